From an optimization exercise on the open Yosys and OpenROAD flow, aimed at small area; shortcuts taken in it are not production practice. Only simulation tests tie the RTL to the original design; equivalence was not proved. The runs stand in the order in which they began. Some may have run side by side, so a run need not build on the results above it, and the first need not be the original design. The series may have gaps, and a smaller design here may also do less where the tests do not look. The flow treats the clock pin as an ideal source, which a real chip does not have. Power is estimated from default activity; no workload was simulated.

$ cat design/flow/run.sh
#!/bin/bash
# synth_recipe.tcl (not shown) runs the flow's synth.tcl, then flattens the netlist and writes it again
# the make line also repeats each setting of config.mk as NAME=value (left out here)
make -C /OpenROAD-flow-scripts/flow DESIGN_CONFIG=/design/flow/config.mk WORK_HOME=/design/flow/orfs CLKGATE_MAP_FILE= SYNTH_SCRIPT=/design/flow/synth_recipe.tcl finish
$ cat design/flow/config.mk
export PLATFORM = sky130hd
export DESIGN_NAME = exp7_test5
export DESIGN_NICKNAME = exp7_test5
export VERILOG_FILES = /design/flow/design.v
export SDC_FILE = /design/flow/constraint.sdc
export NUM_CORES = 4
export LEC_CHECK = 0
export CAP_MARGIN = 20
export CORE_MARGIN = 2
export CORE_UTILIZATION = 40
export SLEW_MARGIN = 20
$ cat design/flow/constraint.sdc
create_clock -name core_clock -period 20.0 [get_ports {clk}]
set_input_delay 4.0000 -clock core_clock [delete_from_list [all_inputs] [get_ports {clk}]]
set_output_delay 4.0000 -clock core_clock [all_outputs]
set_load 0.01 [all_outputs]
$ cat design/flow/design.v
module exp7_test5(clk,rst_div,rst,p_1,p_2,p_3,p_4,host,jt,jf,en1,en2,en3,P_LED,ds,a,b,c,d,e,f,g,h,sound,row,col,out_1hz,out_10hz,out_100hz,out_1khz);
input clk,rst_div;
input rst,p_1,p_2,p_3,p_4,host,jt,jf;
output en1,en2,en3;
output [3:0]P_LED;
output [7:0]ds;
output a,b,c,d,e,f,g;
output h;
output sound;
output [15:0] row;
output [3:0] col;
output out_1hz,out_10hz,out_100hz,out_1khz;
localparam [14:0] TERM = 15'h77b9;
reg [14:0] lf;
wire term = (lf == TERM);
always @(posedge clk)
	if (!rst_div || term) lf <= 15'd0;
	else lf <= {lf[13:0], ~(lf[14] ^ lf[13])};
reg khz, h100, h10, h1;
reg [2:0] ca, cb, cc;
function [2:0] inc5;
	input [2:0] x;
	inc5 = {x[1] & x[0], x[1] ^ x[0], ~(x[0] | x[2])};
endfunction
wire ea = term & khz;
wire eh100 = ea & ca[2];
wire eb = eh100 & h100;
wire eh10 = eb & cb[2];
wire ec = eh10 & h10;
wire eh1 = ec & cc[2];
always @(posedge clk)
	if (!rst_div) begin
		khz <= 1'b0; h100 <= 1'b0; h10 <= 1'b0; h1 <= 1'b0;
		ca <= 3'd0; cb <= 3'd0; cc <= 3'd0;
	end else begin
		khz <= khz ^ term;
		if (ea) ca <= inc5(ca);
		h100 <= h100 ^ eh100;
		if (eb) cb <= inc5(cb);
		h10 <= h10 ^ eh10;
		if (ec) cc <= inc5(cc);
		h1 <= h1 ^ eh1;
	end
wire tick = rst_div & term & ~khz;
assign out_1khz = khz;
assign out_100hz = h100;
assign out_10hz = h10;
assign out_1hz = h1;
reg [1:0] st;
reg [2:0] P;
reg [3:0] s1, s2, s3, s4;
assign en1 = st[0];
assign en2 = st[1];
assign en3 = ~(st[0] | st[1]);
wire anyp = ~(p_1 & p_2 & p_3 & p_4);
wire t1 = P[0] & ~P[1];
wire t2 = P[1] & ~P[0];
wire t3 = P[1] & P[0];
wire t4 = P[2];
assign P_LED = {~t1, ~t2, ~t3, ~t4};
assign sound = anyp & khz;
function [3:0] upd;
	input [3:0] s;
	input up;
	reg [3:0] t;
	begin
		t[0] = up | (|s);
		t[1] = up ? s[0] : (~s[0] & (|s[3:1]));
		t[2] = up ? (&s[1:0]) : (~|s[1:0] & (|s[3:2]));
		t[3] = up ? (&s[2:0]) : (~|s[2:0] & s[3]);
		upd = s ^ t;
	end
endfunction
always @(posedge clk or negedge rst)
	if (!rst) begin
		st <= 2'b00; P <= 3'd0;
		s1 <= 4'd0; s2 <= 4'd0; s3 <= 4'd0; s4 <= 4'd0;
	end else if (tick) begin
		if (st[0] & anyp) begin
			case ({p_1,p_2,p_3,p_4})
				4'b0111: P <= 3'd1;
				4'b1011: P <= 3'd2;
				4'b1101: P <= 3'd3;
				4'b1110: P <= 3'd4;
				default: ;
			endcase
			st <= 2'b10;
		end else if (st[1] & ~(jt & jf)) begin
			if (t1) s1 <= upd(s1, ~jt);
			if (t2) s2 <= upd(s2, ~jt);
			if (t3) s3 <= upd(s3, ~jt);
			if (t4) s4 <= upd(s4, ~jt);
			st <= 2'b00;
		end else if (en3 & ~host) begin
			P <= 3'd0;
			st <= 2'b01;
		end
	end
reg [2:0] w, wp;
reg [3:0] colr;
assign col = colr;
always @(posedge clk)
	if (!rst_div) begin
		w <= 3'd0; wp <= 3'd0; colr <= 4'd0;
	end else if (tick) begin
		wp <= w;
		w <= (&s1) ? 3'd1 : (&s2) ? 3'd2 : (&s3) ? 3'd3 : (&s4) ? 3'd4 : 3'd0;
		colr <= {colr[3] ^ (&colr[2:0]), colr[2] ^ (&colr[1:0]), colr[1] ^ colr[0], ~colr[0]};
	end
wire W1 = wp[0] & ~wp[1];
wire W2 = wp[1] & ~wp[0];
wire W3 = wp[1] & wp[0];
wire W4 = wp[2];
wire [15:0] cpd = 16'd1 << (colr - 4'd1);
wire pF  = (W1 & cpd[7]) | ((W2 | W3) & cpd[10]) | (W4 & (cpd[3] | cpd[11]));
wire pP2 = (W2 & cpd[4]) | (W3 & cpd[3]);
wire pP3 = W3 & cpd[6];
wire pP4a = W4 & (cpd[4] | cpd[5] | cpd[6]);
wire pP4b = W4 & cpd[7];
wire pP4c = W4 & (cpd[8] | cpd[9] | cpd[10]);
wire [5:0] rc;  
assign rc[5] = pF | pP4a | pP4b | pP4c;
assign rc[4] = pF | pP4b;
assign rc[3] = pF | pP2 | pP4b;
assign rc[2] = pF | pP2 | pP3 | pP4b;
assign rc[1] = pF | pP2 | pP3 | pP4a | pP4b;
assign rc[0] = pF | pP2 | pP3;
assign row = {rc[5], rc[4], rc[3], rc[3], rc[2], rc[1], rc[0], rc[0],
              rc[0], rc[0], rc[1], rc[2], rc[3], rc[3], rc[4], rc[5]};
assign ds = ~(8'b1000_0000 >> colr[2:0]);
reg [3:0] sc;
always @(*)
	case (colr[2:1])
		2'd0: sc = s4;
		2'd1: sc = s3;
		2'd2: sc = s2;
		default: sc = s1;
	endcase
reg [6:0] seg;
always @(*)
	case ({colr[0], sc})
		5'd0: seg = 7'b1111110;
		5'd1: seg = 7'b0110000;
		5'd2: seg = 7'b1101101;
		5'd3: seg = 7'b1111001;
		5'd4: seg = 7'b0110011;
		5'd5: seg = 7'b1011011;
		5'd6: seg = 7'b1011111;
		5'd7: seg = 7'b1110000;
		5'd8: seg = 7'b1111111;
		5'd9: seg = 7'b1111011;
		5'd10: seg = 7'b1111110;
		5'd11: seg = 7'b0110000;
		5'd12: seg = 7'b1101101;
		5'd13: seg = 7'b1111001;
		5'd14: seg = 7'b0110011;
		5'd15: seg = 7'b1011011;
		5'd16: seg = 7'b1111110;
		5'd17: seg = 7'b1111110;
		5'd18: seg = 7'b1111110;
		5'd19: seg = 7'b1111110;
		5'd20: seg = 7'b1111110;
		5'd21: seg = 7'b1111110;
		5'd22: seg = 7'b1111110;
		5'd23: seg = 7'b1111110;
		5'd24: seg = 7'b1111110;
		5'd25: seg = 7'b1111110;
		5'd26: seg = 7'b0110000;
		5'd27: seg = 7'b0110000;
		5'd28: seg = 7'b0110000;
		5'd29: seg = 7'b0110000;
		5'd30: seg = 7'b0110000;
		5'd31: seg = 7'b0110000;
		default: seg = 7'b0000000;
	endcase
assign {a,b,c,d,e,f,g} = seg;
assign h = 1'b0;
endmodule
==> run_results.csv, run 1 <==
group,metric,value,unit
status,status,"complete, no violations",
synth,syn_area_per_cell,8.87,um2
final_layout,antenna_cells,0,
synth,yosysMostFrequentCell,"nand2_1",
die,rows,34,
setup_path,cp.required,16.00,ns
placed_design,detailed_place_hpwl,5.07,mm
setup_path,crit_path_end_kind,"output port",
sta,hold_viol,0,
setup_path,path_cells,"clkdlybuf4s50_1 > nand4_1 > and2_1 > clkdlybuf4s50_1",
setup_path,cp-start-kind,"input pin",
drt,vias,2879,
setup_path,cp_num_buf_inv,2,
clocking,cts-htree-levels,3,
setup_path,cpMostUsedCell,"clkdlybuf4s50_1",
power_and_ir_drop,power_leakage,0.00176,uW
final_layout,multi_input_area,1990,um2
final_layout,stdcell_count,541,
synth,ys_dominant_reg_cell,"dfxtp_1",
synth,synth_top_area_cell,"dfxtp_1",
synth,synth_cell_types,50,
sta,setup_tns,0,ns
die,dieWidth,97.7,um
drt,antenna_left,0,
synth,async_flop_share,0.356,
global_route,grt_antenna_before_repair,0,
synth,syn_inst,396,
synth,ys_seq_elements,59,
synth,synth_area_leaders,"dfxtp_1, dfrtp_1, ha_1, mux2i_1, nand2_1",
sta,skew,0.00868,ns
sta,fin_crit_sh,0.476,
placed_design,gp_congestion,0.793,
die,start_util,0.407,
clocking,cts_tree,"built",
flow_run,maxCapViolCount,0,
final_layout,area_growth,20.7,%
clocking,cts_buffers,9,
global_route,grt_max_degree,40,
sta,slew_headroom,0.312,
final_layout,ff_latch_area,1290,um2
synth,yosys_warnings,1,
global_route,gr-total-overflow,0,
clocking,postCtsSetupRepairBufs,0,
clocking,clk_pin_slew_worst_paths,0.07,ns
die,die_y,97.7,um
drt,routed_wl,7.09,mm
hold_path,hold_path_class,"flip-flop to flip-flop",
synth,synth_edf_count,0,
setup_path,reg2reg_setup_slack,16.87,ns
drt,dr.pass1.iters,4,
placed_design,place_ws,10.51,ns
clocking,cts_resized,0,
sta,drv_slew,0,
global_route,grt_use_total,0.159,
power_and_ir_drop,irDropWorstVdd,33.4,uV
global_route,grt_pass1_wl,12.5,mm
synth,synth_nets,426,
final_layout,layout.nets,458,
sta,tightestPinTransition,1.02,ns
drt,drt_iter0_drc,114,
clocking,clock_latency,0.35,ns
setup_path,cp_top_family,"buffers and inverters",
synth,synth_area,3510,um2
drt,wl_per_cell,13.1,um
synth,ys_seq_area_frac,0.366,
setup_path,crit_fanout,6,
clocking,cts_buffer_depth,2,
sta,fmax,105,MHz
sta,setup_viol,0,
placed_design,port_buffers,56,
clocking,hold_buffers,0,
die,ios,58,
setup_path,critPathKind,"input pin to output port",
setup_path,critPathMaxStageDelay,0.60,ns
final_layout,fillers,821,
sta,fin_ws,10.48,ns
die,dieArea,9550,um2
synth,synth_top_cell_area_share,0.217,
setup_path,cp_data_arrival_time,5.52,ns
placed_design,dpl.cell_count,525,
drt,via_per_inst,5.32,
clocking,cts.sinks,59,
clocking,cts_root_buffer,"clkbuf_8",
die,coreArea,8640,um2
sta,grt_setup_unrepaired,"false",
sta,fin_crit,9.52,ns
synth,synth_common_cells,"nand2_1, dfxtp_1, clkbuf_1",
drt,drc_errors,0,
final_layout,final_layout_size_suffix_gt1_frac,0.0808,
setup_path,cp_slowest_cell,"clkdlybuf4s50_1",
power_and_ir_drop,p_per_area,56.4,nW/um2
global_route,first_global_vias,2668,
state kept, by name (all words and copies together), names as in the netlist, 2 cells and up:
signal	flops
P	3
ca	3
cb	3
cc	3
colr	4
lf	15
s1	4
s2	4
s3	4
s4	4
st	2
w	3
wp	3
worst reg2reg max path: cells and delay by family (launching register included):
family,cells,cell delay [ns]
simple gates,6,1.74
fa+ha+maj,3,0.73
flops,1,0.32
xor+xnor,1,0.13
buf+inv,1,0.10
per-layer routing:
metal / vias up / share of wire / global-route usage
li1: 1458 / - / -
met1: 1336 / 0.50 / 0.209
met2: 73 / 0.42 / 0.254
met3: 12 / 0.052 / 0.0266
met4: 0 / 0.022 / 0.0769
met5: - / 0 / 0
power by group:
part / internal [uW] / switching (uW) / leakage, uW / total (uW)
combinational: 4.58 / 6.07 / 0.00106 / 10.7
sequential: 119 / 0.643 / 0.000593 / 119
clock: 58.1 / 51.0 / 0.000100 / 109
kinds of logic (layout without fill, tap and decap cells):
| group | Yosys count | count (layout) | share of synthesized area |
|---|---|---|---|
| flip-flops | 59 | 59 | 0.366 |
| other | 1 | 1 | 0.00107 |
| buffers and inverters | 53 | 90 | 0.0684 |
| adder cells (fa/ha/maj) | 21 | 21 | 0.0741 |
| multiplexers | 22 | 22 | 0.0780 |
| AO/OA/AOI/OAI | 71 | 71 | 0.138 |
| AND/OR/NAND/NOR | 150 | 150 | 0.227 |
| XOR/XNOR | 19 | 19 | 0.0474 |
path summary, 6_finish.rpt:
check                      cells past startpoint              start                  to
hold reg to reg                                2  w[2]$_SDFFE_PN0N_  wp[2]$_SDFFE_PN0N_
min in group asynchronous                      1                rst   s1[2]$_DFFE_PN0P_
setup / recovery                               4                p_3               sound
hold / removal                                 2  w[2]$_SDFFE_PN0N_  wp[2]$_SDFFE_PN0N_
max in group asynchronous                      1                rst   s3[3]$_DFFE_PN0P_
setup reg to reg                              11   lf[2]$_SDFF_PP0_       h1$_SDFF_PN0_
stage by stage:
step	total power, uW	instance area (um2)	utilization	hold slack (ns)
final	239	4240	0.491	0.446
after global routing	250	4240	0.491	0.463
after CTS	243	4240	0.491	0.449
after detailed placement	133	4040	0.468	0.440
after global placement	133	4040	0.468	0.433
after floorplan	128	3510	-	0.423
cells in the final DEF (no fill, tap or decap), drive strengths merged, types with 3 or more instances in the layout:
cell           instances
clkdlybuf4s50         55
nand2                 40
dfxtp                 38
dfrtp                 21
ha                    20
inv                   19
nand3                 17
o21ai                 16
nor2                  16
and3                  16
mux2i                 15
nor2b                 12
a21oi                 10
xor2                  10
and2                   9
xnor2                  9
o22ai                  9
clkbuf                 9
nand2b                 7
or3                    7
nand4                  5
o21a                   5
mux4                   4
nor3b                  4
nor3                   4
a31oi                  4
nor4                   4
or4                    4
mux2                   3
o31ai                  3
a21boi                 3
a21bo                  3
o311ai                 3
o41ai                  3
clkinv                 3
area by class of cell:
class / count / area share
tap: 108 / 0.0319
timing repair buffer: 57 / 0.133
multi-input combinational: 284 / 0.470
inverter: 17 / 0.0150
clock inverter: 7 / 0.0177
clock buffer: 9 / 0.0292
sequential: 59 / 0.303
==> inputs of run 2 (changes only) <==
--- a/design/flow/design.v
+++ b/design/flow/design.v
@@ -12,13 +12,15 @@
 output out_1hz,out_10hz,out_100hz,out_1khz;
-localparam [14:0] TERM = 15'h77b9;
+localparam [14:0] LF_START = 15'h537a;
+localparam [14:0] LF_TERM = 15'h7dd5;
+localparam [14:0] LF_MASK = 15'h557f;
 reg [14:0] lf;
-wire term = (lf == TERM);
+wire term = ((lf & LF_MASK) == (LF_TERM & LF_MASK));
 always @(posedge clk)
-	if (!rst_div || term) lf <= 15'd0;
-	else lf <= {lf[13:0], ~(lf[14] ^ lf[13])};
+	if (!rst_div || term) lf <= LF_START;
+	else lf <= {~lf[13:0], lf[14] ^ lf[13]};
 reg khz, h100, h10, h1;
 reg [2:0] ca, cb, cc;
-function [2:0] inc5;
+function [2:0] tg5;
 	input [2:0] x;
-	inc5 = {x[1] & x[0], x[1] ^ x[0], ~(x[0] | x[2])};
+	tg5 = {x[2] | (x[1] & x[0]), x[0], ~x[2]};
 endfunction
@@ -36,7 +38,7 @@
 		khz <= khz ^ term;
-		if (ea) ca <= inc5(ca);
+		ca <= ca ^ (tg5(ca) & {3{ea}});
 		h100 <= h100 ^ eh100;
-		if (eb) cb <= inc5(cb);
+		cb <= cb ^ (tg5(cb) & {3{eb}});
 		h10 <= h10 ^ eh10;
-		if (ec) cc <= inc5(cc);
+		cc <= cc ^ (tg5(cc) & {3{ec}});
 		h1 <= h1 ^ eh1;
@@ -61,14 +63,18 @@
 assign sound = anyp & khz;
-function [3:0] upd;
-	input [3:0] s;
-	input up;
-	reg [3:0] t;
-	begin
-		t[0] = up | (|s);
-		t[1] = up ? s[0] : (~s[0] & (|s[3:1]));
-		t[2] = up ? (&s[1:0]) : (~|s[1:0] & (|s[3:2]));
-		t[3] = up ? (&s[2:0]) : (~|s[2:0] & s[3]);
-		upd = s ^ t;
-	end
-endfunction
+wire up = ~jt;
+wire go1 = tick & st[0] & anyp;
+wire go2 = tick & st[1] & ~(jt & jf);
+wire go3 = tick & en3 & ~host;
+wire [3:0] ss = ({4{t1}} & s1) | ({4{t2}} & s2) | ({4{t3}} & s3) | ({4{t4}} & s4);
+wire [3:0] tg;
+assign tg[0] = up | (|ss);
+assign tg[1] = up ? ss[0] : (~ss[0] & (|ss[3:1]));
+assign tg[2] = up ? (&ss[1:0]) : (~|ss[1:0] & (|ss[3:2]));
+assign tg[3] = up ? (&ss[2:0]) : (~|ss[2:0] & ss[3]);
+wire [3:0] tm = go2 ? tg : 4'd0;
+wire o1 = ~p_1 & p_2 & p_3 & p_4;
+wire o2 = p_1 & ~p_2 & p_3 & p_4;
+wire o3 = p_1 & p_2 & ~p_3 & p_4;
+wire o4 = p_1 & p_2 & p_3 & ~p_4;
+wire [2:0] Pn = {o4, o2 | o3, o1 | o3};
 always @(posedge clk or negedge rst)
@@ -77,22 +83,9 @@
 		s1 <= 4'd0; s2 <= 4'd0; s3 <= 4'd0; s4 <= 4'd0;
-	end else if (tick) begin
-		if (st[0] & anyp) begin
-			case ({p_1,p_2,p_3,p_4})
-				4'b0111: P <= 3'd1;
-				4'b1011: P <= 3'd2;
-				4'b1101: P <= 3'd3;
-				4'b1110: P <= 3'd4;
-				default: ;
-			endcase
-			st <= 2'b10;
-		end else if (st[1] & ~(jt & jf)) begin
-			if (t1) s1 <= upd(s1, ~jt);
-			if (t2) s2 <= upd(s2, ~jt);
-			if (t3) s3 <= upd(s3, ~jt);
-			if (t4) s4 <= upd(s4, ~jt);
-			st <= 2'b00;
-		end else if (en3 & ~host) begin
-			P <= 3'd0;
-			st <= 2'b01;
-		end
+	end else begin
+		st <= {go1 | (st[1] & ~go2), go3 | (st[0] & ~go1)};
+		P <= go1 ? Pn : go3 ? 3'd0 : P;
+		s1 <= s1 ^ (tm & {4{t1}});
+		s2 <= s2 ^ (tm & {4{t2}});
+		s3 <= s3 ^ (tm & {4{t3}});
+		s4 <= s4 ^ (tm & {4{t4}});
 	end
@@ -104,6 +97,8 @@
 		w <= 3'd0; wp <= 3'd0; colr <= 4'd0;
-	end else if (tick) begin
-		wp <= w;
-		w <= (&s1) ? 3'd1 : (&s2) ? 3'd2 : (&s3) ? 3'd3 : (&s4) ? 3'd4 : 3'd0;
-		colr <= {colr[3] ^ (&colr[2:0]), colr[2] ^ (&colr[1:0]), colr[1] ^ colr[0], ~colr[0]};
+	end else begin
+		if (tick) begin
+			wp <= w;
+			w <= (&s1) ? 3'd1 : (&s2) ? 3'd2 : (&s3) ? 3'd3 : (&s4) ? 3'd4 : 3'd0;
+		end
+		colr <= colr ^ ({&colr[2:0], &colr[1:0], colr[0], 1'b1} & {4{tick}});
 	end
@@ -113,3 +108,7 @@
 wire W4 = wp[2];
-wire [15:0] cpd = 16'd1 << (colr - 4'd1);
+wire [15:0] cpd;  
+genvar gk;
+generate for (gk = 0; gk < 16; gk = gk + 1) begin : g_cpd
+	assign cpd[gk] = (colr == ((gk + 1) % 16));
+end endgenerate
 wire pF  = (W1 & cpd[7]) | ((W2 | W3) & cpd[10]) | (W4 & (cpd[3] | cpd[11]));
@@ -129,3 +128,5 @@
               rc[0], rc[0], rc[1], rc[2], rc[3], rc[3], rc[4], rc[5]};
-assign ds = ~(8'b1000_0000 >> colr[2:0]);
+generate for (gk = 0; gk < 8; gk = gk + 1) begin : g_ds
+	assign ds[7 - gk] = (colr[2:0] != gk);
+end endgenerate
 reg [3:0] sc;
==> run 2 against run 1 <==
Net effect:
- critical endpoint unchanged
- register-to-register slack better by 0.46 ns
- via count shrank 12%
- largest cell class unchanged
- still clean on timing, DRC and antenna
- non-clock buffer count unchanged
- highest routed layer unchanged
==> run_results.csv, run 2 <==
group,metric,value,unit
setup_path,cp_data_arrival_time,5.40,ns
die,start_util,0.416,
power_and_ir_drop,power_leakage,0.00157,uW
die,ios,58,
synth,ys_seq_area_frac,0.398,
global_route,grt_antenna_before_repair,0,
die,dieWidth,93.9,um
sta,setup_viol,0,
clocking,postCtsSetupRepairBufs,0,
synth,synth_top_cell_area_share,0.235,
global_route,grt_max_degree,33,
clocking,cts_buffers,9,
clocking,cts_resized,0,
synth,yosys_warnings,1,
final_layout,final_layout_size_suffix_gt1_frac,0.0863,
final_layout,final_cell_mix,"clkdlybuf4s50_1, nand2_1, dfxtp_1",
clocking,cts.sinks,59,
global_route,grt_use_total,0.161,
die,dieArea,8810,um2
die,rows,32,
sta,skew,0.00892,ns
setup_path,reg2reg_setup_slack,17.33,ns
synth,ys_dominant_reg_cell,"dfxtp_1",
global_route,gr-total-overflow,0,
synth,async_flop_share,0.356,
synth,synth_area_leaders,"dfxtp_1, dfrtp_1, xnor2_1, nand2_1, o21ai_0",
final_layout,layout.nets,409,
sta,fin_crit_sh,0.470,
setup_path,cp-start-kind,"input pin",
synth,ys_seq_elements,59,
hold_path,whs_endpoint,"lf[8]$_SDFF_PP1_",
sta,grt_setup_unrepaired,"false",
sta,tightestPinTransition,0.921,ns
drt,via_per_inst,5.13,
final_layout,antenna_cells,0,
drt,antenna_left,0,
clocking,cts_tree,"built",
clocking,cts_buffer_depth,2,
synth,yosysMostFrequentCell,"nand2_1",
setup_path,rr_startpoint,"lf[3]$_SDFF_PP1_",
final_layout,stdcell_count,496,
hold_path,whs_path_depth,1,
sta,slew_headroom,0.384,
setup_path,cp.required,16.00,ns
final_layout,regMostFlops,"lf",
hold_path,min_from,"lf[7]$_SDFF_PP0_",
drt,drt_iter0_drc,111,
power_and_ir_drop,p_per_area,59.3,nW/um2
clocking,hold_buffers,0,
drt,dr.pass1.iters,4,
placed_design,gp_congestion,0.918,
sta,hold_viol,0,
global_route,grt_pass1_wl,11.3,mm
sta,fin_ws,10.60,ns
setup_path,rr_endpoint,"cc[0]$_SDFF_PN0_",
status,status,"complete, no violations",
setup_path,critPathKind,"input pin to output port",
synth,synth_top_area_cell,"dfxtp_1",
drt,wl_per_cell,13.4,um
final_layout,final_core_util,0.513,
placed_design,dpl.cell_count,480,
clocking,clock_latency,0.32,ns
synth,syn_inst,346,
power_and_ir_drop,irDropWorstVdd,41.6,uV
clocking,cts_root_buffer,"clkbuf_8",
setup_path,crit_fanout,4,
flow_run,maxCapViolCount,0,
drt,routed_wl,6.64,mm
synth,syn_area_per_cell,9.34,um2
die,die_y,93.9,um
clocking,clk_pin_slew_worst_paths,0.07,ns
synth,synth_cell_types,55,
synth,synth_common_cells,"nand2_1, dfxtp_1, o21ai_0, xnor2_1, dfrtp_1",
synth,synth_edf_count,0,
synth,synth_nets,366,
setup_path,crit_path_end_kind,"output port",
drt,drc_errors,0,
placed_design,place_ws,10.59,ns
sta,fin_crit,9.40,ns
final_layout,fillers,781,
placed_design,port_buffers,56,
clocking,cts-htree-levels,3,
sta,fmax,106,MHz
final_layout,area_growth,23.3,%
sta,drv_slew,0,
setup_path,reg2reg_depth,10,
final_layout,mostFrequentLayoutCell,"clkdlybuf4s50_1",
sta,setup_tns,0,ns
die,coreArea,7770,um2
final_layout,largest_reg_flops,15,
placed_design,detailed_place_hpwl,4.82,mm
global_route,first_global_vias,2393,
drt,vias,2543,
hold_path,hold_path_class,"flip-flop to flip-flop",
synth,synth_area,3230,um2
## run 2: cell count changes in the layout (fill, tap and decap cells not counted), sizes merged, moves of 7 or more
cell,delta
ha,-10
xnor2,+17
and3,-15
inv,-7
mux2i,-9
nor2,-7
and2,+11
o21ai,+10
o22ai,-9
## run 2: report_power, final
group / total (uW) / switching (uW) / internal [uW]
logic: 7.10 / 3.85 / 3.24
registers: 121 / 0.936 / 120
clock network: 108 / 45.3 / 62.9
total: 236 / 50.1 / 186
## run 2: cells by family after synthesis
kind of cell	Yosys count	synth area share
compound gates	56	0.112
xor+xnor	32	0.0868
fa+ha+maj	10	0.0387
buf+inv	35	0.0577
flops	59	0.398
mux	16	0.0686
other cells	1	0.00116
simple gates	137	0.237
## run 2: how the worst max path moves through the flow
stage,start,endpoint,slack (ns),depth (start not counted)
5_1_grt,p_3,sound,10.51,4
4_1_cts,p_3,sound,10.58,4
2_1_floorplan,p_4,sound,11.66,2
3_3_place_gp,p_3,sound,10.60,4
3_5_place_dp,p_3,sound,10.59,4
6_report,p_3,sound,10.60,4
## run 2: critical path, cell delays in order
cell and delay, ns:
clkdlybuf4s50_1 0.54, nand4_1 0.18, and2_1 0.21, clkdlybuf4s50_1 0.47
## run 2: routing by layer
layer | part of all wire | GRT usage
met1 | 0.49 | 0.220
met2 | 0.44 | 0.250
met3 | 0.058 | 0.0329
met4 | 0.0096 | 0.0616
met5 | 0 | 0
## run 2: cell type report
type                            instances  area, um2  area share
Multi-Input combinational cell        252       1760       0.441
Sequential cell                        59       1290       0.323
Timing Repair Buffer                   57        568       0.143
Clock buffer                           14        194      0.0487
Tap cell                              102        128      0.0320
Inverter                               10       37.5     0.00942
Clock inverter                          2       12.5     0.00314
## run 2: through the flow
stage	hold slack [ns]	total power, uW	instance area, um2
6_report	0.365	236	3980
5_1_grt	0.384	246	3980
4_1_cts	0.368	239	3980
3_5_place_dp	0.354	130	3780
3_3_place_gp	0.347	130	3780
2_1_floorplan	0.343	126	3230
==> inputs of run 3 (changes only) <==
==> design/flow/flow/run.sh (new file) <==
#!/bin/bash
# Standard layout, but the port buffers use the smallest buffer cell.
set -euo pipefail
export BUFFER_PORTS_ARGS="-buffer_cell sky130_fd_sc_hd__buf_1"
bash standard.sh > standard.log 2>&1
==> design/flow/standard.sh (new file) <==
#!/bin/bash
# synth_recipe.tcl (not shown) runs the flow's synth.tcl, then flattens the netlist and writes it again
# the make line also repeats each setting of config.mk as NAME=value (left out here)
make -C /OpenROAD-flow-scripts/flow DESIGN_CONFIG=/design/flow/config.mk WORK_HOME=/design/flow/orfs CLKGATE_MAP_FILE= SYNTH_SCRIPT=/design/flow/synth_recipe.tcl "${@:-finish}"
removed: design/flow/run.sh
==> run 3 against run 2 <==
Net effect:
- largest power group is now the clock network
- sequential power is essentially flat
- area after synthesis is the same
- largest cell class unchanged
- hold slack gained 0.0029 ns
- clock power grew 15%
- clock skew shrank 0.0012 ns
- clock-buffer cell count shrank 2
- die area is the same
- maximum frequency grew 8.1%
- worst setup slack gained 0.70 ns
==> run_results.csv, run 3 <==
group,metric,value,unit
power_and_ir_drop,p_per_area,68.2,nW/um2
clocking,cts_buffer_depth,2,
drt,drt_iter0_drc,118,
setup_path,crit_path_start,"p_3",
power_and_ir_drop,power_leakage,0.00145,uW
clocking,cts_resized,0,
setup_path,critPathMaxStageDelay,0.21,ns
sta,drv_slew,0,
synth,synth_cell_types,55,
power_and_ir_drop,netSwitchingFraction,0.209,
die,ios,58,
final_layout,final_layout_size_suffix_gt1_frac,0.0937,
sta,fin_crit_sh,0.435,
placed_design,detailed_place_hpwl,4.63,mm
clocking,cts_tree,"built",
sta,grt_setup_unrepaired,"false",
sta,fmax,115,MHz
sta,hold_viol,0,
clocking,cts-htree-levels,3,
setup_path,path_cells,"buf_1 > nand4_1 > and2_1 > buf_1",
final_layout,final_cell_mix,"buf_1, nand2_1, dfxtp_1",
power_and_ir_drop,switchingPower,52.5,uW
power_and_ir_drop,power,251,uW
hold_path,whs_endpoint,"lf[8]$_SDFF_PP1_",
drt,antenna_left,0,
synth,synth_top_area_cell,"dfxtp_1",
global_route,gr-total-overflow,0,
sta,skew,0.00773,ns
setup_path,crit_path_end_kind,"output port",
setup_path,crit_fanout,4,
placed_design,port_buffers,56,
clocking,clock_latency,0.33,ns
sta,slew_headroom,0.486,
final_layout,largest_reg_flops,15,
setup_path,cp_data_arrival_time,4.70,ns
setup_path,cp.required,16.00,ns
global_route,met3_usage,0.0401,
drt,routed_wl,6.55,mm
synth,yosysMostFrequentCell,"nand2_1",
sta,setup_viol,0,
global_route,grt_antenna_before_repair,0,
setup_path,cpMostUsedCell,"buf_1",
setup_path,rr_startpoint,"lf[3]$_SDFF_PP1_",
drt,via_per_inst,5.12,
die,rows,32,
power_and_ir_drop,clkPwrFrac,0.494,
final_layout,area_growth,13.8,%
final_layout,regMostFlops,"lf",
power_and_ir_drop,pwr-share-seq,0.481,
power_and_ir_drop,p_comb_frac,0.024,
hold_path,min_from,"lf[7]$_SDFF_PP0_",
global_route,busiest_layer,"met2",
setup_path,reg2reg_setup_slack,17.36,ns
final_layout,mostFrequentLayoutCell,"buf_1",
synth,ys_dominant_reg_cell,"dfxtp_1",
clocking,postCtsSetupRepairBufs,0,
global_route,first_global_vias,2302,
synth,ys_seq_area_frac,0.398,
die,dieArea,8810,um2
setup_path,critPathKind,"input pin to output port",
setup_path,reg2reg_depth,10,
clocking,cts_buffers,9,
die,start_util,0.416,
synth,synth_nets,366,
synth,synth_area_leaders,"dfxtp_1, dfrtp_1, xnor2_1, nand2_1, o21ai_0",
final_layout,antenna_cells,0,
synth,syn_area_per_cell,9.34,um2
global_route,use_met1,0.223,
synth,synth_common_cells,"nand2_1, dfxtp_1, o21ai_0, xnor2_1, dfrtp_1",
global_route,grt_pass1_wl,11.0,mm
power_and_ir_drop,irDropWorstVdd,56.8,uV
global_route,grt_max_degree,32,
synth,synth_area,3230,um2
status,status,"complete, no violations",
synth,ys_seq_elements,59,
hold_path,hold_path_class,"flip-flop to flip-flop",
drt,wl_per_cell,13.2,um
global_route,grt_use_met2,0.235,
synth,async_flop_share,0.356,
synth,syn_inst,346,
drt,dr.pass1.iters,4,
global_route,grt_use_total,0.159,
placed_design,dpl.cell_count,481,
clocking,cts_root_buffer,"clkbuf_8",
synth,yosys_warnings,1,
hold_path,whs_path_depth,1,
die,dieWidth,93.9,um
setup_path,rr_endpoint,"cc[0]$_SDFF_PN0_",
setup_path,cp_slowest_cell,"and2_1",
placed_design,gp_congestion,0.852,
flow_run,maxCapViolCount,0,
clocking,cts.sinks,59,
final_layout,final_core_util,0.473,
die,coreArea,7770,um2
power_and_ir_drop,p_int,198,uW
clocking,hold_buffers,0,
die,die_y,93.9,um
final_layout,stdcell_count,497,
drt,drc_errors,0,
drt,vias,2546,
synth,synth_edf_count,0,
sta,fin_crit,8.70,ns
synth,synth_top_cell_area_share,0.235,
setup_path,cp-start-kind,"input pin",
sta,tightestPinTransition,0.770,ns
clocking,clk_pin_slew_worst_paths,0.06,ns
sta,setup_tns,0,ns
final_layout,layout.nets,410,
[run 3: worst max path at each step]
| stage | cells after the start | endpoint | slack [ns] |
|---|---|---|---|
| after floorplan | 2 | sound | 11.66 |
| after global placement | 4 | sound | 11.34 |
| after detailed placement | 4 | sound | 11.29 |
| after CTS | 4 | sound | 11.29 |
| after global routing | 4 | sound | 11.22 |
| final | 4 | sound | 11.30 |
[run 3: through the flow]
stage          area (um2)  hold slack (ns)  setup slack, ns
5_1_grt              3680            0.375            11.22
6_report             3680            0.368            11.30
4_1_cts              3670            0.369            11.29
2_1_floorplan        3230            0.343            11.66
3_3_place_gp         3430            0.348            11.34
3_5_place_dp         3430            0.356            11.29
[run 3: final cells by class]
type	instances	area (um2)
fillers	772	4090
multi-input cells	252	1760
flip-flops and latches	59	1290
repair buffers	58	226
clock buffers	12	188
well taps	102	128
clock inverters	4	52.6
inverters	10	37.5
[run 3: critical path, delay by kind of cell]
family                 cells  cell delay [ns]
buffers and inverters      2             0.29
and+or+nand+nor            2             0.40
[run 3: logic make-up after synthesis]
family          synth area share
mux                       0.0686
simple gates               0.237
xor+xnor                  0.0868
flops                      0.398
fa+ha+maj                 0.0387
other cells              0.00116
buf+inv                   0.0577
compound gates             0.112
[run 3: power groups by stage]
stage	sequential, uW	clock (uW)	combinational, uW
floorplan	123	0	3.53
global placement	123	0	6.05
detailed placement	123	0	6.26
CTS	121	128	6.22
global route	121	134	7.11
finish	121	124	6.13
[run 3: routing by layer]
metal | vias to the layer above | wire [um]
met3 | 4 | 427
met1 | 1180 | 3280
met5 | - | 0
met2 | 81 | 2800
met4 | 0 | 50
li1 | 1281 | -
==> inputs of run 4 (changes only) <==
==> design/flow/flow/run.sh (replaced) <==
#!/bin/bash
# Standard ORFS layout with three changes:
#  - synthesis: same script, but no half/full-adder extraction and an area-oriented
#    ABC script (flow/abc_area_deep.script); registers are mapped exactly as standard;
#  - port buffers use the smallest buffer, sky130_fd_sc_hd__buf_1;
#  - clock tree built from smaller clock buffers, without dummy loads.
set -euo pipefail
W=$(pwd)
S=$W/scripts_synth
mkdir -p "$S"
for f in "$FLOW_HOME"/scripts/*; do ln -sf "$f" "$S/$(basename "$f")"; done
rm -f "$S/synth.tcl" "$S/abc_speed.script"
sed 's/^  \[env_var_exists_and_non_empty ADDER_MAP_FILE\] &&$/  0 \&\&/' "$FLOW_HOME/scripts/synth.tcl" > "$S/synth.tcl"
grep -q '^  0 &&$' "$S/synth.tcl"
cp "$W/flow/abc_area_deep.script" "$S/abc_speed.script"

SCRIPTS_DIR=$S bash standard.sh synth > synth.log 2>&1

export BUFFER_PORTS_ARGS="-buffer_cell sky130_fd_sc_hd__buf_1"
export CTS_ARGS="-sink_clustering_enable -repair_clock_nets -dont_use_dummy_load -buf_list sky130_fd_sc_hd__clkbuf_4 -root_buf sky130_fd_sc_hd__clkbuf_4 -sink_clustering_size 20 -sink_clustering_max_diameter 60"
bash standard.sh > layout.log 2>&1
==> design/flow/flow/abc_area_deep.script (new file) <==
strash
&get -n
&deepsyn -T 20
&put
dch -f
map -a
strash
dch -f
map -a
topo
==> run 4 against run 3 <==
Net effect:
- still clean on timing, DRC and antenna
- clock skew grew 0.038 ns
- via count shrank 4.8%
- non-clock buffer count shrank 1
- register-to-register slack lost 0.94 ns
- utilization shrank 2.1 points
- sequential power is essentially flat
- first-iteration DRC count shrank 9.3%
- maximum frequency grew 1.0%
- wire length shrank 7.6%
- sequential share of layout area grew 7.3 points
- hold slack lost 0.011 ns
- sequential cell count is the same
- largest cell class is now sequential cells
- largest power group is now registers
- highest routed layer unchanged
==> run_results.csv, run 4 <==
group,metric,value,unit
status,status,"complete, no violations",
setup_path,cp_slowest_cell,"nor2_1",
synth,synth_nets,361,
sta,grt_setup_unrepaired,"false",
hold_path,hold_path_class,"flip-flop to flip-flop",
final_layout,final_area,3040,um2
sta,slew_headroom,0.456,
sta,fin_crit_sh,0.430,
sta,skew,0.0459,ns
drt,drc_errors,0,
drt,routed_wl,6.05,mm
setup_path,crit_path_end_kind,"output port",
placed_design,detailed_place_hpwl,4.65,mm
drt,wl_per_cell,12.5,um
final_layout,regMostFlops,"lf",
synth,yosys_warnings,1,
die,die_y,86.7,um
synth,ys_dominant_reg_cell,"dfxtp_1",
die,dieWidth,86.7,um
die,start_util,0.407,
clocking,cts_tree,"built",
global_route,gr-total-overflow,0,
synth,synth_cell_types,31,
clocking,postCtsSetupRepairBufs,0,
clocking,cts_buffer_depth,2,
sta,hold_viol,0,
synth,synth_top_area_cell,"dfxtp_1",
hold_path,min_from,"lf[5]$_SDFF_PP1_",
drt,via_per_inst,4.99,
clocking,cts_buffers,9,
clocking,cts-htree-levels,3,
synth,synth_common_cells,"clkinv_1, nand2_1, nor2_1",
setup_path,critPathMaxStageDelay,0.17,ns
drt,antenna_left,0,
synth,syn_inst,351,
clocking,cts_root_buffer,"clkbuf_4",
die,ios,58,
die,dieArea,7510,um2
clocking,hold_buffers,0,
clocking,clk_pin_slew_worst_paths,0.12,ns
sta,fin_crit,8.61,ns
clocking,cts_resized,0,
setup_path,critPathKind,"input pin to output port",
flow_run,maxCapViolCount,0,
sta,setup_viol,0,
synth,synth_area,2730,um2
clocking,clock_latency,0.42,ns
final_layout,layout.nets,418,
setup_path,cp.required,16.00,ns
synth,synth_area_leaders,"dfxtp_1, dfrtp_1, clkinv_1, nand2_1, nor2_1",
drt,drt_iter0_drc,107,
drt,dr.pass1.iters,4,
sta,drv_slew,0,
power_and_ir_drop,power_leakage,0.00112,uW
placed_design,dpl_cell_area,2970,um2
die,rows,30,
placed_design,port_buffers,56,
synth,ys_seq_area_frac,0.470,
global_route,grt_antenna_before_repair,0,
setup_path,path_cells,"buf_1 > nand3_1 > nor2_1 > nor2_1 > buf_1",
global_route,grt_pass1_wl,10.2,mm
final_layout,mostFrequentLayoutCell,"clkinv_1",
final_layout,stdcell_count,486,
synth,yosysMostFrequentCell,"clkinv_1",
setup_path,cp_top_family,"simple AND/OR/NAND/NOR gates",
setup_path,crit_fanout,3,
global_route,grt_max_degree,14,
drt,vias,2424,
power_and_ir_drop,p_per_area,61.9,nW/um2
final_layout,final_layout_size_suffix_gt1_frac,0.0320,
synth,synth_top_cell_area_share,0.278,
final_layout,final_core_util,0.453,
global_route,grt_use_total,0.173,
setup_path,rr_startpoint,"lf[8]$_SDFF_PP1_",
setup_path,cp_data_arrival_time,4.61,ns
final_layout,largest_reg_flops,15,
sta,fmax,116,MHz
placed_design,gp_congestion,0.886,
die,coreArea,6720,um2
synth,syn_area_per_cell,7.79,um2
setup_path,cp-start-kind,"input pin",
final_layout,antenna_cells,0,
synth,async_flop_share,0.356,
setup_path,cp_num_buf_inv,2,
synth,ys_seq_elements,59,
clocking,cts.sinks,59,
setup_path,crit_path_start,"p_1",
global_route,first_global_vias,2170,
sta,setup_tns,0,ns
final_layout,final_cell_mix,"clkinv_1, buf_1, nand2_1",
final_layout,area_growth,11.2,%
power_and_ir_drop,irDropWorstVdd,30.4,uV
sta,tightestPinTransition,0.806,ns
placed_design,dpl.cell_count,477,
synth,synth_edf_count,0,
==> run 4: cell type report <==
type                    instances  area, um2
multi-input cells             223       1150
inverters                      58        218
clock buffers                   9       67.6
repair buffers                 57        221
fillers                       725       3680
flip-flops and latches         59       1290
well taps                      80        100
==> run 4: kinds of logic after synthesis <==
logic type	Yosys count	share of synthesized area
AND/OR/NAND/NOR	137	0.209
flip-flops	59	0.470
AO/OA/AOI/OAI	68	0.155
buffers and inverters	69	0.110
other	1	0.00137
XOR/XNOR	17	0.0545
==> run 4: per-layer routing <==
layer	track usage	up-vias	wire length, um
met3	0.0486	12	257
met5	0	-	0
met1	0.237	1083	3080
met2	0.259	63	2600
li1	-	1266	-
met4	0.0639	0	116
==> run 4: final timing paths <==
check	endpoint	cells after the start	slack (ns)
max	sound	5	11.39
min	lf[6]$_SDFF_PP1_	1	0.36
max reg2reg	s2[3]$_DFF_PN0_	11	16.42
min reg2reg	lf[6]$_SDFF_PP1_	1	0.36
max in group asynchronous	s3[0]$_DFF_PN0_	2	15.87
min in group asynchronous	s2[2]$_DFF_PN0_	1	3.60
==> run 4: through the flow <==
stage                     power, uW  worst slack (ns)  hold slack (ns)
after global placement          132             11.42            0.357
final                           188             11.39            0.357
after global routing            197             11.31            0.376
after detailed placement        133             11.39            0.359
after floorplan                 129             11.72            0.352
after CTS                       191             11.39            0.362
==> run 4: power breakdown <==
| part | total (uW) | switching, uW | internal [uW] |
|---|---|---|---|
| Clock | 58.5 | 37.6 | 20.9 |
| Sequential | 121 | 1.29 | 120 |
| Combinational | 8.54 | 5.93 | 2.61 |
==> inputs of run 5 (changes only) <==
--- a/design/flow/flow/run.sh
+++ b/design/flow/flow/run.sh
@@ -19,3 +19,3 @@
 export BUFFER_PORTS_ARGS="-buffer_cell sky130_fd_sc_hd__buf_1"
-export CTS_ARGS="-sink_clustering_enable -repair_clock_nets -dont_use_dummy_load -buf_list sky130_fd_sc_hd__clkbuf_4 -root_buf sky130_fd_sc_hd__clkbuf_4 -sink_clustering_size 20 -sink_clustering_max_diameter 60"
+export CTS_ARGS="-sink_clustering_enable -repair_clock_nets -dont_use_dummy_load -buf_list sky130_fd_sc_hd__clkbuf_4 -root_buf sky130_fd_sc_hd__clkbuf_8 -sink_clustering_size 12 -sink_clustering_max_diameter 50"
 bash standard.sh > layout.log 2>&1
==> run 5 against run 4 <==
Net effect:
- clock-buffer cell count unchanged
- first-iteration DRC count unchanged
- still clean
- critical path type unchanged
- sequential power about the same
- sequential share of layout area down 0.77 points
- area after synthesis unchanged
- via count about the same
- final cell count unchanged
- wire length up 0.79%
- die area unchanged
- worst setup slack worse by 0.010 ns
- utilization up 0.84 points
==> run_results.csv, run 5 <==
group,metric,value,unit
sta,tightestPinTransition,0.806,ns
clocking,cts_tree,"built",
final_layout,final_layout_size_suffix_gt1_frac,0.0320,
setup_path,reg2reg_depth,11,
synth,ys_seq_area_frac,0.470,
synth,syn_area_per_cell,7.79,um2
clocking,cts_buffer_depth,2,
setup_path,rr_endpoint,"s2[3]$_DFF_PN0_",
power_and_ir_drop,p_per_area,68.0,nW/um2
setup_path,crit_fanout,3,
global_route,first_global_vias,2154,
clocking,hold_buffers,0,
setup_path,reg2reg_setup_slack,16.42,ns
hold_path,whs_endpoint,"lf[6]$_SDFF_PP1_",
die,ios,58,
final_layout,largest_reg_flops,15,
hold_path,min_from,"lf[5]$_SDFF_PP1_",
placed_design,gp_congestion,0.886,
sta,skew,0.0292,ns
hold_path,whs_path_depth,1,
global_route,grt_antenna_before_repair,0,
hold_path,hold_path_class,"flip-flop to flip-flop",
final_layout,mostFrequentLayoutCell,"clkinv_1",
sta,hold_viol,0,
final_layout,final_core_util,0.461,
final_layout,final_area,3100,um2
clocking,clock_latency,0.35,ns
synth,synth_edf_count,0,
final_layout,regMostFlops,"lf",
placed_design,dpl_cell_area,2970,um2
synth,yosysMostFrequentCell,"clkinv_1",
synth,synth_top_cell_area_share,0.278,
drt,dr.pass1.iters,4,
synth,synth_common_cells,"clkinv_1, nand2_1, nor2_1",
clocking,cts_root_buffer,"clkbuf_8",
power_and_ir_drop,power_leakage,0.00115,uW
setup_path,cp-start-kind,"input pin",
final_layout,layout.nets,418,
drt,drt_iter0_drc,107,
drt,antenna_left,0,
sta,slew_headroom,0.456,
synth,synth_area_leaders,"dfxtp_1, dfrtp_1, clkinv_1, nand2_1, nor2_1",
setup_path,cp.required,16.00,ns
setup_path,cp_data_arrival_time,4.62,ns
setup_path,critPathMaxStageDelay,0.17,ns
drt,vias,2423,
setup_path,critPathKind,"input pin to output port",
synth,synth_area,2730,um2
synth,synth_top_area_cell,"dfxtp_1",
global_route,grt_max_degree,14,
setup_path,cp_slowest_cell,"nor2_1",
status,status,"complete, no violations",
die,dieArea,7510,um2
synth,ys_seq_elements,59,
placed_design,detailed_place_hpwl,4.65,mm
setup_path,path_cells,"buf_1 > nand3_1 > nor2_1 > nor2_1 > buf_1",
clocking,cts-htree-levels,3,
setup_path,rr_startpoint,"lf[8]$_SDFF_PP1_",
sta,grt_setup_unrepaired,"false",
setup_path,crit_path_end_kind,"output port",
final_layout,final_cell_mix,"clkinv_1, buf_1, nand2_1",
flow_run,maxCapViolCount,0,
synth,synth_nets,361,
global_route,grt_pass1_wl,10.1,mm
power_and_ir_drop,irDropWorstVdd,35.7,uV
die,coreArea,6720,um2
clocking,postCtsSetupRepairBufs,0,
sta,drv_slew,0,
die,rows,30,
sta,setup_tns,0,ns
placed_design,port_buffers,56,
drt,via_per_inst,4.99,
global_route,gr-total-overflow,0,
global_route,grt_use_total,0.170,
sta,fmax,116,MHz
die,start_util,0.407,
die,dieWidth,86.7,um
final_layout,antenna_cells,0,
synth,async_flop_share,0.356,
drt,wl_per_cell,12.6,um
drt,drc_errors,0,
synth,yosys_warnings,1,
clocking,cts_resized,0,
sta,fin_crit_sh,0.431,
clocking,clk_pin_slew_worst_paths,0.08,ns
final_layout,area_growth,13.3,%
die,die_y,86.7,um
sta,fin_crit,8.62,ns
clocking,cts.sinks,59,
synth,synth_cell_types,31,
synth,syn_inst,351,
drt,routed_wl,6.10,mm
sta,setup_viol,0,
clocking,cts_buffers,9,
synth,ys_dominant_reg_cell,"dfxtp_1",
-- run 5: area by class of cell --
cell class / count / area, um2
sequential: 59 / 1290
fill: 712 / 3620
timing repair buffer: 57 / 221
inverter: 58 / 218
clock buffer: 9 / 124
multi-input combinational: 223 / 1150
tap: 80 / 100
-- run 5: through the flow --
stage	std cells	hold WS [ns]	total power [uW]	worst slack, ns
3_3_place_gp	476	0.357	132	11.42
6_report	486	0.368	210	11.38
3_5_place_dp	477	0.359	133	11.39
4_1_cts	486	0.373	213	11.39
5_1_grt	486	0.388	218	11.31
2_1_floorplan	351	0.352	129	11.72
-- run 5: kinds of logic after synthesis --
family,share of synthesized area
buf+inv,0.110
xor+xnor,0.0545
compound gates,0.155
flops,0.470
other cells,0.00137
simple gates,0.209
-- run 5: power breakdown --
| group | leakage [uW] | switching (uW) | internal, uW |
|---|---|---|---|
| clock | 0.0000647 | 40.5 | 39.9 |
| combinational | 0.000547 | 5.94 | 2.61 |
| sequential | 0.000535 | 1.29 | 120 |
| total | 0.00115 | 47.7 | 163 |
-- run 5: worst max-delay path, delay by kind of cell --
kind	cells	cell delay, ns
buffers and inverters	2	0.26
and+or+nand+nor	3	0.36
-- run 5: layer usage --
metal	GRT usage	vias to the layer above	wire (um)
li1	-	1264	-
met1	0.236	1092	3130
met2	0.258	54	2630
met3	0.0400	13	246
met4	0.0639	0	93
met5	0	-	0
-- run 5: worst max path at each step --
stage | start | endpoint | slack, ns
final | p_1 | sound | 11.38
after global routing | p_2 | sound | 11.31
after CTS | p_1 | sound | 11.39
after detailed placement | p_1 | sound | 11.39
after global placement | p_2 | sound | 11.42
after floorplan | p_2 | sound | 11.72
==> inputs of run 6 (changes only) <==
--- a/design/flow/flow/run.sh
+++ b/design/flow/flow/run.sh
@@ -19,3 +19,3 @@
 export BUFFER_PORTS_ARGS="-buffer_cell sky130_fd_sc_hd__buf_1"
-export CTS_ARGS="-sink_clustering_enable -repair_clock_nets -dont_use_dummy_load -buf_list sky130_fd_sc_hd__clkbuf_4 -root_buf sky130_fd_sc_hd__clkbuf_8 -sink_clustering_size 12 -sink_clustering_max_diameter 50"
+export CTS_ARGS="-sink_clustering_enable -repair_clock_nets -dont_use_dummy_load -buf_list sky130_fd_sc_hd__clkbuf_4 -root_buf sky130_fd_sc_hd__clkbuf_4 -sink_clustering_size 10 -sink_clustering_max_diameter 40"
 bash standard.sh > layout.log 2>&1
==> run 6 against run 5 <==
Net effect:
- utilization decreased by 0.84 points
- clock-buffer cell count unchanged
- die area unchanged
- global-route usage increased by 0.24 points
- maximum frequency increased by 0.12%
- cell area decreased by 1.8%
- critical path type unchanged
- largest cell class unchanged
==> run_results.csv, run 6 <==
group,metric,value,unit
global_route,grt_max_degree,14,
sta,setup_tns,0,ns
die,coreArea,6720,um2
synth,synth_top_family_by_area,"simple AND/OR/NAND/NOR gates",
clocking,clock_latency,0.42,ns
final_layout,fillers,725,
clocking,cts_resized,0,
synth,synth_area,2730,um2
sta,slew_headroom,0.456,
synth,syn_area_per_cell,7.79,um2
global_route,grt_pass1_wl,10.2,mm
sta,grt_setup_unrepaired,"false",
sta,drv_slew,0,
sta,skew,0.0459,ns
status,status,"complete, no violations",
synth,synth_simple_gate_area_frac,0.209,
clocking,cts_tree,"built",
final_layout,mostFrequentLayoutCell,"clkinv_1",
power_and_ir_drop,power_leakage,0.00112,uW
die,dieWidth,86.7,um
sta,fin_crit,8.61,ns
clocking,hold_buffers,0,
synth,async_flop_share,0.356,
global_route,grt_use_total,0.173,
drt,antenna_left,0,
placed_design,detailed_place_hpwl,4.65,mm
synth,synth_cell_types,31,
die,rows,30,
final_layout,ff_latch_area,1290,um2
sta,hold_viol,0,
drt,dr.pass1.iters,4,
setup_path,cp-start-kind,"input pin",
synth,synth_common_cells,"clkinv_1, nand2_1, nor2_1",
drt,wl_per_cell,12.5,um
die,die_y,86.7,um
synth,synth_area_leaders,"dfxtp_1, dfrtp_1, clkinv_1, nand2_1, nor2_1",
setup_path,critPathKind,"input pin to output port",
synth,synth_top_area_cell,"dfxtp_1",
synth,yosys_warnings,1,
clocking,cts.sinks,59,
final_layout,final_cell_mix,"clkinv_1, buf_1, nand2_1",
synth,synth_xor_xnor_area_share,0.0545,
setup_path,cp.required,16.00,ns
clocking,clk_pin_slew_worst_paths,0.12,ns
global_route,gr-total-overflow,0,
setup_path,crit_fanout,3,
power_and_ir_drop,p_per_area,61.9,nW/um2
synth,ys_seq_elements,59,
placed_design,port_buffers,56,
sta,fin_crit_sh,0.430,
synth,synth_edf_count,0,
drt,drc_errors,0,
synth,synth_top_cell_area_share,0.278,
die,dieArea,7510,um2
clocking,cts_buffer_depth,2,
sta,setup_viol,0,
synth,synth_mux_area_frac,0,
final_layout,final_layout_size_suffix_gt1_frac,0.0320,
clocking,cts-htree-levels,3,
global_route,grt_antenna_before_repair,0,
final_layout,largest_reg_flops,15,
final_layout,layout.nets,418,
synth,syn_inst,351,
final_layout,regMostFlops,"lf",
placed_design,gp_congestion,0.886,
setup_path,crit_path_end_kind,"output port",
final_layout,antenna_cells,0,
hold_path,hold_path_class,"flip-flop to flip-flop",
clocking,cts_buffers,9,
die,start_util,0.407,
sta,tightestPinTransition,0.806,ns
flow_run,maxCapViolCount,0,
sta,whs,0.357,ns
synth,yosysMostFrequentCell,"clkinv_1",
synth,ys_seq_area_frac,0.470,
drt,vias,2424,
final_layout,area_growth,11.2,%
synth,yosys.area_share.adder,0,
clocking,postCtsSetupRepairBufs,0,
sta,fmax,116,MHz
global_route,first_global_vias,2170,
final_layout,multi_input_area,1150,um2
drt,drt_iter0_drc,107,
synth,synth_compound_area_frac,0.155,
die,ios,58,
drt,via_per_inst,4.99,
clocking,cts_root_buffer,"clkbuf_4",
synth,synth_nets,361,
synth,ys_dominant_reg_cell,"dfxtp_1",
drt,routed_wl,6.05,mm
setup_path,cp_data_arrival_time,4.61,ns
power_and_ir_drop,irDropWorstVdd,30.4,uV
run 6: path summary, 6_finish.rpt:
kind                                  start  cells past startpoint                to  slack, ns
min reg2reg                lf[5]$_SDFF_PP1_                      1  lf[6]$_SDFF_PP1_       0.36
max                                     p_1                      5             sound      11.39
min in group asynchronous               rst                      1   s2[2]$_DFF_PN0_       3.60
min                        lf[5]$_SDFF_PP1_                      1  lf[6]$_SDFF_PP1_       0.36
max reg2reg                lf[8]$_SDFF_PP1_                     11   s2[3]$_DFF_PN0_      16.42
max in group asynchronous               rst                      2   s3[0]$_DFF_PN0_      15.87
run 6: cell families after synthesis:
kind of cell / after synthesis
simple gates: 137
flops: 59
other cells: 1
buf+inv: 69
compound gates: 68
xor+xnor: 17
run 6: per-stage QoR:
stage	util	area [um2]	power, uW	instances	worst slack (ns)
6_report	0.453	3040	188	486	11.39
2_1_floorplan	-	2730	129	351	11.72
3_3_place_gp	0.441	2960	132	476	11.42
4_1_cts	0.453	3040	191	486	11.39
3_5_place_dp	0.442	2970	133	477	11.39
5_1_grt	0.453	3040	197	486	11.31
run 6: worst max-delay path, cell delays in order:
cell	delay, ns
buf_1	0.13
nand3_1	0.10
nor2_1	0.17
nor2_1	0.07
buf_1	0.13
run 6: layout make-up:
class | instances | share of cell area
Tap cell | 80 | 0.0329
Multi-Input combinational cell | 223 | 0.377
Timing Repair Buffer | 57 | 0.0728
Inverter | 58 | 0.0716
Sequential cell | 59 | 0.423
Clock buffer | 9 | 0.0222
run 6: routing by layer:
| layer | up-vias | wire [um] | part of all wire | global-route usage |
|---|---|---|---|---|
| met2 | 63 | 2600 | 0.43 | 0.259 |
| met4 | 0 | 116 | 0.019 | 0.0639 |
| met3 | 12 | 257 | 0.042 | 0.0486 |
| met5 | - | 0 | 0 | 0 |
| li1 | 1266 | - | - | - |
| met1 | 1083 | 3080 | 0.51 | 0.237 |
run 6: where the power goes:
part	internal (uW)	total, uW	switching, uW
Sequential	120	121	1.29
Combinational	2.61	8.54	5.93
Clock	20.9	58.5	37.6
==> inputs of run 7 (changes only) <==
--- a/design/flow/flow/run.sh
+++ b/design/flow/flow/run.sh
@@ -5,3 +5,4 @@
 #  - port buffers use the smallest buffer, sky130_fd_sc_hd__buf_1;
-#  - clock tree built from smaller clock buffers, without dummy loads.
+#  - clock tree built from clkbuf_4 cells without dummy loads; after CTS, a clock buffer
+#    whose sinks see a slow edge is upsized (flow/post_cts.tcl).
 set -euo pipefail
@@ -19,3 +20,4 @@
 export BUFFER_PORTS_ARGS="-buffer_cell sky130_fd_sc_hd__buf_1"
-export CTS_ARGS="-sink_clustering_enable -repair_clock_nets -dont_use_dummy_load -buf_list sky130_fd_sc_hd__clkbuf_4 -root_buf sky130_fd_sc_hd__clkbuf_4 -sink_clustering_size 10 -sink_clustering_max_diameter 40"
+export CTS_ARGS="-sink_clustering_enable -repair_clock_nets -dont_use_dummy_load -buf_list sky130_fd_sc_hd__clkbuf_4 -root_buf sky130_fd_sc_hd__clkbuf_4 -sink_clustering_size 20 -sink_clustering_max_diameter 60"
+export POST_CTS_TCL=$W/flow/post_cts.tcl
 bash standard.sh > layout.log 2>&1
==> design/flow/flow/abc_area_deep.script (replaced) <==
strash
&get -n
&deepsyn -T 20
&put
dch -f
amap -F 5 -A 5
topo
==> design/flow/flow/post_cts.tcl (new file) <==
estimate_parasitics -placement
set swapped 0
foreach inst [get_cells -quiet clkbuf_*] {
  set ref [get_property $inst ref_name]
  set mx 0
  foreach pin [get_pins -quiet -of_objects [get_nets -of_objects [get_pins -of_objects $inst -filter "direction == output"]] -filter "direction == input"] {
    set s [get_property $pin slew_max]
    if {$s > $mx} { set mx $s }
  }
  if {$mx > 0.090} {
    set big ""
    if {$ref == "sky130_fd_sc_hd__clkbuf_4"} { set big sky130_fd_sc_hd__clkbuf_8 }
    if {$ref == "sky130_fd_sc_hd__clkbuf_8"} { set big sky130_fd_sc_hd__clkbuf_16 }
    if {$big != ""} {
      replace_cell $inst $big
      incr swapped
      puts "post_cts: [get_name $inst] $ref -> $big (sink slew [format %.3f $mx] ns)"
    }
  }
}
if {$swapped > 0} {
  detailed_placement
  check_placement -verbose
  estimate_parasitics -placement
}
==> run 7 against run 6 <==
Net effect:
- hold slack better by 0.0078 ns
- die area shrank 1.3%
- via count rose by 2.7%
- final cell count decreased by 3.7%
- synthesized cell count is 4.3% lower
- clock-buffer cell count stayed put
- sequential cell count did not move
- first-iteration DRC count rose by 46%
- clock power is 8.7% higher
- clock skew decreased by 0.027 ns
==> run_results.csv, run 7 <==
group,metric,value,unit
die,die_y,86.1,um
final_layout,ff_latch_area,1290,um2
clocking,cts_tree,"built",
synth,async_flop_share,0.356,
setup_path,cp.required,16.00,ns
sta,hold_viol,0,
final_layout,multi_input_area,1130,um2
global_route,grt_max_degree,22,
setup_path,cp_top_family,"simple AND/OR/NAND/NOR gates",
synth,yosysMostFrequentCell,"nor2_1",
synth,synth_area_leaders,"dfxtp_1, dfrtp_1, nor2_1, clkinv_1, nand2_1",
final_layout,area_growth,11.8,%
sta,grt_setup_unrepaired,"false",
final_layout,largest_reg_flops,15,
drt,drc_errors,0,
placed_design,port_buffers,56,
drt,drt_iter0_drc,156,
final_layout,regMostFlops,"lf",
setup_path,critPathMaxStageDelay,0.18,ns
final_layout,antenna_cells,0,
clocking,clk_pin_slew_worst_paths,0.06,ns
setup_path,cp_data_arrival_time,4.58,ns
hold_path,hold_path_class,"flip-flop to flip-flop",
drt,via_per_inst,5.32,
synth,ys_seq_area_frac,0.477,
final_layout,final_area,3020,um2
synth,synth_simple_gate_area_frac,0.207,
drt,antenna_left,0,
global_route,grt_antenna_before_repair,0,
sta,slew_headroom,0.377,
power_and_ir_drop,irDropWorstVdd,29.3,uV
final_layout,fillers,647,
die,dieArea,7420,um2
die,ios,58,
synth,synth_top_cell_area_share,0.282,
sta,fin_crit,8.58,ns
sta,fin_ws,11.42,ns
die,coreArea,6420,um2
synth,synth_mux_area_frac,0,
synth,syn_area_per_cell,8.03,um2
power_and_ir_drop,power_leakage,0.00104,uW
placed_design,gp_congestion,0.869,
drt,vias,2490,
synth,synth_area,2700,um2
placed_design,dpl.cell_count,459,
global_route,grt_pass1_wl,9.92,mm
final_layout,stdcell_count,468,
sta,drv_slew,0,
die,dieWidth,86.1,um
final_layout,mostFrequentLayoutCell,"buf_1",
global_route,first_global_vias,2160,
setup_path,cp_num_buf_inv,2,
synth,synth_common_cells,"nor2_1, clkinv_1, dfxtp_1",
final_layout,layout.nets,403,
synth,ys_dominant_reg_cell,"dfxtp_1",
global_route,gr-total-overflow,0,
synth,ys_seq_elements,59,
placed_design,detailed_place_hpwl,4.56,mm
clocking,cts.sinks,59,
die,start_util,0.420,
global_route,busiest_layer,"met2",
synth,synth_nets,346,
status,status,"complete, no violations",
sta,fin_crit_sh,0.429,
global_route,grt_use_total,0.173,
synth,synth_top_family_by_area,"compound AO/OA/AOI/OAI gates",
global_route,met3_usage,0.0549,
die,rows,29,
synth,synth_cell_types,40,
synth,synth_edf_count,0,
drt,routed_wl,6.06,mm
final_layout,final_cell_mix,"buf_1, nor2_1, clkinv_1",
drt,wl_per_cell,12.9,um
synth,syn_inst,336,
drt,dr.pass1.iters,4,
setup_path,cp_slowest_cell,"nor2b_1",
global_route,use_met1,0.227,
setup_path,crit_fanout,3,
global_route,grt_use_met2,0.266,
sta,whs,0.365,ns
flow_run,maxCapViolCount,0,
placed_design,dpl_cell_area,2930,um2
sta,skew,0.0193,ns
sta,fmax,117,MHz
setup_path,crit_path_end_kind,"output port",
sta,tightestPinTransition,0.922,ns
sta,setup_tns,0,ns
setup_path,critPathKind,"input pin to output port",
setup_path,path_cells,"buf_1 > nand3_1 > nor2b_1 > nor2_1 > buf_1",
synth,yosys.area_share.adder,0,
synth,synth_compound_area_frac,0.212,
sta,setup_viol,0,
power_and_ir_drop,p_per_area,62.8,nW/um2
synth,synth_top_area_cell,"dfxtp_1",
placed_design,place_ws,11.41,ns
synth,synth_xor_xnor_area_share,0,
final_layout,final_layout_size_suffix_gt1_frac,0.0256,
synth,yosys_warnings,1,
clocking,clock_latency,0.33,ns
setup_path,cp-start-kind,"input pin",
setup_path,cpMostUsedCell,"buf_1",
## run 7: changes by cell type in the layout (fill, tap and decap cells not counted), sizes merged, moves of 3 or more
cell and delta:
xor2 -16, clkinv -6, nand2 -16, nor4 -3
nand3 -4, a21oi -7, o21ai +8, o311a +4
a31oi +3, a222oi +3, or3 +5, o22ai +4
## run 7: final timing paths
path                             startpoint          endpoint  slack, ns  depth (start not counted)
max                                     p_1             sound      11.42                          5
min                        lf[7]$_SDFF_PP0_  lf[8]$_SDFF_PP1_       0.36                          1
max reg2reg                lf[0]$_SDFF_PP0_   s1[3]$_DFF_PN0_      16.84                         11
min reg2reg                lf[7]$_SDFF_PP0_  lf[8]$_SDFF_PP1_       0.36                          1
max in group asynchronous               rst   s4[0]$_DFF_PN0_      16.14                          2
min in group asynchronous               rst   s3[3]$_DFF_PN0_       3.63                          2
## run 7: stage by stage
step	util	power, uW
after floorplan	-	125
after global placement	0.456	128
after detailed placement	0.456	128
after global routing	0.470	199
final	0.470	189
## run 7: power breakdown
part	internal [uW]	switching, uW
clock network	27.4	36.2
logic	1.38	3.84
registers	120	0.733
## run 7: layout make-up
| cell class | instances | share of cell area |
|---|---|---|
| Sequential cell | 59 | 0.427 |
| Multi-Input combinational cell | 214 | 0.376 |
| Tap cell | 77 | 0.0320 |
| Timing Repair Buffer | 57 | 0.0722 |
| Clock buffer | 9 | 0.0286 |
| Inverter | 52 | 0.0647 |
## run 7: per-layer routing
layer	vias to the layer above	wire [um]
met5	-	0
met4	0	114
met3	12	435
met2	87	2730
met1	1114	2780
li1	1277	-
## run 7: cells by family after synthesis
kind of cell / count (synthesis)
AO/OA/AOI/OAI: 86
buffers and inverters: 63
flip-flops: 59
other: 1
AND/OR/NAND/NOR: 127
==> inputs of run 8 (changes only) <==
--- a/design/flow/flow/run.sh
+++ b/design/flow/flow/run.sh
@@ -5,4 +5,3 @@
 #  - port buffers use the smallest buffer, sky130_fd_sc_hd__buf_1;
-#  - clock tree built from clkbuf_4 cells without dummy loads; after CTS, a clock buffer
-#    whose sinks see a slow edge is upsized (flow/post_cts.tcl).
+#  - a small two-level clock tree built by flow/clock_tree.tcl in place of TritonCTS's.
 set -euo pipefail
@@ -20,4 +19,9 @@
 export BUFFER_PORTS_ARGS="-buffer_cell sky130_fd_sc_hd__buf_1"
-export CTS_ARGS="-sink_clustering_enable -repair_clock_nets -dont_use_dummy_load -buf_list sky130_fd_sc_hd__clkbuf_4 -root_buf sky130_fd_sc_hd__clkbuf_4 -sink_clustering_size 20 -sink_clustering_max_diameter 60"
-export POST_CTS_TCL=$W/flow/post_cts.tcl
+# clock tree: flow/clock_tree.tcl builds it before CTS (root clkbuf_2, 4 clkbuf_8 leaves),
+# so TritonCTS finds the clock port driving a single buffer and leaves it alone
+export PRE_CTS_TCL=$W/flow/clock_tree.tcl
+export CLK_LEAVES=4
+export CLK_LEAF_CELL=sky130_fd_sc_hd__clkbuf_8
+export CLK_ROOT_CELL=sky130_fd_sc_hd__clkbuf_2
+export CTS_ARGS="-clk_nets clk -dont_use_dummy_load"
 bash standard.sh > layout.log 2>&1
==> design/flow/flow/abc_area_deep.script (replaced) <==
strash
&get -n
&deepsyn -T 20
&put
dch -f
map -a
strash
dch -f
amap -F 5 -A 5
strash
dch -f
amap -F 5 -A 5
topo
==> design/flow/flow/clock_tree.tcl (new file) <==
# Hand-built two-level clock tree, run before CTS: clk -> one root buffer -> CLK_LEAVES
# leaf buffers, each driving one cluster of flip-flops (k-means on their placed locations).
set block [ord::get_db_block]
set db [ord::get_db]
set clknet [$block findNet clk]
set nleaf $::env(CLK_LEAVES)
set leafm [$db findMaster $::env(CLK_LEAF_CELL)]
set rootm [$db findMaster $::env(CLK_ROOT_CELL)]
set sinks {}
foreach it [$clknet getITerms] {
  set bb [[$it getInst] getBBox]
  lappend sinks [list $it [expr {([$bb xMin] + [$bb xMax]) / 2.0}] [expr {([$bb yMin] + [$bb yMax]) / 2.0}]]
}
set n [llength $sinks]
# k-means, seeded with sinks spread along the sorted x order
set sorted [lsort -real -index 1 $sinks]
set cx {}; set cy {}
for {set k 0} {$k < $nleaf} {incr k} {
  set s [lindex $sorted [expr {int(($k + 0.5) * $n / $nleaf)}]]
  lappend cx [lindex $s 1]; lappend cy [lindex $s 2]
}
for {set iter 0} {$iter < 50} {incr iter} {
  set asg {}
  foreach s $sinks {
    set best 0; set bd 1e30
    for {set k 0} {$k < $nleaf} {incr k} {
      set d [expr {abs([lindex $s 1] - [lindex $cx $k]) + abs([lindex $s 2] - [lindex $cy $k])}]
      if {$d < $bd} { set bd $d; set best $k }
    }
    lappend asg $best
  }
  set nx {}; set ny {}
  for {set k 0} {$k < $nleaf} {incr k} {
    set sx 0; set sy 0; set c 0
    foreach s $sinks a $asg { if {$a == $k} { set sx [expr {$sx + [lindex $s 1]}]; set sy [expr {$sy + [lindex $s 2]}]; incr c } }
    if {$c > 0} { lappend nx [expr {$sx / $c}]; lappend ny [expr {$sy / $c}] } else { lappend nx [lindex $cx $k]; lappend ny [lindex $cy $k] }
  }
  set cx $nx; set cy $ny
}
set root [odb::dbInst_create $block $rootm clkroot]
set rootnet [odb::dbNet_create $block clknet_root]
$rootnet setSigType CLOCK
set rx 0; set ry 0
for {set k 0} {$k < $nleaf} {incr k} { set rx [expr {$rx + [lindex $cx $k]}]; set ry [expr {$ry + [lindex $cy $k]}] }
$root setLocation [expr {int($rx / $nleaf)}] [expr {int($ry / $nleaf)}]
$root setPlacementStatus PLACED
foreach s $sinks { [lindex $s 0] disconnect }
[$root findITerm A] connect $clknet
[$root findITerm X] connect $rootnet
for {set k 0} {$k < $nleaf} {incr k} {
  set leaf [odb::dbInst_create $block $leafm clkleaf_$k]
  set net [odb::dbNet_create $block clknet_leaf_$k]
  $net setSigType CLOCK
  [$leaf findITerm A] connect $rootnet
  [$leaf findITerm X] connect $net
  $leaf setLocation [expr {int([lindex $cx $k])}] [expr {int([lindex $cy $k])}]
  $leaf setPlacementStatus PLACED
  set c 0
  foreach s $sinks a $asg { if {$a == $k} { [lindex $s 0] connect $net; incr c } }
  puts "clock_tree: leaf $k drives $c sinks"
}
set_propagated_clock [all_clocks]
removed: design/flow/flow/post_cts.tcl
==> run 8 against run 7 <==
Net effect:
- clock power decreased by 16%
- first-iteration DRC count shrank 12%
- global-route usage decreased by 1.4 points
- die area is 1.5% lower
- synthesized cell count stayed put
- highest routed layer unchanged
- critical endpoint unchanged
- worst setup slack lost 0.063 ns
- still clean on timing, DRC and antenna
- largest power group unchanged
- clock skew grew 0.014 ns
==> run_results.csv, run 8 <==
group,metric,value,unit
clocking,clock_latency,0.41,ns
setup_path,reg2reg_setup_slack,17.15,ns
sta,tightestPinTransition,0.769,ns
global_route,grt_antenna_before_repair,0,
final_layout,final_layout_size_suffix_gt1_frac,0.0155,
drt,drc_errors,0,
final_layout,largest_reg_flops,15,
synth,syn_area_per_cell,7.91,um2
sta,fmax,116,MHz
power_and_ir_drop,power_leakage,0.00107,uW
global_route,grt_use_total,0.159,
synth,yosys_warnings,1,
status,status,"complete, no violations",
setup_path,crit_path_end_kind,"output port",
die,start_util,0.416,
clocking,clk_pin_slew_worst_paths,0.11,ns
clocking,hold_buffers,0,
placed_design,port_buffers,56,
synth,synth_top_cell_area_share,0.286,
synth,ys_seq_area_frac,0.484,
drt,dr.pass1.iters,4,
clocking,cts_resized,0,
power_and_ir_drop,irDropWorstVdd,45.7,uV
setup_path,rr_startpoint,"lf[5]$_SDFF_PP1_",
sta,fin_ws,11.36,ns
sta,fin_crit_sh,0.432,
flow_run,maxCapViolCount,0,
hold_path,whs_path_depth,1,
drt,via_per_inst,5.30,
global_route,gr-total-overflow,0,
final_layout,antenna_cells,0,
synth,ys_dominant_reg_cell,"dfxtp_1",
setup_path,reg2reg_depth,12,
placed_design,place_ws,11.35,ns
final_layout,layout.nets,399,
final_layout,mostFrequentLayoutCell,"nor2_1",
setup_path,crit_end,"sound",
placed_design,gp_congestion,0.907,
drt,wl_per_cell,12.7,um
die,dieWidth,85.5,um
synth,synth_nets,346,
setup_path,rr_endpoint,"s4[3]$_DFF_PN0_",
placed_design,dpl_cell_area,2890,um2
synth,synth_edf_count,0,
die,dieArea,7310,um2
sta,setup_tns,0,ns
sta,grt_setup_unrepaired,"false",
hold_path,hold_path_class,"flip-flop to flip-flop",
final_layout,area_growth,11.0,%
synth,async_flop_share,0.356,
global_route,grt_max_degree,22,
drt,vias,2459,
final_layout,final_area,2950,um2
synth,synth_area_leaders,"dfxtp_1, dfrtp_1, nor2_1, clkinv_1, nand2_1",
setup_path,cp.required,16.00,ns
setup_path,crit_path_start,"p_2",
power_and_ir_drop,p_per_area,60.7,nW/um2
global_route,first_global_vias,2248,
die,die_y,85.5,um
drt,routed_wl,5.89,mm
sta,hold_viol,0,
setup_path,crit_fanout,3,
drt,antenna_left,0,
synth,synth_common_cells,"nor2_1, clkinv_1, dfxtp_1",
synth,synth_top_area_cell,"dfxtp_1",
die,coreArea,6390,um2
final_layout,regMostFlops,"lf",
global_route,grt_pass1_wl,9.94,mm
placed_design,detailed_place_hpwl,4.38,mm
synth,synth_area,2660,um2
final_layout,final_cell_mix,"nor2_1, buf_1, clkinv_1",
synth,synth_cell_types,38,
synth,ys_seq_elements,59,
setup_path,cp-start-kind,"input pin",
synth,yosysMostFrequentCell,"nor2_1",
setup_path,cp_data_arrival_time,4.64,ns
setup_path,critPathKind,"input pin to output port",
sta,fin_crit,8.64,ns
synth,syn_inst,336,
die,ios,58,
sta,drv_slew,0,
sta,skew,0.0336,ns
sta,slew_headroom,0.481,
die,rows,29,
clocking,postCtsSetupRepairBufs,0,
drt,drt_iter0_drc,137,
sta,setup_viol,0,
## run 8: per-layer routing
metal,global-route usage,vias to the layer above,wire (um)
met1,0.225,1110,2810
met2,0.262,85,2580
li1,-,1248,-
met4,0.0462,0,147
met3,0.0115,16,359
met5,0,-,0
## run 8: cell type report
cell class,count,area (um2)
Multi-Input combinational cell,220,1110
Buffer,5,60.1
Timing Repair Buffer,57,218
Fill cell,659,3440
Inverter,46,173
Sequential cell,59,1290
Tap cell,77,96.3
## run 8: through the flow
stage          total power [uW]  std cells   util  hold WS (ns)
5_1_grt                     187        464  0.462         0.366
6_report                    179        464  0.462         0.353
2_1_floorplan               125        336      -         0.343
4_1_cts                     182        464  0.462         0.354
3_5_place_dp                128        459  0.452         0.348
3_3_place_gp                128        459  0.452         0.345
## run 8: worst min path at each step
stage | start | endpoint
after floorplan | lf[11]$_SDFF_PP0_ | lf[12]$_SDFF_PP1_
after global placement | lf[7]$_SDFF_PP0_ | lf[8]$_SDFF_PP1_
after detailed placement | lf[7]$_SDFF_PP0_ | lf[8]$_SDFF_PP1_
after CTS | lf[9]$_SDFF_PP1_ | lf[10]$_SDFF_PP0_
after global routing | lf[9]$_SDFF_PP1_ | lf[10]$_SDFF_PP0_
final | lf[9]$_SDFF_PP1_ | lf[10]$_SDFF_PP0_
## run 8: cell families after synthesis
kind of cell           Yosys count  synth area share
AO/OA/AOI/OAI                   87             0.212
buffers and inverters           57            0.0961
flip-flops                      59             0.484
other                            1           0.00141
AND/OR/NAND/NOR                132             0.207
## run 8: power by group
part,total (uW),switching [uW],internal (uW)
Sequential,120,0.711,120
Clock,53.4,34.1,19.2
Combinational,5.16,3.78,1.39
Total,179,38.6,140
## run 8: critical path: stages
cell and delay (ns):
buf_1 0.14, nand3_1 0.12, nor2_1 0.19, nor2_1 0.06
buf_1 0.12
==> inputs of run 9 (changes only) <==
--- a/design/flow/flow/clock_tree.tcl
+++ b/design/flow/flow/clock_tree.tcl
@@ -1,3 +1,4 @@
 # Hand-built two-level clock tree, run before CTS: clk -> one root buffer -> CLK_LEAVES
-# leaf buffers, each driving one cluster of flip-flops (k-means on their placed locations).
+# leaf buffers, each driving one cluster of flip-flops (k-means on their placed locations,
+# with the clusters kept about the same size).
 set block [ord::get_db_block]
@@ -22,10 +23,29 @@
 for {set iter 0} {$iter < 50} {incr iter} {
+  # balanced assignment: at most cap sinks per leaf, sinks with the most to lose choose first
+  set cap [expr {($n + $nleaf - 1) / $nleaf + 1}]
+  set order {}
+  set i 0
+  foreach s $sinks {
+    set ds {}
+    for {set k 0} {$k < $nleaf} {incr k} {
+      lappend ds [list $k [expr {abs([lindex $s 1] - [lindex $cx $k]) + abs([lindex $s 2] - [lindex $cy $k])}]]
+    }
+    set ds [lsort -real -index 1 $ds]
+    set regret [expr {[lindex $ds 1 1] - [lindex $ds 0 1]}]
+    lappend order [list $i $regret $ds]
+    incr i
+  }
+  set used {}
+  for {set k 0} {$k < $nleaf} {incr k} { lappend used 0 }
   set asg {}
-  foreach s $sinks {
-    set best 0; set bd 1e30
-    for {set k 0} {$k < $nleaf} {incr k} {
-      set d [expr {abs([lindex $s 1] - [lindex $cx $k]) + abs([lindex $s 2] - [lindex $cy $k])}]
-      if {$d < $bd} { set bd $d; set best $k }
+  foreach s $sinks { lappend asg 0 }
+  foreach o [lsort -real -decreasing -index 1 $order] {
+    foreach d [lindex $o 2] {
+      set k [lindex $d 0]
+      if {[lindex $used $k] < $cap} {
+        lset used $k [expr {[lindex $used $k] + 1}]
+        lset asg [lindex $o 0] $k
+        break
+      }
     }
-    lappend asg $best
   }
==> run 9 against run 8 <==
Net effect:
- worst setup slack improved by 0.0030 ns
- clock power increased by 3%
- critical endpoint unchanged
- largest cell class unchanged
- synthesized cell count unchanged
- still clean on timing, DRC and antenna
- hold slack better by 0.014 ns
- total power is 1.0% higher
- sequential share of layout area stayed put
- wire length is 1.9% higher
- register-to-register slack better by 0.03 ns
- global-route usage increased by 0.16 points
- final cell count unchanged
- first-iteration DRC count increased by 15%
- sequential cell count unchanged
==> run_results.csv, run 9 <==
group,metric,value,unit
flow_run,maxCapViolCount,0,
final_layout,final_layout_size_suffix_gt1_frac,0.0155,
drt,drc_errors,0,
status,status,"complete, no violations",
sta,grt_setup_unrepaired,"false",
global_route,first_global_vias,2253,
power_and_ir_drop,p_int,140,uW
drt,antenna_left,0,
placed_design,gp_congestion,0.907,
setup_path,cp-start-kind,"input pin",
sta,fmax,116,MHz
placed_design,detailed_place_hpwl,4.38,mm
placed_design,port_buffers,56,
setup_path,cp_slowest_cell,"nor2_1",
sta,drv_slew,0,
synth,ys_seq_elements,59,
power_and_ir_drop,pwr-share-seq,0.666,
clocking,postCtsSetupRepairBufs,0,
power_and_ir_drop,p_comb_frac,0.029,
final_layout,final_cell_mix,"nor2_1, buf_1, clkinv_1",
clocking,hold_buffers,0,
setup_path,critPathMaxStageDelay,0.19,ns
synth,yosysMostFrequentCell,"nor2_1",
synth,async_flop_share,0.356,
drt,wl_per_cell,12.9,um
synth,synth_edf_count,0,
sta,whs,0.366,ns
die,start_util,0.416,
die,die_y,85.5,um
power_and_ir_drop,power_leakage,0.00107,uW
synth,synth_area_leaders,"dfxtp_1, dfrtp_1, nor2_1, clkinv_1, nand2_1",
global_route,grt_pass1_wl,10.0,mm
final_layout,layout.nets,399,
final_layout,final_area,2950,um2
synth,synth_area,2660,um2
drt,vias,2458,
drt,routed_wl,6.01,mm
setup_path,crit_path_end_kind,"output port",
synth,syn_area_per_cell,7.91,um2
global_route,grt_use_total,0.160,
sta,setup_tns,0,ns
final_layout,mostFrequentLayoutCell,"nor2_1",
power_and_ir_drop,p_per_area,61.3,nW/um2
clocking,cts_resized,0,
sta,setup_viol,0,
clocking,clk_pin_slew_worst_paths,0.08,ns
setup_path,crit_fanout,3,
sta,slew_headroom,0.478,
final_layout,regMostFlops,"lf",
sta,fin_crit,8.64,ns
drt,via_per_inst,5.30,
synth,synth_top_area_cell,"dfxtp_1",
die,dieWidth,85.5,um
hold_path,hold_path_class,"flip-flop to flip-flop",
synth,synth_nets,346,
power_and_ir_drop,switchingPower,40.5,uW
global_route,grt_max_degree,22,
die,rows,29,
global_route,grt_antenna_before_repair,0,
placed_design,dpl_cell_area,2890,um2
clocking,clock_latency,0.41,ns
sta,tightestPinTransition,0.773,ns
synth,syn_inst,336,
synth,synth_top_cell_area_share,0.286,
power_and_ir_drop,irDropWorstVdd,38.3,uV
setup_path,critPathKind,"input pin to output port",
setup_path,cp_data_arrival_time,4.64,ns
power_and_ir_drop,clkPwrFrac,0.305,
global_route,gr-total-overflow,0,
final_layout,final_core_util,0.462,
drt,dr.pass1.iters,5,
drt,drt_iter0_drc,157,
sta,skew,0.0236,ns
setup_path,cp.required,16.00,ns
final_layout,largest_reg_flops,15,
sta,hold_viol,0,
power_and_ir_drop,netSwitchingFraction,0.224,
die,dieArea,7310,um2
sta,fin_crit_sh,0.432,
die,coreArea,6390,um2
synth,synth_cell_types,38,
synth,synth_common_cells,"nor2_1, clkinv_1, dfxtp_1",
die,ios,58,
final_layout,area_growth,11.0,%
synth,ys_dominant_reg_cell,"dfxtp_1",
setup_path,path_cells,"buf_1 > nand3_1 > nor2_1 > nor2_1 > buf_1",
synth,ys_seq_area_frac,0.484,
final_layout,antenna_cells,0,
synth,yosys_warnings,1,
## run 9: per-stage QoR
stage / instances / power (uW) / setup WS [ns]
floorplan: 336 / 125 / 11.71
global placement: 459 / 128 / 11.39
detailed placement: 459 / 128 / 11.35
CTS: 464 / 183 / 11.36
global route: 464 / 188 / 11.29
finish: 464 / 181 / 11.36
## run 9: cell type report
cell class | count | area (um2)
buffer | 5 | 60.1
tap | 77 | 96.3
multi-input combinational | 220 | 1110
timing repair buffer | 57 | 218
sequential | 59 | 1290
fill | 661 | 3440
inverter | 46 | 173
## run 9: power by group through the flow
stage / sequential (uW) / combinational (uW) / clock, uW
final: 120 / 5.16 / 55.2
after global routing: 121 / 6.08 / 61.1
after CTS: 120 / 5.26 / 57.2
after detailed placement: 123 / 5.29 / 0
after global placement: 123 / 5.16 / 0
after floorplan: 123 / 2.58 / 0
## run 9: metal layers
metal	up-vias	share of wire	GRT usage
met5	-	0	0
met4	0	0.030	0.0548
met3	19	0.061	0.0135
met2	85	0.43	0.266
met1	1106	0.48	0.222
li1	1248	-	-
## run 9: worst paths after layout
kind / cells after the start / to / startpoint / slack (ns)
setup reg to reg: 12 / s3[1]$_DFF_PN0_ / lf[5]$_SDFF_PP1_ / 17.18
hold reg to reg: 1 / lf[8]$_SDFF_PP1_ / lf[7]$_SDFF_PP0_ / 0.37
hold / removal: 1 / lf[8]$_SDFF_PP1_ / lf[7]$_SDFF_PP0_ / 0.37
min in group asynchronous: 2 / s2[1]$_DFF_PN0_ / rst / 3.52
setup / recovery: 5 / sound / p_2 / 11.36
max in group asynchronous: 2 / st[0]$_DFF_PN0_ / rst / 16.23
## run 9: cells by family after synthesis
| logic type | after synthesis | synth area share |
|---|---|---|
| compound gates | 87 | 0.212 |
| buf+inv | 57 | 0.0961 |
| flops | 59 | 0.484 |
| other cells | 1 | 0.00141 |
| simple gates | 132 | 0.207 |
## run 9: critical path: cells and delay by family
family	cells	cell delay [ns]
simple gates	3	0.37
buf+inv	2	0.26

-- what the ideal ports hide --
How much do the figures lean on ideal ports? The routed layouts below were timed once more, with nothing changed but the port constraints. Step 1, drivers: a clkbuf_16 drives clk and a buf_2 each remaining input, both assumed. Step 2 also shifts input and output timing later by t, the mid clock arrival at the registers, as if the neighbouring blocks saw the same clock. a / b / c = ideal / step 1 / step 2; a / b = the first two.
| run | t (ns) | slack for setup (ns) | hold slack, ns | worst register clock-pin slew, ns | pins driven straight from the clock port |
|---|---|---|---|---|---|
| run 1 | 0.370 | 10.481 / 10.458 / 10.458 | 0.446 / 0.446 / 0.446 | 0.08 / 0.08 | 1 |
| run 2 | 0.345 | 10.599 / 10.576 / 10.576 | 0.365 / 0.365 / 0.365 | 0.07 / 0.07 | 1 |
| run 3 | 0.359 | 11.302 / 11.278 / 11.278 | 0.368 / 0.368 / 0.368 | 0.07 / 0.07 | 1 |
| run 4 | 0.424 | 11.391 / 11.367 / 11.367 | 0.357 / 0.357 / 0.357 | 0.12 / 0.12 | 1 |
| run 5 | 0.361 | 11.381 / 11.356 / 11.356 | 0.368 / 0.368 / 0.368 | 0.08 / 0.08 | 1 |
| run 6 | 0.424 | 11.391 / 11.367 / 11.367 | 0.357 / 0.357 / 0.357 | 0.12 / 0.12 | 1 |
| run 7 | 0.344 | 11.420 / 11.398 / 11.398 | 0.365 / 0.365 / 0.365 | 0.08 / 0.08 | 1 |
| run 8 | 0.416 | 11.357 / 11.335 / 11.335 | 0.353 / 0.353 / 0.353 | 0.11 / 0.11 | 1 |
| run 9 | 0.426 | 11.360 / 11.338 / 11.338 | 0.366 / 0.366 / 0.366 | 0.11 / 0.11 | 1 |
After both steps setup and hold are still met in every run listed. The setup slack of run 5, which loses most, moves by -0.025 ns with the drivers and by -0.025 ns with both steps.
